This design comes from an exercise in tuning for small area and a short achievable clock period on the open sky130 flow, not from production work.
Function was checked by simulation only, so behaviour that the tests miss may differ from the original.
Runs are listed by start time; runs that overlapped did not see each other's results, and the first one shown may already differ from the original design.
The series may have gaps, and a smaller design here may also do less where the tests do not look.
Power is estimated from default activity; no workload was simulated.

## design/flow/design.v

```verilog
`timescale 1ns / 1ps
module lifo #(parameter DEPTH = 64, DATA_WIDTH = 32)(
    input clk , rst, push, pop,
    input [DATA_WIDTH -1 :0]data_in,
    output reg [DATA_WIDTH -1 :0]data_out,
    output reg full, empty
    );
    reg [DATA_WIDTH - 1 : 0]lifo_mem[0:DEPTH-1];
    reg [$clog2(DEPTH):0]sp;
    always@(posedge clk)begin 
    if (rst)begin 
        sp<=0;
        full <= 0;
        empty <= 1;
    end 
     else begin 
        if (push && !full)begin 
            lifo_mem[sp] <= data_in;
            sp<=sp+1;
            empty <=0;
            if(sp == DEPTH-1)
                full <= 1;
         end 
         else
            if(pop && !empty)begin
            sp <= sp-1; 
            data_out <= lifo_mem[sp-1];
            full <= 0;
            if (sp == 1)
                empty <= 1;
            end 
      end 
    end 
endmodule
```

## design/flow/run.sh

```bash
#!/bin/bash
# synth_recipe.tcl (not shown) runs the flow's synth.tcl, then flattens the netlist and writes it again
# the make line also repeats each setting of config.mk as NAME=value (left out here)
make -C /OpenROAD-flow-scripts/flow DESIGN_CONFIG=/design/flow/config.mk WORK_HOME=/design/flow/orfs CLKGATE_MAP_FILE= SYNTH_SCRIPT=/design/flow/synth_recipe.tcl finish
```

## design/flow/config.mk

```make
export PLATFORM = sky130hd
export DESIGN_NAME = lifo
export DESIGN_NICKNAME = lifo
export VERILOG_FILES = /design/flow/design.v
export SDC_FILE = /design/flow/constraint.sdc
export NUM_CORES = 4
export LEC_CHECK = 0
export CAP_MARGIN = 20
export CORE_MARGIN = 2
export CORE_UTILIZATION = 45
export SLEW_MARGIN = 20
```

## design/flow/constraint.sdc

```tcl
create_clock -name core_clock -period 4.0 [get_ports {clk}]
set_input_delay 0.8000 -clock core_clock [delete_from_list [all_inputs] [get_ports {clk}]]
set_output_delay 0.8000 -clock core_clock [all_outputs]
set_load 0.01 [all_outputs]
```

==> results.ini, run 1 <==
[status]
status = finished clean

[sta]
rsz0062_at_grt = false
min_period_ns = 3.83
finalMaxSlewViolations = 0
period_share_pct = 95.8
finClkSkew_ns = 0.0382
fmax_mhz = 261
tns_ns = 0
slew_headroom_pct = 21.0
final_hold_viol_count = 0
setup_violations = 0
worst_pin_slew_ns = 1.19

[finish]
area_growth_pct = 15.4
n_fill_cell = 13800
fin_util_pct = 52.1
nets = 4015
final_area_um2 = 92800
layout-drive-gt1-share_pct = 28.2
multiInputGateArea_um2 = 17300
seqCellArea_um2 = 62600

[logic_synthesis]
synth_top_area_cell = edfxtp_1
synth_flop_cell = edfxtp_1
syn_inst = 3686
synth-edff-count = 2080
syn_area_um2 = 80500
synth_seq_area_share_pct = 77.8
avgSynthCellArea_um2 = 21.8
synth_fp_nets = 3725
synth_area_leaders = edfxtp_1, mux4_2, nand2_1, nand3_1, and3_1
synth_seq_cells = 2089
yosysWarningCount = 1
synth_cell_types = 46
yosys.area.top_type_share_pct = 77.6
async_reset_ff_share_pct = 0

[global_routing]
grt_antenna_before_repair = 22
grt_pass1_wl_mm = 307
grt_max_degree = 98
grt_pass1_vias = 40000
grt_util_all_layers_pct = 24.2
gr-total-overflow = 0

[floorplan]
die_x_um = 427
rows = 155
coreArea_um2 = 178000
start_util_pct = 45.2
fp.dieH_um = 427
die_area_um2 = 182000
io-pin-count = 70

[power]
irDropWorstVdd_mv = 0.479
leakagePower_uw = 0.0289
pwr-share-seq_pct = 48.2
powerDensity_nw_per_um2 = 542
p_comb_share_pct = 14.9
swShare_pct = 25.1
clkPwrFrac_pct = 36.9
internal-power_uw = 37700
netSwitchingPower_uw = 12600

[route]
routed-via-count = 40100
drc_errors = 0
ant_nets = 0
wirelength_mm = 219
drtIter0Drc = 5139
dr.pass1.iters = 5
wl_per_cell_um = 33.7
via_per_inst = 6.17

[job]
maxCapViolCount = 0

[setup_path]
reg2reg_setup_slack_ns = 0.17
cp.required_ns = 4.54
arrival_ns = 4.37
start_kind = flip-flop
critPathKind = flip-flop to flip-flop
cp-end-kind = flip-flop
worstPathMaxFanout = 44

[cts]
clkSinkCount = 2089
cts_max_level = 4
clkTransAtPathRegs_ns = 0.07
cts_tree = yes
numCtsBuffers = 203
worstSkewPairLatency_ns = 0.84
ctsRootBufferMaster = clkbuf_16
cts_setup_buffers = 0
holdBufCountCts = 0
clockBufferDepth = 3

[placed_design]
portBuffers = 69
gp_congestion = 0.787
dpl_cell_area_um2 = 86400
dp_hpwl_mm = 121

[worst_hold_path]
hold_class = primary input to flip-flop

-- repair_timing --
| item | in CTS | in global routing |
|---|---|---|
| gates resized for setup | 0 | 1 |
| endpoints found under the hold margin | 0 | 0 |
| endpoints found under the setup margin | 0 | 1 |
-- metal layers --
metal	global-route usage (%)	up-vias	share of wire [%]
li1	-	16100	-
met1	34.5	21800	41
met2	38.8	1918	49
met3	4.20	321	8.2
met4	6.73	12	2.5
met5	0	-	0.032
-- worst paths after layout --
path	from	endpoint	cells after the start
hold reg to reg	sp[6]$_SDFFE_PP0P_	sp[6]$_SDFFE_PP0P_	2
setup reg to reg	sp[1]$_SDFFE_PP0P_	data_out[19]$_DFFE_PP_	10
hold / removal	data_in[15]	lifo_mem[46][15]$_DFFE_PP_	1
setup / recovery	sp[1]$_SDFFE_PP0P_	data_out[19]$_DFFE_PP_	10
-- critical path, cell delays in order, from the launching register on --
cell and delay [ns]:
dfxtp_1 0.43, inv_1 0.22, ha_4 0.53, buf_12 0.29, buf_4 0.28, buf_12 0.32
mux4_2 0.39, nand2_1 0.09, nand2_1 0.07, a221oi_2 0.71, a22oi_1 0.17
-- cell usage after synthesis (all sizes together) (5+ instances only) --
cell     instances
nor2b            5
o21ai           28
nor4             7
a21oi            8
mux2i           18
nand2b           6
nand2          274
buf            117
nor2            74
a221oi          27
a211oi          52
xor2             5
clkbuf         111
a21boi          26
mux4           536
or3              5
nand3          111
a2bb2oi         26
a311o           26
edfxtp        2080
and3            78
dfxtp            9
a22oi           28
-- power by group through the flow --
stage	logic, µW	registers, µW	clock network [µW]
floorplan	4200	24700	0
global route	7860	24300	19600
CTS	7520	24300	18800
finish	7470	24300	18600
global placement	7460	24700	0
detailed placement	7510	24700	0
-- state kept, by name (all words and copies together), names as in the netlist --
name	count
sp	7
data_out	32
lifo_mem	2048
empty	1
full	1
-- kinds of logic (layout without fill, tap and decap cells) --
kind of cell | count (synthesis) | count (layout) | synth area share [%]
compound gates | 225 | 225 | 2.19
simple gates | 573 | 573 | 3.22
buf+inv | 232 | 681 | 1.36
xor+xnor | 9 | 9 | 0.107
flops | 2089 | 2089 | 77.8
mux | 555 | 555 | 15.2
other cells | 0 | 7 | 0
fa+ha+maj | 3 | 3 | 0.0467
-- per-stage QoR --
| stage | std cells | hold slack [ns] | total power (µW) | setup slack [ns] |
|---|---|---|---|---|
| 6_report | 6497 | 0.360 | 50300 | 0.167 |
| 5_1_grt | 6492 | 0.341 | 51800 | 0.0226 |
| 4_1_cts | 6488 | 0.310 | 50600 | 0.125 |
| 3_5_place_dp | 6124 | 0.537 | 32200 | 0.0997 |
| 3_3_place_gp | 6122 | 0.532 | 32200 | -0.343 |
| 2_1_floorplan | 3686 | 0.501 | 28900 | -1.20 |
-- cell type report --
cell class                 count  area share, %
sequential                  2089           67.5
multi-input combinational   1365           18.7
clock buffer                 254           5.77
timing repair buffer         313           3.78
tap                         2355           3.17
clock inverter               110           1.08
antenna                        7         0.0189
inverter                       4         0.0162
-- layout by cell type (no fill, tap or decap), drive strengths merged, types with 3 or more instances in the layout --
master         instances
nor3                   4
bufinv                17
and3                  78
diode                  7
ha                     3
a211oi                52
a311o                 26
nor2                  74
inv                    6
xnor2                  4
a221oi                27
or3                    5
buf                  276
a22oi                 28
clkdlybuf4s50         37
xor2                   5
clkbuf               254
clkinvlp               4
dfxtp                  9
mux2i                 18
a21boi                26
nand3                111
a2bb2oi               26
nor2b                  5
nand4                  3
nor4                   7
o21ai                 28
a21oi                  8
nand2b                 6
nand2                274
clkinv                87
edfxtp              2080
mux4                 536
==> run 2, diff against run 1 <==
==> design/flow/design.v (replaced) <==
module lifo #(parameter DEPTH = 64, DATA_WIDTH = 32)(
    input clk , rst, push, pop,
    input [DATA_WIDTH -1 :0]data_in,
    output reg [DATA_WIDTH -1 :0]data_out,
    output reg full, empty
    );
    reg [DATA_WIDTH-1:0] mem [0:DEPTH-1];
    reg [5:0] t;
    wire [DEPTH-1:0] dec;
    genvar i;
    generate
        for (i = 0; i < DEPTH; i = i + 1) begin : g_row
            assign dec[i] = (t == i);
            wire wen = (i == 0) ? (dec[DEPTH-1] & ~full) : dec[i-1];
            always @(posedge clk)
                if (wen) mem[i] <= data_in;
        end
    endgenerate
    reg [DATA_WIDTH-1:0] rd;
    integer k;
    always @(*) begin
        rd = {DATA_WIDTH{1'b0}};
        for (k = 0; k < DEPTH; k = k + 1)
            rd = rd | ({DATA_WIDTH{dec[k]}} & mem[k]);
    end
    wire do_push = push & ~full;
    wire do_pop  = ~do_push & pop & ~empty;
    always @(posedge clk) begin
        if (rst) begin
            t <= 6'd63;
            full <= 1'b0;
            empty <= 1'b1;
        end else if (do_push) begin
            t <= t + 6'd1;
            empty <= 1'b0;
            full <= (t == 6'd62);
        end else if (do_pop) begin
            t <= t - 6'd1;
            full <= 1'b0;
            empty <= (t == 6'd0);
        end
    end
    always @(posedge clk)
        if (do_pop) data_out <= rd;
endmodule
==> results.ini, run 2 <==
[setup_path]
max_stage_delay_ns = 0.59  ; -0.12 ns
critPathKind = flip-flop to flip-flop
worst-path-buf-inv = 3  ; -1
arrival_ns = 4.03  ; -0.34 ns
reg2reg_setup_slack_ns = 0.50  ; +0.33 ns
worstReg2RegEnd = data_out[23]$_DFFE_PP_
crit_chain = inv_1 > ha_1 > nand2b_1 > buf_4 > nor2_4 > buf_4 > a22oi_1 > nand4_1 > or4_1 > or4_1
critPathTopFamily = simple AND/OR/NAND/NOR gates
slowest_stage = or4_1
r2r-start = t[0]$_SDFFE_PP1P_
worstPathMaxFanout = 14  ; -68%
reg2regPathDepth = 10  ; unchanged
cp-end-kind = flip-flop
cp.required_ns = 4.53  ; about the same
start_kind = flip-flop

[sta]
tns_ns = 0  ; unchanged
final_hold_viol_count = 0  ; unchanged
finClkSkew_ns = 0.0505  ; +0.0123 ns
setup_violations = 0  ; unchanged
min_period_ns = 3.50  ; -0.332 ns
finalMaxSlewViolations = 0  ; unchanged
rsz0062_at_grt = false
final.setup.worst_slack_ns = 0.499  ; +0.332 ns
whs_ns = 0.515  ; +0.155 ns
period_share_pct = 87.5  ; -8.3 points
worst_pin_slew_ns = 1.08  ; -0.109 ns
slew_headroom_pct = 28.3  ; +7.3 points
fmax_mhz = 286  ; +9.5%

[placed_design]
preCtsSetupSlack_ns = 0.554  ; +0.454 ns
portBuffers = 69  ; unchanged
dp_hpwl_mm = 132  ; +9.1%
gp_congestion = 0.863  ; +9.6%

[worst_hold_path]
hold_path_end = mem[54][6]$_DFFE_PN_
hold_class = primary input to flip-flop
min_path_cells = 1  ; unchanged
min_from = data_in[6]

[finish]
final_cell_mix = edfxtp_1, a22oi_1, a22o_1
layout-drive-gt1-share_pct = 15.0  ; -13 points
largest_register_ffs = 2048  ; unchanged
mostFrequentLayoutCell = edfxtp_1
nets = 4116  ; +2.5%
top_register = mem
reg_top3 = mem: 2048 flops, data_out: 32 flops, t: 6 flops
area_growth_pct = 16.4
n_fill_cell = 13000  ; -6.3%

[logic_synthesis]
synthAdderAreaFrac_pct = 0.0838  ; +0.037 points
synthXorXnorAreaFrac_pct = 0.0469  ; -0.060 points
synth_top_area_cell = edfxtp_1
yosys.area.top_type_share_pct = 83.7  ; +6.1 points
syn_inst = 3769  ; +2.3%
async_reset_ff_share_pct = 0  ; unchanged
syn_area_um2 = 74600  ; -7.3%
synth_seq_area_share_pct = 83.9  ; +6.1 points
synth_top_family_by_area = compound AO/OA/AOI/OAI gates
synth_seq_cells = 2088  ; -0.048%
synth-compound-area-share_pct = 11.3  ; +9.1 points
avgSynthCellArea_um2 = 19.8  ; -9.3%
synth_flop_cell = edfxtp_1
synth_area_leaders = edfxtp_1, a22oi_1, a22o_1, a221oi_1, nand4_1
synth_fp_nets = 3810  ; +2.3%
yosysMostFrequentCell = edfxtp_1
yosysWarningCount = 2  ; +1
synth_cell_types = 49  ; +6.5%
synth-edff-count = 2080  ; unchanged
synthTopCellsByCount = edfxtp_1, a22oi_1, a22o_1
synth.area.mux_share_pct = 0.429  ; -15 points
synth_simple_gate_area_share_pct = 3.00  ; -0.22 points

[route]
routed-via-count = 42900  ; +7.1%
drtIter0Drc = 6730  ; +31%
drc_errors = 0  ; unchanged
wl_per_cell_um = 37.4  ; +11%
dr.pass1.iters = 5  ; unchanged
via_per_inst = 6.68  ; +8.1%
wirelength_mm = 241  ; +9.9%
ant_nets = 0  ; unchanged

[cts]
cts_setup_buffers = 0  ; unchanged
holdBufCountCts = 0  ; unchanged
clkSinkCount = 2088  ; -0.048%
clkTransAtPathRegs_ns = 0.06  ; about the same
ctsRootBufferMaster = clkbuf_16
cts_resized = 0  ; unchanged
numCtsBuffers = 201  ; -0.99%
worstSkewPairLatency_ns = 0.84  ; about the same
cts_max_level = 4  ; unchanged
cts_tree = yes
clockBufferDepth = 3  ; unchanged

[power]
irDropWorstVdd_mv = 0.480  ; +0.18%
powerDensity_nw_per_um2 = 533  ; -1.6%
leakagePower_uw = 0.0272  ; -5.9%

[floorplan]
coreArea_um2 = 165000  ; -7.4%
fp.dieH_um = 411  ; -3.7%
start_util_pct = 45.3  ; +0.082 points
die_area_um2 = 169000  ; -7.2%
rows = 149  ; -3.9%
io-pin-count = 70  ; unchanged
die_x_um = 411  ; -3.7%

[global_routing]
gr-total-overflow = 0  ; unchanged
grt_max_degree = 65  ; -34%
grt_util_all_layers_pct = 28.3  ; +4.1 points
grt_pass1_wl_mm = 331  ; +7.7%
grt_antenna_before_repair = 13  ; -41%
grt_pass1_vias = 40800  ; +2.0%

[job]
maxCapViolCount = 0  ; unchanged

[status]
status = finished clean

## run 2: cell types whose count changed after synthesis, sizes merged, moves of 32 or more
cell	change
and3	-67
nand3	-69
a22oi	+329
a22o	+300
nand2	-250
o22ai	+34
or4	+46
a21oi	+35
a211oi	-52
nand4	+138
buf	-32
mux4	-536
a221oi	+262
## run 2: kinds of logic (layout without fill, tap and decap cells)
family | count (synthesis) | after routing
mux | 32 | 32
xor+xnor | 4 | 4
simple gates | 382 | 382
fa+ha+maj | 5 | 5
compound gates | 1042 | 1042
flops | 2088 | 2088
buf+inv | 216 | 687
other cells | 0 | 3
## run 2: report_power, final
part | switching (µW) | internal [µW] | total [µW] | leakage [µW]
sequential | 212 | 24700 | 24900 | 0.0188
clock | 8090 | 10300 | 18400 | 0.00308
combinational | 2190 | 891 | 3080 | 0.00535
total | 10500 | 35900 | 46300 | 0.0272
## run 2: layout make-up
cell class	count	area [µm²]	area share (%)
diodes	3	7.51	0.00864
clock buffers	258	5330	6.13
clock inverters	110	982	1.13
inverters	5	18.8	0.0216
multi-input cells	1465	11600	13.3
flip-flops and latches	2088	62600	72.1
well taps	2189	2740	3.15
repair buffers	314	3620	4.17
## run 2: per-stage QoR
stage	util, %	total power, µW	area [µm²]	cells
3_5_place_dp	48.8	28400	80500	6060
6_report	52.7	46300	86900	6432
3_3_place_gp	48.8	28400	80500	6060
4_1_cts	52.7	46400	86800	6428
2_1_floorplan	-	26600	74600	3769
5_1_grt	52.7	47500	86900	6431
## run 2: worst max path at each step
stage	start	to	slack, ns	depth (start not counted)
floorplan	t[1]$_SDFFE_PP1P_	mem[0][0]$_DFFE_PP_	0.61	3
global placement	t[0]$_SDFFE_PP1P_	data_out[30]$_DFFE_PP_	0.59	10
finish	t[0]$_SDFFE_PP1P_	data_out[23]$_DFFE_PP_	0.50	10
global route	t[0]$_SDFFE_PP1P_	data_out[14]$_DFFE_PP_	0.36	10
CTS	t[0]$_SDFFE_PP1P_	data_out[14]$_DFFE_PP_	0.54	10
detailed placement	t[0]$_SDFFE_PP1P_	data_out[14]$_DFFE_PP_	0.55	10
## run 2: routing by layer
layer  GRT usage [%]  vias up  share of wire (%)
met5               0        -              0.011
met4            7.69        4                2.9
met3            5.17      426                 11
met2            45.0     2845                 47
met1            40.2    22700                 39
li1                -    16900                  -
==> run 3, diff against run 2 <==
==> design/flow/design.v (replaced) <==
module lifo #(parameter DEPTH = 64, DATA_WIDTH = 32)(
    input clk , rst, push, pop,
    input [DATA_WIDTH -1 :0]data_in,
    output reg [DATA_WIDTH -1 :0]data_out,
    output reg full, empty
    );
    reg [DATA_WIDTH-1:0] mem [0:DEPTH-1];
    reg [DEPTH-1:0] sel;
    genvar i;
    generate
        for (i = 0; i < DEPTH; i = i + 1) begin : g_row
            wire wen = (i == 0) ? (sel[DEPTH-1] & ~full) : sel[i-1];
            always @(posedge clk)
                if (wen) mem[i] <= data_in;
        end
    endgenerate
    wire do_push = push & ~full;
    wire do_pop  = ~do_push & pop & ~empty;
    reg [DATA_WIDTH-1:0] dnext;
    integer k;
    always @(*) begin
        dnext = {DATA_WIDTH{~do_pop}} & data_out;
        for (k = 0; k < DEPTH; k = k + 1)
            dnext = dnext | ({DATA_WIDTH{do_pop & sel[k]}} & mem[k]);
    end
    always @(posedge clk)
        data_out <= dnext;
    always @(posedge clk) begin
        if (rst) begin
            sel <= {1'b1, {(DEPTH-1){1'b0}}};
            full <= 1'b0;
            empty <= 1'b1;
        end else if (do_push) begin
            sel <= {sel[DEPTH-2:0], sel[DEPTH-1]};
            empty <= 1'b0;
            full <= sel[DEPTH-2];
        end else if (do_pop) begin
            sel <= {sel[0], sel[DEPTH-1:1]};
            full <= 1'b0;
            empty <= sel[0];
        end
    end
endmodule
--- a/design/flow/config.mk
+++ b/design/flow/config.mk
@@ -8,4 +8,7 @@
 export CAP_MARGIN = 20
 export CORE_MARGIN = 2
-export CORE_UTILIZATION = 45
+export CORE_UTILIZATION = 70
+export CTS_CLUSTER_DIAMETER = 100
+export CTS_CLUSTER_SIZE = 25
+export SETUP_SLACK_MARGIN = 1.85
 export SLEW_MARGIN = 20
==> results.ini, run 3 <==
[sta]
final_hold_viol_count = 0  ; unchanged
finalMaxSlewViolations = 0  ; unchanged
slew_headroom_pct = 26.9  ; -1.4 points
rsz0062_at_grt = true
min_period_ns = 2.21  ; -1.29 ns
final.setup.worst_slack_ns = 1.79  ; +1.29 ns
fmax_mhz = 452  ; +58%
period_share_pct = 55.3  ; -32 points
setup_violations = 0  ; unchanged
finClkSkew_ns = 0.0339  ; -0.0166 ns
tns_ns = 0  ; unchanged
worst_pin_slew_ns = 1.10  ; +0.0205 ns

[logic_synthesis]
synth_top_area_cell = edfxtp_1
synthAdderAreaFrac_pct = 0  ; -0.084 points
synth_cell_types = 34  ; -31%
synth_seq_area_share_pct = 83.2  ; -0.69 points
synth_top_family_by_area = compound AO/OA/AOI/OAI gates
synth-compound-area-share_pct = 12.0  ; +0.74 points
synth_simple_gate_area_share_pct = 2.43  ; -0.57 points
synthXorXnorAreaFrac_pct = 0  ; -0.047 points
syn_inst = 3976  ; +5.5%
syn_area_um2 = 76300  ; +2.2%
yosysWarningCount = 2  ; unchanged
synth_flop_cell = edfxtp_1
synth_area_leaders = edfxtp_1, a22oi_1, a221oi_1, a22o_1, dfxtp_1
synth_seq_cells = 2146  ; +2.8%
yosys.area.top_type_share_pct = 80.6  ; -3.0 points
yosysMostFrequentCell = edfxtp_1
async_reset_ff_share_pct = 0  ; unchanged
synth.area.mux_share_pct = 0.840  ; +0.41 points
synth-edff-count = 2048  ; -1.5%
synth_fp_nets = 4012  ; +5.3%
synthTopCellsByCount = edfxtp_1, a22oi_1, a221oi_1
avgSynthCellArea_um2 = 19.2  ; -3.1%

[global_routing]
grt_pass1_vias = 44800  ; +9.8%
grt_util_all_layers_pct = 50.1  ; +22 points
grt_max_degree = 90  ; +38%
grt_pass1_wl_mm = 372  ; +13%
grt_antenna_before_repair = 14  ; +1
gr-total-overflow = 0  ; unchanged

[finish]
n_fill_cell = 5424  ; -58%
final_area_um2 = 85700  ; -1.3%
final_cell_mix = edfxtp_1, a22oi_1, buf_4
mostFrequentLayoutCell = edfxtp_1
layout-drive-gt1-share_pct = 16.6  ; +1.6 points
nets = 4327  ; +5.1%
largest_register_ffs = 2048  ; unchanged
top_register = mem
layoutNonFillerInstCount = 5786  ; -10%
area_growth_pct = 12.4
reg_top3 = mem: 2048 flops, sel: 64 flops, data_out: 32 flops

[power]
powerDensity_nw_per_um2 = 510  ; -4.3%
clkPwrFrac_pct = 25.8  ; -14 points
pwr-share-seq_pct = 61.6  ; +7.8 points
irDropWorstVdd_mv = 0.389  ; -19%
p_comb_share_pct = 12.7  ; +6.1 points
finalPower_uw = 43700  ; -5.6%
swShare_pct = 26.1  ; +3.5 points
internal-power_uw = 32300  ; -9.8%
netSwitchingPower_uw = 11400  ; +8.8%
leakagePower_uw = 0.0273  ; +0.40%

[setup_path]
cp-end-kind = flip-flop
critPathKind = flip-flop to flip-flop
start_kind = flip-flop
arrival_ns = 2.85  ; -1.18 ns
cp.required_ns = 4.63  ; +0.10 ns
worstPathMaxFanout = 89  ; +75

[placed_design]
place_inst = 5368  ; -11%
dp_hpwl_mm = 125  ; -5.0%
portBuffers = 69  ; unchanged
dpl_cell_area_um2 = 79600  ; -1.2%
preCtsSetupSlack_ns = 0.878  ; +0.324 ns
gp_congestion = 0.863  ; about the same

[route]
dr.pass1.iters = 7  ; +2
via_per_inst = 8.49  ; +27%
wl_per_cell_um = 49.0  ; +31%
wirelength_mm = 283  ; +18%
ant_nets = 0  ; unchanged
drtIter0Drc = 11700  ; +74%
drc_errors = 0  ; unchanged
wl_met2_mm = 118  ; +4.0%
maxUsedRoutingLayer = met5
routed-via-count = 49100  ; +14%
dr_wl_met3_mm = 56.8  ; +110%
wl_met1_mm = 84.3  ; -10%

[floorplan]
start_util_pct = 70.3  ; +25 points
die_area_um2 = 112000  ; -34%
coreArea_um2 = 108000  ; -34%
rows = 121  ; -19%
io-pin-count = 70  ; unchanged
fp.dieH_um = 334  ; -19%
die_x_um = 334  ; -19%

[cts]
clkTransAtPathRegs_ns = 0.11  ; +0.05 ns
worstSkewPairLatency_ns = 0.76  ; -0.08 ns
numCtsBuffers = 95  ; -53%
cts_tree = yes
holdBufCountCts = 0  ; unchanged
clockBufferDepth = 3  ; unchanged
cts_max_level = 3  ; -1
clkSinkCount = 2146  ; +2.8%
ctsRootBufferMaster = clkbuf_16

[worst_hold_path]
hold_class = flip-flop to flip-flop

[job]
maxCapViolCount = 0  ; unchanged

[status]
status = finished clean

-- run 3: kinds of logic after synthesis --
logic type	count (synthesis)
mux	64
compound gates	1120
flops	2146
buf+inv	292
simple gates	354
-- run 3: path summary, 6_finish.rpt --
path | from | end | slack (ns) | depth (start not counted)
max reg2reg | full$_SDFFE_PP0P_ | sel[34]$_SDFFE_PP0P_ | 1.79 | 6
max | full$_SDFFE_PP0P_ | sel[34]$_SDFFE_PP0P_ | 1.79 | 6
min | data_out[8]$_DFF_P_ | data_out[8]$_DFF_P_ | 0.51 | 2
min reg2reg | data_out[8]$_DFF_P_ | data_out[8]$_DFF_P_ | 0.51 | 2
-- run 3: cell type report --
| class | count | area, µm² | area share (%) |
|---|---|---|---|
| sequential | 2146 | 63800 | 74.4 |
| multi-input combinational | 1539 | 12000 | 13.9 |
| timing repair buffer | 509 | 5500 | 6.42 |
| clock buffer | 161 | 2670 | 3.11 |
| tap | 1414 | 1770 | 2.06 |
| antenna | 16 | 40.0 | 0.0467 |
| clock inverter | 1 | 30.0 | 0.0350 |
-- run 3: worst max-delay path, cell delays in order, from the launching register on --
cell and delay (ns):
dfxtp_4 0.41, buf_4 0.19, nand2b_4 0.28, buf_16 0.35, buf_6 0.35, nor2_1 0.09
a211oi_1 0.36
-- run 3: power by group through the flow --
stage / combinational [µW] / sequential [µW] / clock [µW]
2_1_floorplan: 1660 / 27300 / 0
3_3_place_gp: 3480 / 27900 / 0
3_5_place_dp: 3560 / 28000 / 0
4_1_cts: 4800 / 27000 / 11100
5_1_grt: 5410 / 27000 / 11900
6_report: 5540 / 26900 / 11300
-- run 3: metal layers --
layer | vias up | global-route usage, %
li1 | 17500 | -
met2 | 6044 | 70.1
met4 | 14 | 30.9
met5 | - | 0.825
met3 | 1503 | 19.1
met1 | 24000 | 67.5
-- run 3: through the flow --
| step | hold WS, ns | util (%) |
|---|---|---|
| finish | 0.506 | 79.1 |
| global route | 0.528 | 79.0 |
| CTS | 0.496 | 78.2 |
| detailed placement | 0.480 | 73.4 |
| global placement | 0.482 | 73.4 |
| floorplan | 0.487 | - |
-- run 3: repair_timing --
action / in CTS / in global routing
buffers inserted: 159 / 76
pin swaps: 1 / 8
gates resized for setup: 187 / 47
endpoints found under the setup margin: 95 / 65
cloned: 4 / 1
==> run 4, diff against run 3 <==
--- a/design/flow/config.mk
+++ b/design/flow/config.mk
@@ -8,5 +8,5 @@
 export CAP_MARGIN = 20
 export CORE_MARGIN = 2
-export CORE_UTILIZATION = 70
+export CORE_UTILIZATION = 60
 export CTS_CLUSTER_DIAMETER = 100
 export CTS_CLUSTER_SIZE = 25
==> results.ini, run 4 <==
[status]
status = finished clean

[placed_design]
dp_hpwl_mm = 136  ; +8.6%
dpl_cell_area_um2 = 80100  ; +0.66%
place_inst = 5630  ; +4.9%
portBuffers = 69  ; unchanged
gp_congestion = 0.838  ; -2.9%

[route]
routed-via-count = 48500  ; -1.3%
drc_errors = 0  ; unchanged
drtIter0Drc = 10500  ; -9.9%
wl_per_cell_um = 48.9  ; -0.25%
wirelength_mm = 296  ; +4.4%
ant_nets = 0  ; unchanged
via_per_inst = 8.01  ; -5.6%
dr.pass1.iters = 6  ; -1

[finish]
layoutNonFillerInstCount = 6053  ; +4.6%
final_cell_mix = edfxtp_1, a22oi_1, buf_4
seqCellArea_um2 = 63800  ; about the same
mostFrequentLayoutCell = edfxtp_1
nets = 4358  ; +0.72%
multiInputGateArea_um2 = 12000  ; +0.73%
fin_util_pct = 68.6  ; -11 points
final_area_um2 = 86300  ; +0.70%
reg_top3 = mem: 2048 flops, sel: 64 flops, data_out: 32 flops
layout-drive-gt1-share_pct = 17.8  ; +1.2 points
top_register = mem
n_fill_cell = 8085  ; +49%
area_growth_pct = 13.2
largest_register_ffs = 2048  ; unchanged

[cts]
clkTransAtPathRegs_ns = 0.11  ; about the same
clkSinkCount = 2146  ; unchanged
worstSkewPairLatency_ns = 0.76  ; about the same
cts_tree = yes
holdBufCountCts = 0  ; unchanged
ctsRootBufferMaster = clkbuf_16
numCtsBuffers = 95  ; unchanged
cts_max_level = 3  ; unchanged
clockBufferDepth = 3  ; unchanged

[logic_synthesis]
synth_top_area_cell = edfxtp_1
synthTopCellsByCount = edfxtp_1, a22oi_1, a221oi_1
synth_seq_area_share_pct = 83.2  ; unchanged
synth_fp_nets = 4012  ; unchanged
syn_inst = 3976  ; unchanged
synth-edff-count = 2048  ; unchanged
syn_area_um2 = 76300  ; unchanged
avgSynthCellArea_um2 = 19.2  ; unchanged
synth_cell_types = 34  ; unchanged
yosysMostFrequentCell = edfxtp_1
synth_area_leaders = edfxtp_1, a22oi_1, a221oi_1, a22o_1, dfxtp_1
yosys.area.top_type_share_pct = 80.6  ; unchanged
synth_flop_cell = edfxtp_1
synth_seq_cells = 2146  ; unchanged
yosysWarningCount = 2  ; unchanged
async_reset_ff_share_pct = 0  ; unchanged

[setup_path]
critPathKind = flip-flop to flip-flop
crit_end = data_out[4]$_DFF_P_
reg2regPathDepth = 6  ; unchanged
cp.required_ns = 4.60  ; -0.03 ns
worstReg2RegEnd = data_out[4]$_DFF_P_
r2r-start = sel[19]$_SDFFE_PP0P_
reg2reg_setup_slack_ns = 1.77  ; about the same
arrival_ns = 2.83  ; -0.02 ns
crit_path_start = sel[19]$_SDFFE_PP0P_
start_kind = flip-flop
cp-end-kind = flip-flop
worstPathMaxFanout = 20  ; -78%

[sta]
min_period_ns = 2.23  ; +0.0145 ns
worst_pin_slew_ns = 1.12  ; +0.0238 ns
final_hold_viol_count = 0  ; unchanged
rsz0062_at_grt = true
whs_ns = 0.503  ; -0.00359 ns
fmax_mhz = 449  ; -0.65%
finalMaxSlewViolations = 0  ; unchanged
period_share_pct = 55.7  ; +0.36 points
setup_violations = 0  ; unchanged
slew_headroom_pct = 25.3  ; -1.6 points
tns_ns = 0  ; unchanged
finClkSkew_ns = 0.0287  ; -0.00523 ns

[power]
irDropWorstVdd_mv = 0.391  ; +0.47%
leakagePower_uw = 0.0275  ; +0.71%
powerDensity_nw_per_um2 = 511  ; +0.15%

[floorplan]
rows = 130  ; +7.4%
coreArea_um2 = 126000  ; +16%
io-pin-count = 70  ; unchanged
die_area_um2 = 130000  ; +16%
start_util_pct = 60.6  ; -9.8 points
die_x_um = 361  ; +7.9%
fp.dieH_um = 361  ; +7.9%

[global_routing]
gr-total-overflow = 0  ; unchanged
grt_max_degree = 115  ; +28%
grt_pass1_vias = 44200  ; -1.2%
grt_util_all_layers_pct = 44.9  ; -5.3 points
grt_pass1_wl_mm = 390  ; +4.6%
grt_antenna_before_repair = 12  ; -2

[job]
maxCapViolCount = 0  ; unchanged

[worst_hold_path]
hold_class = flip-flop to flip-flop

run 4: cell counts after synthesis:
No cell type changed its count.
run 4: metrics by stage:
step,setup slack [ns],power [µW]
floorplan,1.86,28900
global placement,0.928,31600
detailed placement,0.903,31800
CTS,1.70,43500
global route,1.83,44800
finish,1.77,44100
run 4: final cells by class:
class	count	share of cell area, %
clock inverter	3	0.0638
timing repair buffer	540	6.50
tap	1650	2.39
multi-input combinational	1539	13.9
sequential	2146	73.9
antenna	13	0.0377
clock buffer	162	3.17
run 4: worst min path at each step:
stage | start | to | slack [ns] | cells after the start
finish | data_out[16]$_DFF_P_ | data_out[16]$_DFF_P_ | 0.50 | 2
floorplan | data_out[25]$_DFF_P_ | data_out[25]$_DFF_P_ | 0.49 | 2
detailed placement | data_out[16]$_DFF_P_ | data_out[16]$_DFF_P_ | 0.49 | 2
CTS | data_out[16]$_DFF_P_ | data_out[16]$_DFF_P_ | 0.50 | 2
global placement | data_out[16]$_DFF_P_ | data_out[16]$_DFF_P_ | 0.48 | 2
global route | data_out[5]$_DFF_P_ | data_out[5]$_DFF_P_ | 0.52 | 2
run 4: logic make-up after synthesis:
kind of cell / count (synthesis) / share of synthesized area [%]
simple gates: 354 / 2.43
compound gates: 1120 / 12.0
flops: 2146 / 83.2
mux: 64 / 0.840
buf+inv: 292 / 1.48
run 4: power breakdown:
group	internal [µW]	switching, µW
clock network	4780	6800
registers	26100	795
logic	1590	4050
total	32500	11600
run 4: repair_timing:
action / in CTS / in global routing
endpoints found under the setup margin: 129 / 42
setup buffers: 175 / 67
pin swaps: 2 / 14
resized for setup: 228 / 47
gates cloned: 3 / 0
run 4: critical path, cell delays in order, from the launching register on:
cell and delay (ns):
dfxtp_4 0.52, buf_6 0.32, a22o_1 0.26, a221oi_1 0.21
nand4_1 0.29, nor3_2 0.31, a31oi_1 0.12
run 4: routing by layer:
| layer | vias up | wire length, µm | GRT usage (%) |
|---|---|---|---|
| li1 | 17600 | - | - |
| met1 | 25000 | 98500 | 62.3 |
| met2 | 4938 | 128000 | 64.8 |
| met3 | 963 | 50600 | 14.6 |
| met4 | 14 | 18100 | 21.8 |
| met5 | - | 123 | 0 |
==> run 5, diff against run 4 <==
--- a/design/flow/config.mk
+++ b/design/flow/config.mk
@@ -8,7 +8,7 @@
 export CAP_MARGIN = 20
 export CORE_MARGIN = 2
-export CORE_UTILIZATION = 60
+export CORE_UTILIZATION = 65
 export CTS_CLUSTER_DIAMETER = 100
 export CTS_CLUSTER_SIZE = 25
-export SETUP_SLACK_MARGIN = 1.85
+export SETUP_SLACK_MARGIN = 2.0
 export SLEW_MARGIN = 20
==> results.ini, run 5 <==
[power]
swShare_pct = 26.9  ; +0.54 points
irDropWorstVdd_mv = 0.529  ; +35%
finalPower_uw = 45000  ; +2.1%
clkPwrFrac_pct = 25.6  ; -0.6 points
internal-power_uw = 32900  ; +1.3%
powerDensity_nw_per_um2 = 503  ; -1.6%
p_comb_share_pct = 14.9  ; +2.1 points
netSwitchingPower_uw = 12100  ; +4.2%
leakagePower_uw = 0.0291  ; +5.8%
pwr-share-seq_pct = 59.5  ; -1.5 points

[route]
drc_errors = 0  ; unchanged
drtIter0Drc = 12300  ; +17%
via_per_inst = 8.43  ; +5.2%
wl_per_cell_um = 51.2  ; +4.7%
routed-via-count = 51600  ; +6.4%
wirelength_mm = 313  ; +5.9%
dr.pass1.iters = 12  ; +6
ant_nets = 0  ; unchanged

[logic_synthesis]
synthTopCellsByCount = edfxtp_1, a22oi_1, a221oi_1
avgSynthCellArea_um2 = 19.2  ; unchanged
synth_area_leaders = edfxtp_1, a22oi_1, a221oi_1, a22o_1, dfxtp_1
async_reset_ff_share_pct = 0  ; unchanged
synth_flop_cell = edfxtp_1
synth_seq_area_share_pct = 83.2  ; unchanged
yosys.area.top_type_share_pct = 80.6  ; unchanged
synth_cell_types = 34  ; unchanged
syn_inst = 3976  ; unchanged
yosysMostFrequentCell = edfxtp_1
synth_seq_cells = 2146  ; unchanged
synth_fp_nets = 4012  ; unchanged
synth-edff-count = 2048  ; unchanged
synth_top_area_cell = edfxtp_1
yosysWarningCount = 2  ; unchanged
syn_area_um2 = 76300  ; unchanged

[finish]
final_cell_mix = edfxtp_1, buf_4, a22oi_1
layout-drive-gt1-share_pct = 23.5  ; +5.8 points
nets = 4537  ; +4.1%
final_area_um2 = 89500  ; +3.7%
reg_top3 = mem: 2048 flops, sel: 64 flops, data_out: 32 flops
top_register = mem
area_growth_pct = 17.4
largest_register_ffs = 2048  ; unchanged
mostFrequentLayoutCell = edfxtp_1

[setup_path]
slowest_stage = nor4_4
r2r-start = sel[35]$_SDFFE_PP0P_
cp.required_ns = 4.63  ; +0.03 ns
critPathKind = flip-flop to flip-flop
reg2reg_setup_slack_ns = 1.71  ; -0.06 ns
worstPathMaxFanout = 4  ; -80%
max_stage_delay_ns = 0.63  ; +0.11 ns
arrival_ns = 2.91  ; +0.08 ns
start_kind = flip-flop
crit_chain = buf_4 > a22o_1 > a221oi_2 > nand4_1 > nor4_4 > a31oi_2
cp-end-kind = flip-flop
reg2regPathDepth = 6  ; unchanged
worstReg2RegEnd = data_out[18]$_DFF_P_

[sta]
period_share_pct = 57.2  ; +1.5 points
final.setup.worst_slack_ns = 1.71  ; -0.0583 ns
worst_pin_slew_ns = 1.12  ; -0.000861 ns
slew_headroom_pct = 25.4  ; +0.057 points
whs_ns = 0.505  ; +0.00196 ns
setup_violations = 0  ; unchanged
finalMaxSlewViolations = 0  ; unchanged
final_hold_viol_count = 0  ; unchanged
rsz0062_at_grt = true
fmax_mhz = 437  ; -2.6%
min_period_ns = 2.29  ; +0.0583 ns
tns_ns = 0  ; unchanged
finClkSkew_ns = 0.0327  ; +0.00395 ns

[placed_design]
dp_hpwl_mm = 128  ; -5.9%
dpl_cell_area_um2 = 79800  ; -0.38%
gp_congestion = 0.850  ; +1.5%
portBuffers = 69  ; unchanged
preCtsSetupSlack_ns = 0.883  ; -0.0204 ns

[floorplan]
start_util_pct = 65.6  ; +5.1 points
io-pin-count = 70  ; unchanged
die_x_um = 347  ; -3.9%
coreArea_um2 = 116000  ; -7.7%
rows = 125  ; -3.8%
fp.dieH_um = 347  ; -3.9%
die_area_um2 = 120000  ; -7.6%

[cts]
clkTransAtPathRegs_ns = 0.11  ; about the same
clkSinkCount = 2146  ; unchanged
cts_tree = yes
ctsRootBufferMaster = clkbuf_16
numCtsBuffers = 95  ; unchanged
cts_max_level = 3  ; unchanged
worstSkewPairLatency_ns = 0.77  ; about the same
clockBufferDepth = 3  ; unchanged

[status]
status = finished clean

[global_routing]
grt_pass1_wl_mm = 402  ; +3.1%
grt_antenna_before_repair = 24  ; +12
grt_max_degree = 119  ; +3.5%
grt_pass1_vias = 45900  ; +3.7%
gr-total-overflow = 0  ; unchanged
grt_util_all_layers_pct = 50.8  ; +5.9 points

[worst_hold_path]
hold_path_end = data_out[17]$_DFF_P_
min_path_cells = 2  ; unchanged
hold_class = flip-flop to flip-flop
min_from = data_out[17]$_DFF_P_

[job]
maxCapViolCount = 0  ; unchanged

==> run 5: how the worst max path moves through the flow <==
stage	from	endpoint	slack, ns	depth (start not counted)
after floorplan	sel[14]$_SDFFE_PP0P_	data_out[16]$_DFF_P_	2.00	7
after global placement	push	data_out[6]$_DFF_P_	0.90	7
after detailed placement	pop	data_out[20]$_DFF_P_	0.88	6
after CTS	data_out[29]$_DFF_P_	data_out[29]	1.87	1
after global routing	sel[10]$_SDFFE_PP0P_	data_out[18]$_DFF_P_	1.83	6
final	sel[35]$_SDFFE_PP0P_	data_out[18]$_DFF_P_	1.71	6
==> run 5: through the flow <==
stage	util, %	instances
after floorplan	-	3976
after global placement	68.7	5487
after detailed placement	68.7	5487
after CTS	75.2	5999
after global routing	77.0	6096
final	77.0	6121
==> run 5: critical path: cells and delay by family (launching register included) <==
kind	cells	cell delay (ns)
simple gates	2	0.90
compound gates	3	0.65
flops	1	0.40
buf+inv	1	0.21
==> run 5: logic make-up (layout without fill, tap and decap cells) <==
family,Yosys count,after routing,synth area share [%]
AND/OR/NAND/NOR,354,355,2.43
flip-flops,2146,2146,83.2
buffers and inverters,292,885,1.48
other,0,27,0
multiplexers,64,64,0.840
AO/OA/AOI/OAI,1120,1120,12.0
==> run 5: what timing repair did <==
item / 4_1_cts / 5_1_grt
setup buffers: 342 / 89
cloned: 4 / 6
pin swaps: 30 / 92
resized for setup: 326 / 196
setup endpoints to repair: 163 / 124
hold buffers: 0 / 0
==> run 5: final cells by class <==
type | instances | area [µm²]
diodes | 27 | 67.6
clock buffers | 163 | 2740
clock inverters | 3 | 55.1
fillers | 6211 | 26700
multi-input cells | 1539 | 12800
flip-flops and latches | 2146 | 63800
well taps | 1524 | 1910
repair buffers | 719 | 8170
==> run 5: metal layers <==
layer	global-route usage, %	part of all wire (%)	up-vias
li1	-	-	18000
met1	66.1	30	25500
met2	68.8	40	6326
met3	24.0	20	1751
met4	32.2	9.0	34
met5	2.00	0.20	-
==> run 5: power by group through the flow <==
stage          combinational (µW)  sequential (µW)  clock, µW
2_1_floorplan                1670            27300          0
3_3_place_gp                 3440            28100          0
3_5_place_dp                 3490            28100          0
4_1_cts                      5700            26800      11400
5_1_grt                      6470            26800      12100
6_report                     6700            26800      11500
==> run 6, diff against run 5 <==
==> design/flow/config.mk (replaced) <==
export PLATFORM = sky130hd
export DESIGN_NAME = lifo
export DESIGN_NICKNAME = lifo
export VERILOG_FILES = /design/flow/design.v
export SDC_FILE = /design/flow/constraint.sdc
export NUM_CORES = 4
export LEC_CHECK = 0
export CAP_MARGIN = 10
export CORE_MARGIN = 2
export CORE_UTILIZATION = 60
export CTS_CLUSTER_DIAMETER = 100
export CTS_CLUSTER_SIZE = 25
export SETUP_SLACK_MARGIN = 1.85
export SLEW_MARGIN = 10
==> results.ini, run 6 <==
[global_routing]
grt_antenna_before_repair = 12  ; -50%
gr-total-overflow = 0  ; unchanged
grt_max_degree = 115  ; -3.4%
grt_util_all_layers_pct = 44.9  ; -5.9 points
grt_pass1_wl_mm = 390  ; -3.0%
grt_pass1_vias = 44200  ; -3.6%

[floorplan]
io-pin-count = 70  ; unchanged
start_util_pct = 60.6  ; -5.1 points
rows = 130  ; +4.0%
coreArea_um2 = 126000  ; +8.3%
die_area_um2 = 130000  ; +8.2%
fp.dieH_um = 361  ; +4.0%
die_x_um = 361  ; +4.0%

[logic_synthesis]
synth_cell_types = 34  ; unchanged
syn_area_um2 = 76300  ; unchanged
synth_seq_cells = 2146  ; unchanged
synthXorXnorAreaFrac_pct = 0  ; unchanged
synthAdderAreaFrac_pct = 0  ; unchanged
synth-compound-area-share_pct = 12.0  ; unchanged
synth.area.mux_share_pct = 0.840  ; unchanged
synth_top_area_cell = edfxtp_1
yosysMostFrequentCell = edfxtp_1
synth_fp_nets = 4012  ; unchanged
yosysWarningCount = 2  ; unchanged
synth_seq_area_share_pct = 83.2  ; unchanged
synth_top_family_by_area = compound AO/OA/AOI/OAI gates
yosys.area.top_type_share_pct = 80.6  ; unchanged
synth-edff-count = 2048  ; unchanged
synth_simple_gate_area_share_pct = 2.43  ; unchanged
synth_flop_cell = edfxtp_1
avgSynthCellArea_um2 = 19.2  ; unchanged
synthTopCellsByCount = edfxtp_1, a22oi_1, a221oi_1
async_reset_ff_share_pct = 0  ; unchanged
syn_inst = 3976  ; unchanged
synth_area_leaders = edfxtp_1, a22oi_1, a221oi_1, a22o_1, dfxtp_1

[sta]
min_period_ns = 2.23  ; -0.0552 ns
period_share_pct = 55.8  ; -1.4 points
final_hold_viol_count = 0  ; unchanged
setup_violations = 0  ; unchanged
fmax_mhz = 448  ; +2.5%
worst_pin_slew_ns = 1.18  ; +0.0649 ns
rsz0062_at_grt = true
finClkSkew_ns = 0.0334  ; +0.000711 ns
tns_ns = 0  ; unchanged
slew_headroom_pct = 21.0  ; -4.3 points
finalMaxSlewViolations = 0  ; unchanged

[finish]
largest_register_ffs = 2048  ; unchanged
layoutNonFillerInstCount = 6055  ; -1.1%
reg_top3 = mem: 2048 flops, sel: 64 flops, data_out: 32 flops
layout-drive-gt1-share_pct = 17.8  ; -5.8 points
mostFrequentLayoutCell = edfxtp_1
nets = 4358  ; -3.9%
final_area_um2 = 86300  ; -3.6%
final_cell_mix = edfxtp_1, a22oi_1, buf_4
fin_util_pct = 68.6  ; -8.5 points
top_register = mem
area_growth_pct = 13.2

[cts]
worstSkewPairLatency_ns = 0.76  ; about the same
clkTransAtPathRegs_ns = 0.11  ; about the same
cts_tree = yes
clockBufferDepth = 3  ; unchanged
numCtsBuffers = 95  ; unchanged
clkSinkCount = 2146  ; unchanged
ctsRootBufferMaster = clkbuf_16
holdBufCountCts = 0  ; unchanged
cts_max_level = 3  ; unchanged

[route]
ant_nets = 0  ; unchanged
drtIter0Drc = 10500  ; -14%
wl_per_cell_um = 48.9  ; -4.5%
via_per_inst = 8.03  ; -4.7%
wirelength_mm = 296  ; -5.6%
routed-via-count = 48600  ; -5.7%
drc_errors = 0  ; unchanged
dr.pass1.iters = 6  ; -6

[power]
irDropWorstVdd_mv = 0.391  ; -26%
leakagePower_uw = 0.0275  ; -5.5%
powerDensity_nw_per_um2 = 511  ; +1.6%

[setup_path]
worstReg2RegEnd = data_out[4]$_DFF_P_
reg2reg_setup_slack_ns = 1.77  ; +0.06 ns
start_kind = flip-flop
critPathKind = flip-flop to flip-flop
cp.required_ns = 4.60  ; -0.03 ns
worstPathMaxFanout = 20  ; +16
arrival_ns = 2.83  ; -0.08 ns
r2r-start = sel[19]$_SDFFE_PP0P_
cp-end-kind = flip-flop
reg2regPathDepth = 6  ; unchanged

[placed_design]
gp_congestion = 0.838  ; -1.5%
dpl_cell_area_um2 = 80100  ; +0.38%
place_inst = 5630  ; +2.6%
dp_hpwl_mm = 136  ; +6.2%
portBuffers = 69  ; unchanged

[worst_hold_path]
hold_class = flip-flop to flip-flop
min_path_cells = 2  ; unchanged
hold_path_end = data_out[16]$_DFF_P_
min_from = data_out[16]$_DFF_P_

[status]
status = finished clean

[job]
maxCapViolCount = 0  ; unchanged

run 6: where the power goes:
group / switching (µW) / internal [µW] / leakage, µW
clock network: 6790 / 4780 / 0.00133
logic: 4050 / 1590 / 0.00637
registers: 797 / 26100 / 0.0198
run 6: layout make-up:
cell class / count / area [µm²]
diodes: 15 / 37.5
fillers: 8084 / 39600
clock inverters: 3 / 55.1
clock buffers: 162 / 2740
flip-flops and latches: 2146 / 63800
well taps: 1650 / 2060
repair buffers: 540 / 5610
multi-input cells: 1539 / 12000
run 6: worst max path at each step:
| stage | startpoint | to | cells past startpoint |
|---|---|---|---|
| after detailed placement | pop | data_out[14]$_DFF_P_ | 7 |
| after CTS | data_out[27]$_DFF_P_ | data_out[27] | 1 |
| after global placement | pop | data_out[12]$_DFF_P_ | 7 |
| final | sel[19]$_SDFFE_PP0P_ | data_out[4]$_DFF_P_ | 6 |
| after floorplan | sel[63]$_SDFFE_PP1P_ | mem[0][0]$_DFFE_PP_ | 4 |
| after global routing | sel[40]$_SDFFE_PP0P_ | data_out[0]$_DFF_P_ | 7 |
run 6: cell families after synthesis:
logic type | Yosys count
flops | 2146
buf+inv | 292
compound gates | 1120
simple gates | 354
mux | 64
run 6: layer usage:
| layer | routed length [µm] | vias to the layer above | track usage (%) |
|---|---|---|---|
| li1 | - | 17600 | - |
| met1 | 98600 | 25100 | 62.3 |
| met5 | 159 | - | 0 |
| met4 | 18200 | 16 | 21.8 |
| met3 | 50500 | 966 | 14.6 |
| met2 | 128000 | 4957 | 64.8 |
run 6: repair_timing:
action | in CTS | in global routing
cloned | 3 | 0
buffers inserted | 175 | 67
endpoints found under the setup margin | 129 | 42
gates resized for setup | 228 | 47
pin swaps | 2 | 14
run 6: through the flow:
stage / power (µW) / worst slack [ns] / hold slack (ns)
after floorplan: 28900 / 1.86 / 0.487
after global placement: 31600 / 0.928 / 0.481
after detailed placement: 31800 / 0.903 / 0.487
after CTS: 43500 / 1.70 / 0.500
after global routing: 44800 / 1.83 / 0.517
final: 44100 / 1.77 / 0.502
run 6: critical path: stages (launching register included):
cell and delay [ns]:
dfxtp_4 0.52, buf_6 0.32, a22o_1 0.26, a221oi_1 0.21, nand4_1 0.29, nor3_2 0.31
a31oi_1 0.12
==> run 7, diff against run 6 <==
--- a/design/flow/config.mk
+++ b/design/flow/config.mk
@@ -6,9 +6,9 @@
 export NUM_CORES = 4
 export LEC_CHECK = 0
-export CAP_MARGIN = 10
+export CAP_MARGIN = 20
 export CORE_MARGIN = 2
 export CORE_UTILIZATION = 60
 export CTS_CLUSTER_DIAMETER = 100
 export CTS_CLUSTER_SIZE = 25
-export SETUP_SLACK_MARGIN = 1.85
-export SLEW_MARGIN = 10
+export SETUP_SLACK_MARGIN = 1.7
+export SLEW_MARGIN = 20
==> results.ini, run 7 <==
[status]
status = finished clean

[cts]
ctsRootBufferMaster = clkbuf_16
worstSkewPairLatency_ns = 0.75  ; about the same
holdBufCountCts = 0  ; unchanged
clkSinkCount = 2146  ; unchanged
cts_tree = yes
numCtsBuffers = 95  ; unchanged
clockBufferDepth = 3  ; unchanged
cts_max_level = 3  ; unchanged
clkTransAtPathRegs_ns = 0.10  ; about the same

[finish]
reg_top3 = mem: 2048 flops, sel: 64 flops, data_out: 32 flops
final_area_um2 = 84700  ; -1.9%
layout-drive-gt1-share_pct = 13.9  ; -3.9 points
mostFrequentLayoutCell = edfxtp_1
top_register = mem
area_growth_pct = 11.1
nets = 4244  ; -2.6%
final_cell_mix = edfxtp_1, a22oi_1, a221oi_1
fin_util_pct = 67.3  ; -1.3 points
largest_register_ffs = 2048  ; unchanged

[setup_path]
critPathKind = primary input to flip-flop
cp.required_ns = 4.64  ; +0.04 ns
worstPathMaxFanout = 64  ; +220%
arrival_ns = 3.02  ; +0.19 ns
start_kind = primary input
crit_path_start = pop
r2r-start = sel[61]$_SDFFE_PP0P_
cp-end-kind = flip-flop

[sta]
finClkSkew_ns = 0.0231  ; -0.0103 ns
whs_ns = 0.501  ; -0.00138 ns
final.setup.worst_slack_ns = 1.61  ; -0.154 ns
slew_headroom_pct = 27.2  ; +6.2 points
finalMaxSlewViolations = 0  ; unchanged
worst_pin_slew_ns = 1.09  ; -0.0926 ns
period_share_pct = 59.6  ; +3.9 points
min_period_ns = 2.39  ; +0.154 ns
rsz0062_at_grt = true
final_hold_viol_count = 0  ; unchanged
tns_ns = 0  ; unchanged
setup_violations = 0  ; unchanged
fmax_mhz = 419  ; -6.5%

[logic_synthesis]
yosysWarningCount = 2  ; unchanged
syn_inst = 3976  ; unchanged
synthTopCellsByCount = edfxtp_1, a22oi_1, a221oi_1
avgSynthCellArea_um2 = 19.2  ; unchanged
yosysMostFrequentCell = edfxtp_1
synth-edff-count = 2048  ; unchanged
synth_flop_cell = edfxtp_1
async_reset_ff_share_pct = 0  ; unchanged
yosys.area.top_type_share_pct = 80.6  ; unchanged
syn_area_um2 = 76300  ; unchanged
synth_area_leaders = edfxtp_1, a22oi_1, a221oi_1, a22o_1, dfxtp_1
synth_top_area_cell = edfxtp_1
synth_fp_nets = 4012  ; unchanged
synth_seq_area_share_pct = 83.2  ; unchanged
synth_seq_cells = 2146  ; unchanged
synth_cell_types = 34  ; unchanged

[placed_design]
portBuffers = 69  ; unchanged
preCtsSetupSlack_ns = 0.720  ; -0.183 ns
gp_congestion = 0.836  ; -0.24%
dpl_cell_area_um2 = 80200  ; +0.11%
dp_hpwl_mm = 138  ; +1.1%

[floorplan]
start_util_pct = 60.6  ; unchanged
rows = 130  ; unchanged
die_area_um2 = 130000  ; unchanged
fp.dieH_um = 361  ; unchanged
die_x_um = 361  ; unchanged
coreArea_um2 = 126000  ; unchanged
io-pin-count = 70  ; unchanged

[route]
routed-via-count = 46900  ; -3.6%
dr.pass1.iters = 8  ; +2
drc_errors = 0  ; unchanged
wl_per_cell_um = 47.6  ; -2.6%
via_per_inst = 7.89  ; -1.7%
wirelength_mm = 282  ; -4.5%
drtIter0Drc = 10000  ; -4.7%
ant_nets = 0  ; unchanged

[power]
irDropWorstVdd_mv = 0.510  ; +30%
powerDensity_nw_per_um2 = 514  ; +0.61%
leakagePower_uw = 0.0267  ; -3.0%

[global_routing]
grt_pass1_vias = 42600  ; -3.6%
grt_util_all_layers_pct = 42.1  ; -2.8 points
gr-total-overflow = 0  ; unchanged
grt_antenna_before_repair = 10  ; -2
grt_pass1_wl_mm = 369  ; -5.3%
grt_max_degree = 73  ; -37%

[worst_hold_path]
min_from = data_out[7]$_DFF_P_
hold_class = flip-flop to flip-flop

[job]
maxCapViolCount = 0  ; unchanged

run 7: layout make-up:
cell class	count	area (µm²)
timing repair buffer	427	4270
fill	8368	41200
clock inverter	4	56.3
antenna	7	17.5
sequential	2146	63700
clock buffer	165	2730
tap	1650	2060
multi-input combinational	1538	11800
run 7: path summary, 6_finish.rpt:
check | end | slack (ns) | depth (start not counted)
worst min-delay path | data_out[7]$_DFF_P_ | 0.50 | 2
worst max register to register | data_out[7]$_DFF_P_ | 1.68 | 6
worst min register to register | data_out[7]$_DFF_P_ | 0.50 | 2
worst max-delay path | sel[63]$_SDFFE_PP1P_ | 1.61 | 6
run 7: repair_timing:
| action | CTS | global route |
|---|---|---|
| endpoints found under the hold margin | 0 | 0 |
| endpoints found under the setup margin | 89 | 31 |
| resized for setup | 88 | 22 |
| setup buffers | 44 | 68 |
| pin swaps | 0 | 1 |
run 7: power by group:
group / switching [µW] / internal, µW / total [µW]
Combinational: 3450 / 1370 / 4820
Sequential: 1120 / 26100 / 27200
Clock: 6740 / 4750 / 11500
Total: 11300 / 32200 / 43500
run 7: layer usage:
layer / track usage (%) / share of wire, % / vias to the layer above
met5: 0 / 0.017 / -
met4: 16.7 / 5.2 / 8
met3: 9.51 / 16 / 812
met2: 63.2 / 45 / 4541
met1: 60.7 / 34 / 24100
li1: - / - / 17400
run 7: through the flow:
| step | power, µW | std cells |
|---|---|---|
| floorplan | 28900 | 3976 |
| global placement | 31700 | 5648 |
| detailed placement | 31800 | 5649 |
| CTS | 43000 | 5862 |
| global route | 44300 | 5933 |
| finish | 43500 | 5937 |
run 7: worst max-delay path, stage by stage:
cell and delay, ns:
clkdlybuf4s50_1 0.57, nor2b_4 0.30, clkbuf_8 0.64, mux2i_1 0.25
a21oi_1 0.08, or2_2 0.28
run 7: cell families after synthesis:
group	count (synthesis)	synth area share [%]
flip-flops	2146	83.2
AO/OA/AOI/OAI	1120	12.0
AND/OR/NAND/NOR	354	2.43
buffers and inverters	292	1.48
multiplexers	64	0.840
==> run 8, diff against run 7 <==
--- a/design/flow/config.mk
+++ b/design/flow/config.mk
@@ -8,7 +8,7 @@
 export CAP_MARGIN = 20
 export CORE_MARGIN = 2
-export CORE_UTILIZATION = 60
+export CORE_UTILIZATION = 70
 export CTS_CLUSTER_DIAMETER = 100
 export CTS_CLUSTER_SIZE = 25
-export SETUP_SLACK_MARGIN = 1.7
+export SETUP_SLACK_MARGIN = 1.9
 export SLEW_MARGIN = 20
==> results.ini, run 8 <==
[placed_design]
gp_congestion = 0.854  ; +2.2%
dp_hpwl_mm = 125  ; -9.4%
portBuffers = 69  ; unchanged

[status]
status = finished clean

[global_routing]
globalRouteMet2Util_pct = 71.8  ; +8.6 points
grt_pass1_vias = 44800  ; +5.2%
grt_use_met3_pct = 20.1  ; +11 points
grt_pass1_wl_mm = 375  ; +1.8%
grt_util_all_layers_pct = 50.6  ; +8.5 points
grt_max_degree = 66  ; -9.6%
busiest_layer = met2
grt_antenna_before_repair = 17  ; +7
met1_usage_pct = 67.6  ; +6.8 points
gr-total-overflow = 0  ; unchanged

[cts]
worstSkewPairLatency_ns = 0.75  ; about the same
clockBufferDepth = 3  ; unchanged
clkTransAtPathRegs_ns = 0.10  ; about the same
cts_tree = yes
numCtsBuffers = 95  ; unchanged
clkSinkCount = 2146  ; unchanged
ctsRootBufferMaster = clkbuf_16
cts_max_level = 3  ; unchanged

[floorplan]
io-pin-count = 70  ; unchanged
rows = 121  ; -6.9%
coreArea_um2 = 108000  ; -14%
die_area_um2 = 112000  ; -14%
fp.dieH_um = 334  ; -7.3%
die_x_um = 334  ; -7.3%
start_util_pct = 70.3  ; +9.8 points

[finish]
final_cell_mix = edfxtp_1, a22oi_1, buf_4
area_growth_pct = 13.4
layout-drive-gt1-share_pct = 18.0  ; +4.1 points
multiInputGateArea_um2 = 12100  ; +2.4%
largest_register_ffs = 2048  ; unchanged
top_register = mem
n_fill_cell = 5381  ; -36%
seqCellArea_um2 = 63800  ; about the same
reg_top3 = mem: 2048 flops, sel: 64 flops, data_out: 32 flops
nets = 4370  ; +3.0%
mostFrequentLayoutCell = edfxtp_1

[logic_synthesis]
synth_area_leaders = edfxtp_1, a22oi_1, a221oi_1, a22o_1, dfxtp_1
synth_cell_types = 34  ; unchanged
async_reset_ff_share_pct = 0  ; unchanged
avgSynthCellArea_um2 = 19.2  ; unchanged
synth-edff-count = 2048  ; unchanged
syn_inst = 3976  ; unchanged
synth_fp_nets = 4012  ; unchanged
synth_seq_area_share_pct = 83.2  ; unchanged
syn_area_um2 = 76300  ; unchanged
synth_top_area_cell = edfxtp_1
synthTopCellsByCount = edfxtp_1, a22oi_1, a221oi_1
yosys.area.top_type_share_pct = 80.6  ; unchanged
yosysWarningCount = 2  ; unchanged
synth_seq_cells = 2146  ; unchanged
yosysMostFrequentCell = edfxtp_1
synth_flop_cell = edfxtp_1

[worst_hold_path]
hold_class = flip-flop to flip-flop
min_path_cells = 2  ; unchanged

[power]
leakagePower_uw = 0.0277  ; +3.7%
powerDensity_nw_per_um2 = 510  ; -0.89%
irDropWorstVdd_mv = 0.410  ; -20%

[route]
wl_per_cell_um = 48.5  ; +2.0%
wirelength_mm = 284  ; +0.70%
dr.pass1.iters = 9  ; +1
ant_nets = 0  ; unchanged
routed-via-count = 49700  ; +6.1%
drc_errors = 0  ; unchanged
drtIter0Drc = 11500  ; +15%
via_per_inst = 8.49  ; +7.5%

[sta]
whs_ns = 0.497  ; -0.00425 ns
setup_violations = 0  ; unchanged
finClkSkew_ns = 0.0242  ; +0.00106 ns
min_period_ns = 2.17  ; -0.213 ns
fmax_mhz = 460  ; +9.8%
period_share_pct = 54.3  ; -5.3 points
slew_headroom_pct = 24.8  ; -2.4 points
finalMaxSlewViolations = 0  ; unchanged
rsz0062_at_grt = true
tns_ns = 0  ; unchanged
final_hold_viol_count = 0  ; unchanged
worst_pin_slew_ns = 1.13  ; +0.0357 ns

[setup_path]
critical_path_depth = 7  ; +1
start_kind = flip-flop
worst-path-buf-inv = 2  ; unchanged
cp.required_ns = 4.60  ; -0.04 ns
cp-end-kind = flip-flop
arrival_ns = 2.77  ; -0.25 ns
slowest_stage = dfxtp_4
critPathTopFamily = compound AO/OA/AOI/OAI gates
reg2regPathDepth = 7  ; +1
critPathKind = flip-flop to flip-flop
cpMostUsedCell = buf_4
worstPathMaxFanout = 13  ; -80%
max_stage_delay_ns = 0.51  ; -0.13 ns
crit_chain = buf_4 > a22o_1 > a221oi_1 > nand4_1 > nor4_2 > buf_4 > a31oi_1

[job]
maxCapViolCount = 0  ; unchanged

==> run 8: cell counts after synthesis <==
No cell type changed its count.
==> run 8: path summary, 6_finish.rpt <==
path | from | end | slack, ns
max reg2reg | sel[60]$_SDFFE_PP0P_ | data_out[26]$_DFF_P_ | 1.83
min | data_out[2]$_DFF_P_ | data_out[2]$_DFF_P_ | 0.50
min reg2reg | data_out[2]$_DFF_P_ | data_out[2]$_DFF_P_ | 0.50
max | sel[60]$_SDFFE_PP0P_ | data_out[26]$_DFF_P_ | 1.83
==> run 8: metrics by stage <==
step / util (%) / total power (µW) / cells / instance area [µm²] / setup slack (ns)
2_1_floorplan: - / 28900 / 3976 / 76400 / 1.92
4_1_cts: 78.7 / 43200 / 5750 / 85300 / 1.82
6_report: 79.8 / 44100 / 5861 / 86500 / 1.83
3_5_place_dp: 73.4 / 31500 / 5370 / 79600 / 0.779
3_3_place_gp: 73.4 / 31400 / 5370 / 79600 / 0.783
5_1_grt: 79.7 / 44500 / 5832 / 86400 / 1.81
==> run 8: report_power, final <==
| part | total [µW] | internal [µW] | switching, µW |
|---|---|---|---|
| Sequential | 26900 | 26100 | 782 |
| Combinational | 5730 | 1640 | 4090 |
| Clock | 11400 | 4790 | 6650 |
==> run 8: kinds of logic (layout without fill, tap and decap cells) <==
logic type / count (synthesis) / count (layout) / share of synthesized area (%)
and+or+nand+nor: 354 / 356 / 2.43
muxes: 64 / 64 / 0.840
buffers and inverters: 292 / 731 / 1.48
other: 0 / 30 / 0
DFF: 2146 / 2146 / 83.2
AOI/OAI and AO/OA: 1120 / 1120 / 12.0
==> run 8: final cells by class <==
type,count,share of cell area [%]
antenna,30,0.0868
clock buffer,176,3.20
clock inverter,4,0.0651
multi-input combinational,1540,14.0
sequential,2146,73.8
tap,1414,2.05
timing repair buffer,551,6.84
==> run 8: worst register-to-register path, stage by stage (launching register included) <==
cell,delay [ns]
dfxtp_4,0.51
buf_4,0.26
a22o_1,0.21
a221oi_1,0.32
nand4_1,0.18
nor4_2,0.29
buf_4,0.17
a31oi_1,0.08
==> run 8: per-layer routing <==
layer,share of wire (%),up-vias
met5,0.024,-
met2,42,6113
met3,20,1475
li1,-,17700
met1,30,24500
met4,8.0,12
==> run 8: what timing repair did <==
action,CTS,global route
setup buffers,195,78
hold buffers,0,0
resized for setup,256,47
cloned,5,2
setup endpoints to repair,92,35
pin swaps,3,26
==> run 9, diff against run 8 <==
--- a/design/flow/config.mk
+++ b/design/flow/config.mk
@@ -8,7 +8,7 @@
 export CAP_MARGIN = 20
 export CORE_MARGIN = 2
-export CORE_UTILIZATION = 70
+export CORE_UTILIZATION = 75
 export CTS_CLUSTER_DIAMETER = 100
 export CTS_CLUSTER_SIZE = 25
-export SETUP_SLACK_MARGIN = 1.9
+export SETUP_SLACK_MARGIN = 1.85
 export SLEW_MARGIN = 20
==> results.ini, run 9 <==
[power]
finalPower_uw = 44000  ; -0.12%
irDropWorstVdd_mv = 0.511  ; +25%
netSwitchingPower_uw = 11600  ; +0.52%
p_comb_share_pct = 12.9  ; about the same
leakagePower_uw = 0.0275  ; -0.73%
powerDensity_nw_per_um2 = 511  ; +0.37%
clkPwrFrac_pct = 25.8  ; -0.2 points
internal-power_uw = 32400  ; -0.35%
swShare_pct = 26.3  ; +0.17 points
pwr-share-seq_pct = 61.2  ; +0.2 points

[logic_synthesis]
yosysWarningCount = 2  ; unchanged
synth_top_area_cell = edfxtp_1
synth_area_leaders = edfxtp_1, a22oi_1, a221oi_1, a22o_1, dfxtp_1
yosys.area.top_type_share_pct = 80.6  ; unchanged
synthTopCellsByCount = edfxtp_1, a22oi_1, a221oi_1
synth_seq_cells = 2146  ; unchanged
async_reset_ff_share_pct = 0  ; unchanged
synth_seq_area_share_pct = 83.2  ; unchanged
synth-edff-count = 2048  ; unchanged
synth_flop_cell = edfxtp_1
yosysMostFrequentCell = edfxtp_1
syn_area_um2 = 76300  ; unchanged
syn_inst = 3976  ; unchanged
synth_cell_types = 34  ; unchanged
avgSynthCellArea_um2 = 19.2  ; unchanged
synth_fp_nets = 4012  ; unchanged

[worst_hold_path]
hold_class = flip-flop to flip-flop

[finish]
mostFrequentLayoutCell = edfxtp_1
final_cell_mix = edfxtp_1, a22oi_1, buf_4
reg_top3 = mem: 2048 flops, sel: 64 flops, data_out: 32 flops
final_area_um2 = 86000  ; -0.49%
nets = 4336  ; -0.78%
largest_register_ffs = 2048  ; unchanged
layout-drive-gt1-share_pct = 17.1  ; -0.83 points
area_growth_pct = 12.8
top_register = mem

[sta]
slew_headroom_pct = 20.1  ; -4.8 points
finClkSkew_ns = 0.0505  ; +0.0264 ns
setup_violations = 0  ; unchanged
rsz0062_at_grt = true
worst_pin_slew_ns = 1.20  ; +0.0717 ns
min_period_ns = 2.27  ; +0.0961 ns
fmax_mhz = 441  ; -4.2%
finalMaxSlewViolations = 0  ; unchanged
period_share_pct = 56.7  ; +2.4 points
final_hold_viol_count = 0  ; unchanged
tns_ns = 0  ; unchanged

[route]
dr.pass1.iters = 12  ; +3
drc_errors = 0  ; unchanged
wl_per_cell_um = 49.8  ; +2.5%
drtIter0Drc = 12400  ; +7.6%
dr_wl_met3_mm = 61.0  ; +7.8%
routed-via-count = 50600  ; +1.8%
wl_met1_mm = 80.5  ; -6.4%
wirelength_mm = 286  ; +0.47%
ant_nets = 0  ; unchanged
via_per_inst = 8.81  ; +3.9%
wl_met2_mm = 116  ; -3.0%
maxUsedRoutingLayer = met5

[cts]
cts_tree = yes
numCtsBuffers = 95  ; unchanged
clockBufferDepth = 3  ; unchanged
clkTransAtPathRegs_ns = 0.11  ; about the same
cts_max_level = 3  ; unchanged
ctsRootBufferMaster = clkbuf_16
worstSkewPairLatency_ns = 0.78  ; +0.03 ns
clkSinkCount = 2146  ; unchanged

[setup_path]
crit_chain = buf_4 > a22oi_1 > nand4_1 > nor4_4 > a31oi_1
start_kind = flip-flop
max_stage_delay_ns = 0.57  ; +0.06 ns
cp-end-kind = flip-flop
cp.required_ns = 4.64  ; +0.04 ns
slowest_stage = dfxtp_4
arrival_ns = 2.90  ; +0.13 ns
critPathKind = flip-flop to flip-flop
worstPathMaxFanout = 17  ; +4

[global_routing]
gr-total-overflow = 0  ; unchanged
grt_max_degree = 69  ; +4.5%
grt_pass1_wl_mm = 370  ; -1.5%
grt_pass1_vias = 45400  ; +1.2%
grt_util_all_layers_pct = 53.8  ; +3.2 points
grt_antenna_before_repair = 18  ; +1

[floorplan]
coreArea_um2 = 100000  ; -7.3%
start_util_pct = 75.9  ; +5.6 points
die_x_um = 323  ; -3.3%
fp.dieH_um = 323  ; -3.3%
rows = 116  ; -4.1%
die_area_um2 = 104000  ; -6.6%
io-pin-count = 70  ; unchanged

[placed_design]
portBuffers = 69  ; unchanged
dpl_cell_area_um2 = 79500  ; -0.10%
dp_hpwl_mm = 121  ; -2.7%
gp_congestion = 0.857  ; +0.39%

[status]
status = finished clean

[job]
maxCapViolCount = 0  ; unchanged

run 9: cell count changes in the layout (fill, tap and decap cells not counted), sizes merged:
cell           before  now
dlymetal6s2s        0    1
buf               530  485
clkdlybuf4s50      14   19
clkbuf            179  160
clkdlybuf4s15       0    2
bufbuf              3    6
dlygate4sd2         1    0
nand2b              2    1
diode              30   25
run 9: cells by family (layout without fill, tap and decap cells):
logic type             Yosys count  count (layout)  share of synthesized area (%)
AO/OA/AOI/OAI                 1120            1120                           12.0
AND/OR/NAND/NOR                354             355                           2.43
multiplexers                    64              64                          0.840
other                            0              25                              0
buffers and inverters          292             677                           1.48
flip-flops                    2146            2146                           83.2
run 9: layout make-up:
cell class                      instances  area, µm²
Timing Repair Buffer                  518       5690
Sequential cell                      2146      63800
Antenna cell                           25       62.6
Clock inverter                          4       56.3
Fill cell                            4212      14400
Multi-Input combinational cell       1539      12100
Tap cell                             1357       1700
Clock buffer                          155       2690
run 9: worst max-delay path, delay by kind of cell (launching register included):
| kind | cells | cell delay, ns |
|---|---|---|
| AND/OR/NAND/NOR | 2 | 0.71 |
| AO/OA/AOI/OAI | 2 | 0.43 |
| buffers and inverters | 1 | 0.39 |
| flip-flops | 1 | 0.57 |
run 9: what timing repair did:
action,4_1_cts,5_1_grt
setup buffers,157,100
hold buffers,0,0
gates cloned,7,1
resized for setup,226,64
endpoints found under the setup margin,86,72
pin swaps,4,16
run 9: per-stage QoR:
step	hold slack [ns]	util, %	worst slack (ns)	std cells
6_report	0.514	85.7	1.73	5744
5_1_grt	0.522	85.6	1.76	5720
4_1_cts	0.508	84.3	1.76	5618
3_5_place_dp	0.495	79.2	1.03	5295
3_3_place_gp	0.497	79.2	1.02	5295
2_1_floorplan	0.487	-	1.86	3976
run 9: path summary, 6_finish.rpt:
| path | end | startpoint | slack [ns] | depth (start not counted) |
|---|---|---|---|---|
| max | data_out[5]$_DFF_P_ | sel[22]$_SDFFE_PP0P_ | 1.73 | 5 |
| min | data_out[16]$_DFF_P_ | data_out[16]$_DFF_P_ | 0.51 | 2 |
| max reg2reg | data_out[5]$_DFF_P_ | sel[22]$_SDFFE_PP0P_ | 1.73 | 5 |
| min reg2reg | data_out[16]$_DFF_P_ | data_out[16]$_DFF_P_ | 0.51 | 2 |
run 9: routing by layer:
metal  global-route usage, %  up-vias
li1                        -    17500
met1                    70.3    24200
met2                    74.3     6881
met3                    24.0     1993
met4                    34.5       28
met5                    1.48        -
run 9: power groups by stage:
stage	clock, µW	combinational (µW)	sequential (µW)
2_1_floorplan	0	1660	27300
3_3_place_gp	0	3520	27800
3_5_place_dp	0	3600	27900
4_1_cts	11100	4760	27000
5_1_grt	11800	5500	27000
6_report	11400	5700	26900

[port drivers added, routing unchanged]
The flow's constraints put no driver on any port. The routed layouts listed below were extracted and timed again, unchanged, in two steps.
Step 1 assumes that a clkbuf_16 drives the clock port and a buf_2 every other input.
Step 2 times the ports against the registers' clock, not the clock port: input delays grow and output delays shrink by t, the midpoint of the rising clock arrivals with the driver on.
a / b / c = ideal / step 1 / step 2; a / b = the first two.
| run | t (ns) | setup WS [ns] | hold WS [ns] | clock arrival spread, ns | pins driven straight from the clock port |
|---|---|---|---|---|---|
| run 1 | 0.899 | 0.167 / 0.167 / 0.167 | 0.360 / 0.300 / 0.548 | 0.040 / 0.040 | 1 |
| run 2 | 0.895 | 0.499 / 0.499 / 0.499 | 0.515 / 0.470 / 0.555 | 0.051 / 0.050 | 1 |
| run 3 | 0.826 | 1.787 / 1.779 / 1.092 | 0.506 / 0.506 / 0.506 | 0.034 / 0.034 | 1 |
| run 4 | 0.822 | 1.772 / 1.759 / 1.070 | 0.503 / 0.503 / 0.503 | 0.034 / 0.034 | 1 |
| run 5 | 0.828 | 1.714 / 1.714 / 1.267 | 0.505 / 0.505 / 0.505 | 0.037 / 0.037 | 1 |
| run 6 | 0.823 | 1.769 / 1.766 / 1.060 | 0.502 / 0.502 / 0.502 | 0.037 / 0.037 | 1 |
| run 7 | 0.808 | 1.615 / 1.649 / 0.844 | 0.501 / 0.501 / 0.501 | 0.027 / 0.028 | 1 |
| run 8 | 0.811 | 1.828 / 1.773 / 1.140 | 0.497 / 0.497 / 0.497 | 0.030 / 0.031 | 1 |
| run 9 | 0.835 | 1.731 / 1.731 / 0.960 | 0.514 / 0.514 / 0.514 | 0.052 / 0.052 | 1 |
After both steps every run listed still meets setup and hold.
